This design comes from an exercise in tuning for small area on the open sky130 flow, not from production work.
Function was checked by simulation only, so behaviour that the tests miss may differ from the original.
Runs are listed by start time; runs that overlapped did not see each other's results, and the first one shown may already differ from the original design.
Some runs may be left out. An edit can pass the tests and still lose a function that they never use.
The clock cells of runs 6 to 8 come from the design's own scripts or RTL, not from TritonCTS.
The clock input has no modelled driver; a real chip could not lean on it and would need a root buffer or a full tree.

<file path="design/flow/design.v">
module tmds_encoder (
    input clk,
    input rst,
    input [7:0] data_in,
    input c0,
    input c1,
    input de,
    output reg [9:0] data_out
  );
  reg [9:0] M_dout_d, M_dout_q;
  reg [4:0] M_count_d, M_count_q;
  reg [3:0] M_num_ones_d, M_num_ones_q;
  reg [7:0] M_din_d, M_din_q;
  reg [3:0] M_num_ones9_d, M_num_ones9_q;
  reg [1:0] M_c0_pipe_d, M_c0_pipe_q;
  reg [1:0] M_c1_pipe_d, M_c1_pipe_q;
  reg [1:0] M_de_pipe_d, M_de_pipe_q;
  reg [8:0] M_data9_pipe_d, M_data9_pipe_q;
  reg xor_flag;
  reg [8:0] data9;
  integer i;
  reg cond_flip;
  reg flip;
  always @* begin
    M_c1_pipe_d = M_c1_pipe_q;
    M_din_d = M_din_q;
    M_count_d = M_count_q;
    M_data9_pipe_d = M_data9_pipe_q;
    M_num_ones9_d = M_num_ones9_q;
    M_de_pipe_d = M_de_pipe_q;
    M_num_ones_d = M_num_ones_q;
    M_dout_d = M_dout_q;
    M_c0_pipe_d = M_c0_pipe_q;
    data_out = M_dout_q;
    M_c0_pipe_d = {M_c0_pipe_q[0+0-:1], c0};
    M_c1_pipe_d = {M_c1_pipe_q[0+0-:1], c1};
    M_de_pipe_d = {M_de_pipe_q[0+0-:1], de};
    M_num_ones_d = data_in[0+0-:1] + data_in[1+0-:1] + data_in[2+0-:1] + data_in[3+0-:1] + data_in[4+0-:1] + data_in[5+0-:1] + data_in[6+0-:1] + data_in[7+0-:1];
    M_din_d = data_in;
    xor_flag = (M_num_ones_q > 3'h4) || (M_num_ones_q == 3'h4 && M_din_q[0+0-:1] == 1'h0);
    data9[0+0-:1] = M_din_q[0+0-:1];
    for (i = 1; i < 8; i = i + 1) begin
      data9[i] = xor_flag ? data9[i - 1] ~^ M_din_q[i] : data9[i - 1] ^ M_din_q[i];
    end
    data9[8+0-:1] = ~xor_flag;
    M_num_ones9_d = data9[0+0-:1] + data9[1+0-:1] + data9[2+0-:1] + data9[3+0-:1] + data9[4+0-:1] + data9[5+0-:1] + data9[6+0-:1] + data9[7+0-:1];
    M_data9_pipe_d = data9;
    cond_flip = M_count_q == 1'h0 || M_num_ones9_q == 3'h4;
    flip = ((~M_count_q[4+0-:1]) && (M_num_ones9_q > 3'h4)) || (M_count_q[4+0-:1] && (3'h4 > M_num_ones9_q));
    if (M_de_pipe_q[1+0-:1]) begin
      if (cond_flip) begin
        M_dout_d[9+0-:1] = ~M_data9_pipe_q[8+0-:1];
        M_dout_d[8+0-:1] = M_data9_pipe_q[8+0-:1];
        M_dout_d[0+7-:8] = M_data9_pipe_q[8+0-:1] ? M_data9_pipe_q[0+7-:8] : ~M_data9_pipe_q[0+7-:8];
        M_count_d = (~M_data9_pipe_q[8+0-:1]) ? (M_count_q + (4'h8 - M_num_ones9_q) - M_num_ones9_q) : (M_count_q + M_num_ones9_q - (4'h8 - M_num_ones9_q));
      end else begin
        if (flip) begin
          M_dout_d[9+0-:1] = 1'h1;
          M_dout_d[8+0-:1] = M_data9_pipe_q[8+0-:1];
          M_dout_d[0+7-:8] = ~M_data9_pipe_q[0+7-:8];
          M_count_d = M_count_q + {M_data9_pipe_q[8+0-:1], 1'h0} + (4'h8 - M_num_ones9_q) - M_num_ones9_q;
        end else begin
          M_dout_d[9+0-:1] = 1'h0;
          M_dout_d[0+8-:9] = M_data9_pipe_q[0+8-:9];
          M_count_d = M_count_q - {~M_data9_pipe_q[8+0-:1], 1'h0} + M_num_ones9_q - (4'h8 - M_num_ones9_q);
        end
      end
    end else begin
      case ({M_c1_pipe_q[1+0-:1], M_c0_pipe_q[1+0-:1]})
        2'h0: begin
          M_dout_d = 10'h354;
        end
        2'h1: begin
          M_dout_d = 10'h0ab;
        end
        2'h2: begin
          M_dout_d = 10'h154;
        end
        default: begin
          M_dout_d = 10'h2ab;
        end
      endcase
      M_count_d = 1'h0;
    end
  end
  always @(posedge clk) begin
    M_num_ones_q <= M_num_ones_d;
    M_din_q <= M_din_d;
    M_num_ones9_q <= M_num_ones9_d;
    M_c0_pipe_q <= M_c0_pipe_d;
    M_c1_pipe_q <= M_c1_pipe_d;
    M_de_pipe_q <= M_de_pipe_d;
    M_data9_pipe_q <= M_data9_pipe_d;
    if (rst == 1'b1) begin
      M_dout_q <= 1'h0;
      M_count_q <= 1'h0;
    end else begin
      M_dout_q <= M_dout_d;
      M_count_q <= M_count_d;
    end
  end
endmodule
module hdmi_tx_core (
    input clk,
    input rst,
    input [7:0] red,
    input [7:0] green,
    input [7:0] blue,
    output reg active,
    output reg [10:0] x,
    output reg [9:0] y,
    output [9:0] tmds_red,
    output [9:0] tmds_green,
    output [9:0] tmds_blue
  );
  localparam Y_RES = 10'h2d0;
  localparam X_RES = 11'h500;
  localparam Y_FRAME = 10'h2ee;
  localparam X_FRAME = 11'h683;
  reg [10:0] M_ctrX_d, M_ctrX_q;
  reg [9:0] M_ctrY_d, M_ctrY_q;
  reg hSync;
  reg vSync;
  reg drawArea;
  tmds_encoder enc_blue (
    .clk(clk),
    .rst(rst),
    .data_in(blue),
    .c0(hSync),
    .c1(vSync),
    .de(drawArea),
    .data_out(tmds_blue)
  );
  tmds_encoder enc_green (
    .clk(clk),
    .rst(rst),
    .data_in(green),
    .c0(hSync),
    .c1(vSync),
    .de(drawArea),
    .data_out(tmds_green)
  );
  tmds_encoder enc_red (
    .clk(clk),
    .rst(rst),
    .data_in(red),
    .c0(hSync),
    .c1(vSync),
    .de(drawArea),
    .data_out(tmds_red)
  );
  always @* begin
    M_ctrX_d = M_ctrX_q;
    M_ctrY_d = M_ctrY_q;
    M_ctrX_d = (M_ctrX_q == 12'h682) ? 1'h0 : M_ctrX_q + 1'h1;
    if (M_ctrX_q == 12'h682) begin
      M_ctrY_d = (M_ctrY_q == 11'h2ed) ? 1'h0 : M_ctrY_q + 1'h1;
    end
    hSync = (M_ctrX_q >= 12'h50a) && (M_ctrX_q < 12'h514);
    vSync = (M_ctrY_q >= 11'h2da) && (M_ctrY_q < 11'h2dc);
    drawArea = (M_ctrX_q < 11'h500) && (M_ctrY_q < 10'h2d0);
    active = drawArea;
    x = M_ctrX_q;
    y = M_ctrY_q;
  end
  always @(posedge clk) begin
    if (rst == 1'b1) begin
      M_ctrX_q <= 1'h0;
      M_ctrY_q <= 1'h0;
    end else begin
      M_ctrX_q <= M_ctrX_d;
      M_ctrY_q <= M_ctrY_d;
    end
  end
endmodule
</file>
<file path="design/flow/run.sh">
#!/bin/bash
# synth_recipe.tcl (not shown) runs the flow's synth.tcl, then flattens the netlist and writes it again
# the make line also repeats each setting of config.mk as NAME=value (left out here)
make -C /OpenROAD-flow-scripts/flow DESIGN_CONFIG=/design/flow/config.mk WORK_HOME=/design/flow/orfs CLKGATE_MAP_FILE= SYNTH_SCRIPT=/design/flow/synth_recipe.tcl finish
</file>
<file path="design/flow/config.mk">
export PLATFORM = sky130hd
export DESIGN_NAME = hdmi_tx_core
export DESIGN_NICKNAME = hdmi_tx_core
export VERILOG_FILES = /design/flow/design.v
export SDC_FILE = /design/flow/constraint.sdc
export NUM_CORES = 4
export LEC_CHECK = 0
export CAP_MARGIN = 20
export CORE_MARGIN = 2
export CORE_UTILIZATION = 40
export SLEW_MARGIN = 20
</file>
<file path="design/flow/constraint.sdc">
create_clock -name core_clock -period 5.0 [get_ports {clk}]
set_input_delay 1.0000 -clock core_clock [delete_from_list [all_inputs] [get_ports {clk}]]
set_output_delay 1.0000 -clock core_clock [all_outputs]
set_load 0.01 [all_outputs]
</file>
==> summary.md, run 1 <==
| Metric | Value |
|---|---|
| Die area | `22,700 um^2` |
| Initial Utilization | `40.8%` |
| H-tree depth | `4` |
| RSZ-0062 raised after global routing | `false` |
| Async SR Flop Fraction | `0%` |
| Post-detail-place hpwl | `13,200 um` |
| CTS buffer count | `17` |
| Setup violators final | `0` |
| TritonCTS Sinks | `147` |
| Post-cts resize count | `0` |
| CP cell instances | `o21ba_1 -> a31oi_1 -> xnor2_2 -> xnor2_4 -> xor2_2 -> xnor2_1 -> fa_1 -> fa_1 -> fa_1 -> fa_1 -> inv_1` |
| DR WL/cell | `13.5 um` |
| Final period utilization | `74.1%` |
| Worst setup EP type | `flop` |
| RR Startpoint | `enc_green.M_din_q[0]` |
| Worst Path Arrival | `4030 ps` |
| Initial drt markers | `224` |
| Setup Skew | `15.8 ps` |
| Number of antenna diodes | `0` |
| Total GRT Usage | `16.2%` |
| Yosys reg bits | `147` |
| YS warnings | `2` |
| Tmin final | `3710 ps` |
| Vias in the first global route | `5,981` |
| PortBufs | `77` |
| Crit path top cell by count | `fa_1` |
| DRC Markers | `0` |
| Avg Cell Area, Syn | `9.66 um^2` |
| Fillers | `2,014` |
| Final std cells w/o fill | `1,256` |
| Cells after DPL | `1,224` |
| Register-to-register path setup slack | `1290 ps` |
| First-pass GRT wire length | `28,800 um` |
| Die width | `151 um` |
| Crit path max fanout | `6` |
| CTS tree | `yes` |
| GRT overflow | `0` |
| # hold bufs at CTS | `0` |
| Row cnt | `53` |
| Status | `complete, no violations` |
| Layout cells sized above 1 | `5.91%` |
| Core area | `21,100 um^2` |
| Cell Area, Synth | `8600 um^2` |
| CP Data Required Time | `5330 ps` |
| Die height | `151 um` |
| Max-Cap Viols | `0` |
| Post-synth net total | `1,040` |
| Ys flop type | `dfxtp_1` |
| Initial antenna violation count | `0` |
| GP Congestion | `0.826` |
| Setup Buffers After CTS | `0` |
| Critical path class | `flop to flop` |
| Clock latency on the worst-skew pair | `430 ps` |
| Slew Viols, Final | `0` |
| Number of flops mapped to enable cells by yosys | `0` |
| Measured slew at the worst slew-check pin | `950 ps` |
| Fmax | `270 MHz` |
| Worst path max stage delay | `490 ps` |
| Routed WL | `17,000 um` |
| Layout area overhead | `18.7%` |
| Sum Neg Setup Slack | `0 ps` |
| Normalized max-slew margin | `36.3%` |
| Critical path startpoint category | `flop` |
| Synth cell types | `57` |
| Vias/cell | `4.76` |
| I/O pin cnt | `78` |
| Reg clk slew, reported paths | `60 ps` |
| Routed Antenna Nets | `0` |
| NumNets Final | `1,118` |
| Crit path from | `enc_green.M_din_q[0]` |
| Via count | `5,978` |
| Seq/Total Area, Yosys | `34.2%` |
| 1st-pass router iterations | `4` |
| Mapped Cells | `890` |
| Hold Crit Class | `flop to flop` |
| CP max-delay cell | `fa_1` |
| Root Buffer | `clkbuf_16` |
| Hold_sp | `enc_red.M_c1_pipe_q[0]` |
| Pin count of the biggest net entering global routing | `40` |
| Hold Fails Final Rpt | `0` |
| Longest Clk Path Bufs | `2` |
[per-layer routing]
metal | up-vias | global-route usage, % | share of wire [%]
li1 | 3105 | - | -
met1 | 2748 | 21.9 | 49
met2 | 113 | 25.8 | 46
met3 | 12 | 3.94 | 4.4
met4 | 0 | 4.67 | 0.87
met5 | - | 0 | 0
[cells by family (layout without fill, tap and decap cells)]
kind of cell             count (synthesis)  in the layout  synth area share, %
AO/OA/AOI/OAI                          175            175                 13.4
buffers and inverters                  136            227                 6.10
flip-flops                             147            147                 34.2
AND/OR/NAND/NOR                        157            157                 8.99
multiplexers                            11             11                 1.31
adder cells (fa/ha/maj)                124            124                 21.2
XOR/XNOR                               140            140                 14.7
[synthesized netlist by cell type, types with 11 or more instances]
library cell	instances	share of area, %
clkbuf_1	15	0.65
nor2b_1	11	0.80
a21o_1	12	1.0
nand2_1	34	1.5
nand3_1	12	0.70
nor3_1	11	0.64
a21oi_1	43	2.5
o21ai_1	17	0.99
nor2_1	54	2.4
ha_1	88	13
xnor2_1	99	10
a211oi_1	15	1.3
fa_1	36	8.4
dfxtp_1	147	34
o21ai_0	43	2.5
inv_1	115	5.0
xor2_1	37	3.8
[final timing paths]
kind / cells after the start / to
worst max-delay path: 11 / enc_green.M_num_ones9_q[1]
worst min-delay path: 0 / enc_blue.M_c1_pipe_q[1]
worst max register to register: 11 / enc_green.M_num_ones9_q[1]
worst min register to register: 0 / enc_blue.M_c1_pipe_q[1]
[metrics by stage]
stage | cell area [um^2] | util, % | hold WS, ps | setup slack, ps
after CTS | 10200 | 48.4 | 326 | 1280
after global routing | 10200 | 48.4 | 334 | 1050
after detailed placement | 9640 | 45.7 | 312 | 1240
after floorplan | 8600 | - | 310 | 1510
final | 10200 | 48.4 | 324 | 1290
after global placement | 9640 | 45.7 | 310 | 1290
[worst max-delay path: cells and delay by family (launching register included)]
kind | cells | cell delay, ps
buffers and inverters | 1 | 40
DFF | 1 | 440
AOI/OAI and AO/OA | 2 | 410
xor gates and xnor gates | 4 | 890
adders and majority gates | 4 | 1820
[cell usage in the layout, fill, tap and decap left out, types with 5 or more instances in the layout]
master	Yosys	final
o211a_1	5	5
nor3_1	11	11
ha_1	88	88
inv_6	0	5
nand3_1	12	12
xnor2_1	99	99
nand2_1	34	34
o21ai_1	17	19
dfxtp_1	147	147
clkbuf_16	0	17
inv_1	115	115
nor2_1	54	54
clkdlybuf4s50_1	0	77
o31ai_1	6	6
mux2i_1	9	9
a21boi_0	6	6
a21oi_1	43	43
o21ai_0	43	41
xor2_1	37	37
fa_1	36	36
a211oi_1	15	15
or3_1	7	7
nor2b_1	11	11
a21o_1	12	12
[final cells by class]
| cell class | instances | area, um^2 | share of cell area [%] |
|---|---|---|---|
| clock inverter | 13 | 116 | 1.14 |
| multi-input combinational | 607 | 5130 | 50.3 |
| clock buffer | 19 | 443 | 4.34 |
| timing repair buffer | 80 | 793 | 7.78 |
| tap | 275 | 344 | 3.37 |
| sequential | 147 | 2940 | 28.8 |
| inverter | 115 | 432 | 4.23 |
[flip-flops by register name, indices dropped and copies added, names as in the netlist, 4 cells and up]
name                      cells
enc_blue.M_data9_pipe_q       9
enc_red.M_num_ones_q          4
enc_blue.M_dout_q            10
enc_green.M_num_ones_q        4
enc_green.M_count_q           5
enc_red.M_dout_q             10
enc_red.M_din_q               8
enc_blue.M_count_q            5
enc_red.M_count_q             5
M_ctrX_q                     11
enc_green.M_num_ones9_q       4
M_ctrY_q                     10
enc_blue.M_num_ones9_q        4
enc_blue.M_num_ones_q         4
enc_red.M_data9_pipe_q        9
enc_blue.M_din_q              8
enc_green.M_dout_q           10
enc_red.M_num_ones9_q         4
enc_green.M_data9_pipe_q      9
enc_green.M_din_q             8
Power of run 1 is not shown: default switching activity piles up to over one toggle a cycle in this logic, so the estimate is an artifact.
==> inputs of run 2 (changes only) <==
==> design/flow/design.v (replaced) <==
module tmds_encoder (
    input clk,
    input rst,
    input [7:0] data_in,
    input c0,
    input c1,
    input de,
    output reg [9:0] data_out
  );
  reg [7:0] din1, din2;
  reg [3:0] cnt;              
  reg xf;                     
  reg [7:0] q;
  reg [3:0] n;                
  reg inv;
  reg [3:0] cnt_d;
  integer i;
  always @* begin
    xf = (din2[1] + din2[2] + din2[3] + din2[4] + din2[5] + din2[6] + din2[7]) > 3'd3;
    q[0] = din2[0];
    for (i = 1; i < 8; i = i + 1)
      q[i] = q[i-1] ^ din2[i] ^ xf;
    n = q[0] + q[1] + q[2] + q[3] + q[4] + q[5] + q[6] + q[7];
    if (cnt == 4'd0 || n == 4'd4)
      inv = xf;
    else
      inv = cnt[3] == (n < 4'd4);
    if (inv)
      cnt_d = cnt + 4'd4 - n + {3'd0, ~xf};
    else
      cnt_d = cnt + n - 4'd5 + {3'd0, ~xf};
  end
  always @(posedge clk) begin
    din1 <= data_in;
    din2 <= din1;
    if (rst) begin
      data_out <= 10'd0;
      cnt <= 4'd0;
    end else if (de) begin
      data_out <= {inv, ~xf, q ^ {8{inv}}};
      cnt <= cnt_d;
    end else begin
      data_out <= {~(c1 ^ c0), ~c0, 8'h54 ^ {8{c0}}};
      cnt <= 4'd0;
    end
  end
endmodule
module hdmi_tx_core (
    input clk,
    input rst,
    input [7:0] red,
    input [7:0] green,
    input [7:0] blue,
    output reg active,
    output reg [10:0] x,
    output reg [9:0] y,
    output [9:0] tmds_red,
    output [9:0] tmds_green,
    output [9:0] tmds_blue
  );
  reg hsync, vsync;
  reg de1, de2, c01, c02, c11, c12;
  always @* begin
    active = (x < 11'd1280) && (y < 10'd720);
    hsync = (x >= 11'd1290) && (x < 11'd1300);
    vsync = (y >= 10'd730) && (y < 10'd732);
  end
  always @(posedge clk) begin
    if (rst) begin
      x <= 11'd0;
      y <= 10'd0;
    end else begin
      x <= (x == 11'd1666) ? 11'd0 : x + 11'd1;
      if (x == 11'd1666)
        y <= (y == 10'd749) ? 10'd0 : y + 10'd1;
    end
  end
  always @(posedge clk) begin
    de1 <= active;
    c01 <= hsync;
    c11 <= vsync;
    de2 <= de1;
    c02 <= c01;
    c12 <= c11;
  end
  tmds_encoder enc_blue (
    .clk(clk), .rst(rst), .data_in(blue),
    .c0(c02), .c1(c12), .de(de2), .data_out(tmds_blue));
  tmds_encoder enc_green (
    .clk(clk), .rst(rst), .data_in(green),
    .c0(c02), .c1(c12), .de(de2), .data_out(tmds_green));
  tmds_encoder enc_red (
    .clk(clk), .rst(rst), .data_in(red),
    .c0(c02), .c1(c12), .de(de2), .data_out(tmds_red));
endmodule
==> run 2 against run 1 <==
Die area decreased by 28%. Now fails the layout checks on setup timing. Worst hold slack about the same. Final cell count down 23%.
==> summary.md, run 2 <==
| Metric | Value |
|---|---|
| DR WL/cell | `13.7 um` |
| CTS tree | `yes` |
| Clock latency on the worst-skew pair | `410 ps` |
| Layout area overhead | `46.9%` |
| Final worst slack | `-1110 ps` |
| Mapped Cells | `599` |
| Cells after DPL | `930` |
| Ys flop type | `dfxtp_1` |
| Post-synth net total | `704` |
| R2r worst-path depth | `27` |
| Fmax | `164 MHz` |
| Worst hold stages | `0` |
| DRC Markers | `0` |
| Hold_sp | `enc_blue.din1[7]` |
| Setup violators final | `39` |
| Setup Skew | `10.1 ps` |
| Max FFs per register | `11` |
| Final std cells w/o fill | `972` |
| Most common cell after layout, fill and taps aside | `dfxtp_1` |
| Post-detail-place hpwl | `9750 um` |
| Routed WL | `13,300 um` |
| Core area | `15,100 um^2` |
| RR Endpoint | `enc_blue.cnt[3]` |
| Synth cell types | `49` |
| Vias/cell | `4.72` |
| CP bufs+invs | `7` |
| Tmin final | `6110 ps` |
| Cell Area, Synth | `6110 um^2` |
| Hold Fails Final Rpt | `0` |
| Seq/Total Area, Yosys | `38.3%` |
| Final period utilization | `122%` |
| Yosys reg bits | `117` |
| Reg clk slew, reported paths | `60 ps` |
| RR Startpoint | `enc_blue.din2[2]` |
| Synth area leader | `dfxtp_1` |
| Die width | `128 um` |
| NumNets Final | `876` |
| Routed Antenna Nets | `0` |
| Worst Path Arrival | `6390 ps` |
| RSZ-0062 raised after global routing | `true` |
| CP max-delay cell | `fa_1` |
| Crit path top cell by count | `inv_2` |
| Critical path class | `flop to flop` |
| Synth top area share | `38.3%` |
| Longest Clk Path Bufs | `2` |
| Failing Checks | `setup timing` |
| I/O pin cnt | `78` |
| Initial drt markers | `111` |
| Number of flops mapped to enable cells by yosys | `0` |
| Worst path max stage delay | `510 ps` |
| WHS Endpoint | `enc_blue.din2[7]` |
| Commonest non-fill, non-tap cells in the layout | `111 x dfxtp_1, 77 x clkdlybuf4s50_1, 72 x buf_4` |
| Layout cells sized above 1 | `31.8%` |
| Top cells by area, synth | `dfxtp_1 38%, ha_1 11%, fa_1 7.9%` |
| YS warnings | `2` |
| Status | `complete, but fails checks` |
| GRT overflow | `0` |
| Register-to-register path setup slack | `-1110 ps` |
| Vias in the first global route | `4,946` |
| Avg Cell Area, Syn | `10.2 um^2` |
| Die area | `16,300 um^2` |
| Place WS | `-1220 ps` |
| Top delay family on crit path | `adder cells` |
| First-pass GRT wire length | `22,800 um` |
| Total GRT Usage | `17.7%` |
| CP Data Required Time | `5280 ps` |
| TritonCTS Sinks | `117` |
| Critical path startpoint category | `flop` |
| Crit path depth | `27` |
| CTS buffer count | `17` |
| Biggest register | `x` |
| Async SR Flop Fraction | `0%` |
| 1st-pass router iterations | `4` |
| Initial Utilization | `40.5%` |
| Post-layout util | `59.5%` |
| Row cnt | `45` |
| Die height | `128 um` |
| Worst setup EP type | `flop` |
| Via count | `4,592` |
| Synth cell count leaders | `117 x dfxtp_1, 77 x inv_1, 55 x ha_1` |
| Root Buffer | `clkbuf_16` |
| H-tree depth | `4` |
| Max-Cap Viols | `0` |
| # hold bufs at CTS | `0` |
| PortBufs | `77` |
| Crit path max fanout | `2` |
| Hold Crit Class | `flop to flop` |
| Most frequent cell after synthesis | `dfxtp_1` |
| GP Congestion | `0.846` |
| Measured slew at the worst slew-check pin | `605 ps` |
| Pin count of the biggest net entering global routing | `34` |
| Slew Viols, Final | `0` |
| Number of antenna diodes | `0` |
| Initial antenna violation count | `0` |
| Normalized max-slew margin | `59.6%` |
-- run 2: how the worst max path moves through the flow --
| stage | from | end |
|---|---|---|
| 6_report | enc_blue.din2[2] | enc_blue.cnt[3] |
| 5_1_grt | enc_blue.din2[2] | enc_blue.cnt[3] |
| 4_1_cts | enc_blue.din2[2] | enc_blue.cnt[3] |
| 3_5_place_dp | enc_red.din2[2] | enc_red.cnt[3] |
| 3_3_place_gp | enc_red.din2[2] | enc_red.cnt[3] |
| 2_1_floorplan | enc_blue.din2[1] | enc_blue.cnt[3] |
-- run 2: cell type report --
type	count	area, um^2
Fill cell	1267	6110
Tap cell	188	235
Sequential cell	117	2350
Clock inverter	15	169
Inverter	79	304
Timing Repair Buffer	165	1500
Multi-Input combinational cell	391	3990
Clock buffer	17	425
-- run 2: layer usage --
layer	vias up	wire, um	track usage [%]	share of wire (%)
li1	2302	-	-	-
met1	2207	5890	21.3	44
met2	65	6840	30.8	51
met3	18	350	3.98	2.6
met4	0	249	6.72	1.9
met5	-	0	0	0
-- run 2: metrics by stage --
stage                     instance area [um^2]  hold WS (ps)  setup TNS [ps]
after floorplan                           6340           310          -25840
after global placement                    7860           310          -28820
after detailed placement                  7860           312          -33230
after CTS                                 8820           325          -32500
after global routing                      8980           331          -40540
final                                     8980           324          -31570
-- run 2: logic make-up (layout without fill, tap and decap cells) --
group,after synthesis,count (layout),synth area share [%]
AO/OA/AOI/OAI,86,86,8.82
XOR/XNOR,99,99,16.8
buffers and inverters,91,276,5.83
AND/OR/NAND/NOR,118,118,9.58
multiplexers,9,9,1.54
flip-flops,117,117,38.3
adder cells (fa/ha/maj),79,79,19.1
-- run 2: worst register-to-register path, delay by kind of cell (launching register included) --
family	cells	cell delay (ps)
XOR/XNOR	2	330
flip-flops	1	350
buffers and inverters	7	440
adder cells (fa/ha/maj)	11	3930
AO/OA/AOI/OAI	4	580
AND/OR/NAND/NOR	3	370
-- run 2: repair_timing --
item | in CTS | in global routing
gates resized for setup | 62 | 27
setup buffers | 6 | 6
pin swaps | 69 | 46
setup endpoints to repair | 39 | 39
Power of run 2 is left out for the same reason.
==> inputs of run 3 (changes only) <==
--- a/design/flow/design.v
+++ b/design/flow/design.v
@@ -5,21 +5,25 @@
     input c0,
     input c1,
     input de,
+    output bit0,
     output reg [9:0] data_out
   );
-  reg [7:0] din1, din2;
+  reg [7:0] din;
+  reg xf;                     
+  reg [7:0] q;                
   reg [3:0] cnt;              
-  reg xf;                     
-  reg [7:0] q;
+  reg xf_d;
+  reg [7:0] q_d;
   reg [3:0] n;                
   reg inv;
   reg [3:0] cnt_d;
   integer i;
+  assign bit0 = q[0];
   always @* begin
-    xf = (din2[1] + din2[2] + din2[3] + din2[4] + din2[5] + din2[6] + din2[7]) > 3'd3;
-    q[0] = din2[0];
+    xf_d = (din[1] + din[2] + din[3] + din[4] + din[5] + din[6] + din[7]) > 3'd3;
+    q_d[0] = din[0];
     for (i = 1; i < 8; i = i + 1)
-      q[i] = q[i-1] ^ din2[i] ^ xf;
+      q_d[i] = q_d[i-1] ^ din[i] ^ xf_d;
     n = q[0] + q[1] + q[2] + q[3] + q[4] + q[5] + q[6] + q[7];
     if (cnt == 4'd0 || n == 4'd4)
       inv = xf;
@@ -31,8 +35,9 @@
       cnt_d = cnt + n - 4'd5 + {3'd0, ~xf};
   end
   always @(posedge clk) begin
-    din1 <= data_in;
-    din2 <= din1;
+    din <= data_in;
+    xf <= xf_d;
+    q <= q_d;
     if (rst) begin
       data_out <= 10'd0;
       cnt <= 4'd0;
@@ -59,7 +64,8 @@
     output [9:0] tmds_blue
   );
   reg hsync, vsync;
-  reg de1, de2, c01, c02, c11, c12;
+  reg de1, de2;
+  wire c0, c1;
   always @* begin
     active = (x < 11'd1280) && (y < 10'd720);
     hsync = (x >= 11'd1290) && (x < 11'd1300);
@@ -77,19 +83,15 @@
   end
   always @(posedge clk) begin
     de1 <= active;
-    c01 <= hsync;
-    c11 <= vsync;
     de2 <= de1;
-    c02 <= c01;
-    c12 <= c11;
   end
   tmds_encoder enc_blue (
-    .clk(clk), .rst(rst), .data_in(blue),
-    .c0(c02), .c1(c12), .de(de2), .data_out(tmds_blue));
+    .clk(clk), .rst(rst), .data_in({blue[7:1], active ? blue[0] : hsync}),
+    .c0(c0), .c1(c1), .de(de2), .bit0(c0), .data_out(tmds_blue));
   tmds_encoder enc_green (
-    .clk(clk), .rst(rst), .data_in(green),
-    .c0(c02), .c1(c12), .de(de2), .data_out(tmds_green));
+    .clk(clk), .rst(rst), .data_in({green[7:1], active ? green[0] : vsync}),
+    .c0(c0), .c1(c1), .de(de2), .bit0(c1), .data_out(tmds_green));
   tmds_encoder enc_red (
     .clk(clk), .rst(rst), .data_in(red),
-    .c0(c02), .c1(c12), .de(de2), .data_out(tmds_red));
+    .c0(c0), .c1(c1), .de(de2), .bit0(), .data_out(tmds_red));
 endmodule
==> run 3 against run 2 <==
The run now finishes clean. Via count shrank 7.3%. Sequential share of layout area grew 4.1 points. Die area is the same. Critical endpoint is now enc_green.cnt[3]. Maximum frequency grew 39%. Core utilization shrank 8.6 points. Non-clock buffer count shrank 82. Flip-flop and latch count shrank 1.
==> summary.md, run 3 <==
| Metric | Value |
|---|---|
| Die area | `16,300 um^2` |
| Synth cell count leaders | `116 x dfxtp_1, 107 x inv_1, 75 x xnor2_1` |
| Crit path top cell by count | `fa_1` |
| I/O pin cnt | `78` |
| RSZ-0062 raised after global routing | `false` |
| Vias/cell | `4.69` |
| Tmin final | `4400 ps` |
| Cells after DPL | `875` |
| Via count | `4,255` |
| Seq/Total Area, Yosys | `38.0%` |
| Fmax | `227 MHz` |
| Die height | `128 um` |
| Commonest non-fill, non-tap cells in the layout | `116 x dfxtp_1, 107 x inv_1, 77 x clkdlybuf4s50_1` |
| Post-synth net total | `727` |
| Core area | `15,100 um^2` |
| Synth cell types | `47` |
| Root Buffer | `clkbuf_16` |
| DR WL/cell | `13.4 um` |
| CP max-delay cell | `fa_1` |
| Reg clk slew, reported paths | `50 ps` |
| # hold bufs at CTS | `0` |
| Routed Antenna Nets | `0` |
| Final period utilization | `88.0%` |
| Pin count of the biggest net entering global routing | `35` |
| Initial drt markers | `170` |
| 1st-pass router iterations | `4` |
| NumNets Final | `814` |
| Synth top area share | `38.0%` |
| Clock latency on the worst-skew pair | `410 ps` |
| Routed WL | `12,200 um` |
| Synth area leader | `dfxtp_1` |
| Initial Utilization | `40.5%` |
| Setup violators final | `0` |
| Number of flops mapped to enable cells by yosys | `0` |
| First-pass GRT wire length | `21,100 um` |
| CP Data Required Time | `5300 ps` |
| Avg Cell Area, Syn | `9.87 um^2` |
| DRC Markers | `0` |
| Most common cell after layout, fill and taps aside | `dfxtp_1` |
| Max FFs per register | `11` |
| Hold Crit Class | `flop to flop` |
| Initial antenna violation count | `0` |
| Layout cells sized above 1 | `7.51%` |
| Final std cells w/o fill | `907` |
| Top cells by area, synth | `dfxtp_1 38%, ha_1 12%, xnor2_1 11%` |
| Measured slew at the worst slew-check pin | `667 ps` |
| Post-detail-place hpwl | `9110 um` |
| Normalized max-slew margin | `55.5%` |
| Async SR Flop Fraction | `0%` |
| Post-layout util | `50.9%` |
| GP Congestion | `0.840` |
| Longest Clk Path Bufs | `2` |
| Hold Fails Final Rpt | `0` |
| Max-Cap Viols | `0` |
| CTS buffer count | `17` |
| PortBufs | `77` |
| Critical path class | `flop to flop` |
| Setup Skew | `4.58 ps` |
| Layout area overhead | `25.6%` |
| Ys flop type | `dfxtp_1` |
| Cell Area, Synth | `6110 um^2` |
| CP cell instances | `ha_1 -> inv_1 -> fa_1 -> fa_1 -> fa_1 -> fa_1 -> ha_1 -> inv_1 -> ha_1 -> a21o_1 -> a21oi_1 -> xor2_1 -> nor3_1 -> a211o_1` |
| GRT overflow | `0` |
| TritonCTS Sinks | `116` |
| Vias in the first global route | `4,524` |
| Mapped Cells | `619` |
| YS warnings | `2` |
| Post-cts resize count | `0` |
| Critical path startpoint category | `flop` |
| Number of antenna diodes | `0` |
| Top delay family on crit path | `adder cells` |
| Row cnt | `45` |
| Most frequent cell after synthesis | `dfxtp_1` |
| CTS tree | `yes` |
| H-tree depth | `4` |
| Setup Buffers After CTS | `0` |
| Die width | `128 um` |
| Worst path max stage delay | `500 ps` |
| Biggest register | `x` |
| Slew Viols, Final | `0` |
| Sum Neg Setup Slack | `0 ps` |
| Yosys reg bits | `116` |
| CP bufs+invs | `2` |
| Worst setup EP type | `flop` |
| Total GRT Usage | `16.5%` |
| Status | `complete, no violations` |
| Worst Path Arrival | `4700 ps` |
| Crit path max fanout | `3` |
run 3: changes by cell type in the layout (fill, tap and decap cells not counted), moves of 7 or more:
cell	change
a21oi_1	+13
xor2_1	-14
inv_1	+45
ha_1	+19
fa_1	+15
xnor2_2	-11
buf_4	-66
ha_4	-14
buf_6	-14
xnor2_1	+43
inv_2	-13
a21oi_2	-12
nor2_1	+7
fa_2	-15
run 3: per-stage QoR:
step / hold WS [ps] / cell area (um^2) / worst slack, ps
6_report: 327 / 7670 / 599
5_1_grt: 338 / 7670 / 380
4_1_cts: 333 / 7670 / 577
3_5_place_dp: 316 / 7080 / 588
3_3_place_gp: 313 / 7080 / 696
2_1_floorplan: 310 / 6110 / 874
run 3: cell type report:
| type | instances | area (um^2) |
|---|---|---|
| clock buffers | 18 | 439 |
| clock inverters | 14 | 160 |
| fillers | 1377 | 7410 |
| inverters | 107 | 402 |
| multi-input cells | 381 | 3300 |
| flip-flops and latches | 116 | 2320 |
| well taps | 188 | 235 |
| repair buffers | 83 | 816 |
run 3: per-layer routing:
metal / track usage, % / routed length [um]
met1: 20.0 / 5500
met2: 27.6 / 5970
met3: 5.15 / 540
met4: 6.08 / 189
met5: 0 / 0
run 3: worst reg2reg max path, delay by kind of cell, from the launching register on:
family                     cells  cell delay [ps]
adders and majority gates      7             2770
AOI/OAI and AO/OA              3              640
DFF                            1              420
xor gates and xnor gates       1              230
buffers and inverters          2              150
and+or+nand+nor                1               70
run 3: logic make-up after synthesis:
| logic type | Yosys count | share of synthesized area [%] |
|---|---|---|
| xor+xnor | 100 | 14.7 |
| fa+ha+maj | 82 | 19.7 |
| buf+inv | 122 | 8.00 |
| simple gates | 110 | 9.25 |
| compound gates | 77 | 8.29 |
| flops | 116 | 38.0 |
| mux | 12 | 2.03 |
run 3: final timing paths:
path | start | endpoint | slack (ps) | cells past startpoint
setup / recovery | enc_green.q[0] | enc_green.cnt[3] | 600 | 14
hold / removal | de1 | de2 | 330 | 0
setup reg to reg | enc_green.q[0] | enc_green.cnt[3] | 600 | 14
hold reg to reg | de1 | de2 | 330 | 0
Power of run 3 is left out for the same reason.
==> inputs of run 4 (changes only) <==
--- a/design/flow/config.mk
+++ b/design/flow/config.mk
@@ -8,4 +8,7 @@
 export CAP_MARGIN = 20
 export CORE_MARGIN = 2
 export CORE_UTILIZATION = 40
+export CTS_BUF_LIST = sky130_fd_sc_hd__clkbuf_4
+export CTS_CLUSTER_DIAMETER = 100
+export CTS_CLUSTER_SIZE = 30
 export SLEW_MARGIN = 20
==> run 4 against run 3 <==
Worst hold slack better by 10 ps. Register-to-register slack about the same. First-iteration DRC count is 6.5% lower. Critical path depth stayed put. Synthesized cell count did not move. Design area shrank 4.0%. Clock-buffer cell count down 1. Critical path type unchanged.
==> summary.md, run 4 <==
| Metric | Value |
|---|---|
| Measured slew at the worst slew-check pin | `649 ps` |
| Hold Fails Final Rpt | `0` |
| Yosys reg bits | `116` |
| Routed WL | `11,900 um` |
| Register-to-register path setup slack | `590 ps` |
| Post-cts resize count | `0` |
| Die height | `128 um` |
| Worst Path Arrival | `4840 ps` |
| First-pass GRT wire length | `20,700 um` |
| RSZ-0062 raised after global routing | `false` |
| Row cnt | `45` |
| Synth cell count leaders | `116 x dfxtp_1, 107 x inv_1, 75 x xnor2_1` |
| Mapped Cells | `619` |
| Post-layout util | `48.8%` |
| GRT overflow | `0` |
| Place WS | `588 ps` |
| YS warnings | `2` |
| Seq/Total Area, Yosys | `38.0%` |
| Initial drt markers | `159` |
| R2r worst-path depth | `14` |
| Most common cell after layout, fill and taps aside | `dfxtp_1` |
| # hold bufs at CTS | `0` |
| Setup Skew | `13.4 ps` |
| Vias in the first global route | `4,487` |
| Root Buffer | `clkbuf_4` |
| Longest Clk Path Bufs | `2` |
| Pin count of the biggest net entering global routing | `35` |
| Initial Utilization | `40.5%` |
| Post-synth net total | `727` |
| Async SR Flop Fraction | `0%` |
| Core area | `15,100 um^2` |
| Design Area, Final | `7370 um^2` |
| Vias/cell | `4.66` |
| Number of flops mapped to enable cells by yosys | `0` |
| Status | `complete, no violations` |
| Worst hold stages | `0` |
| Max FFs per register | `11` |
| Critical path class | `flop to flop` |
| Worst setup EP type | `flop` |
| Clock latency on the worst-skew pair | `540 ps` |
| Slew Viols, Final | `0` |
| Total GRT Usage | `16.1%` |
| Normalized max-slew margin | `56.7%` |
| Fillers | `1,425` |
| Final period utilization | `88.2%` |
| Synth area leader | `dfxtp_1` |
| 1st-pass router iterations | `4` |
| GP Congestion | `0.840` |
| Hold_sp | `de1` |
| CTS tree | `yes` |
| Critical path startpoint category | `flop` |
| Final worst slack | `589 ps` |
| Layout area overhead | `20.5%` |
| RR Startpoint | `enc_green.q[0]` |
| Layout cells sized above 1 | `7.37%` |
| Top cells by area, synth | `dfxtp_1 38%, ha_1 12%, xnor2_1 11%` |
| Initial antenna violation count | `0` |
| Sum Neg Setup Slack | `0 ps` |
| Avg Cell Area, Syn | `9.87 um^2` |
| Register area | `2320 um^2` |
| Ys flop type | `dfxtp_1` |
| Setup violators final | `0` |
| Commonest non-fill, non-tap cells in the layout | `116 x dfxtp_1, 107 x inv_1, 77 x clkdlybuf4s50_1` |
| Routed Antenna Nets | `0` |
| Crit path max fanout | `3` |
| Die width | `128 um` |
| Post-DP Area | `7080 um^2` |
| Via count | `4,224` |
| PortBufs | `77` |
| Fmax | `227 MHz` |
| RR Endpoint | `enc_green.cnt[3]` |
| Cell Area, Synth | `6110 um^2` |
| H-tree depth | `4` |
| CP Data Required Time | `5430 ps` |
| Setup Buffers After CTS | `0` |
| Multi-input gate area in the final layout | `3300 um^2` |
| CTS buffer count | `17` |
| Post-detail-place hpwl | `9110 um` |
| NumNets Final | `814` |
| DRC Markers | `0` |
| WHS Endpoint | `de2` |
| Die area | `16,300 um^2` |
| Synth cell types | `47` |
| Synth top area share | `38.0%` |
| Tmin final | `4410 ps` |
| Number of antenna diodes | `0` |
| DR WL/cell | `13.1 um` |
| Biggest register | `x` |
| TritonCTS Sinks | `116` |
| Max-Cap Viols | `0` |
| Reg clk slew, reported paths | `110 ps` |
| I/O pin cnt | `78` |
| Hold Crit Class | `flop to flop` |
| Most frequent cell after synthesis | `dfxtp_1` |
==> run 4: cell count changes in the layout (fill, tap and decap cells not counted) <==
| cell | before | now |
|---|---|---|
| clkbuf_4 | 0 | 17 |
| clkbuf_8 | 1 | 0 |
| clkbuf_16 | 17 | 0 |
| clkinv_1 | 0 | 1 |
==> run 4: worst max path at each step <==
| stage | from | depth (start not counted) | endpoint |
|---|---|---|---|
| detailed placement | enc_blue.q[0] | 14 | enc_blue.cnt[3] |
| global placement | enc_blue.q[0] | 14 | enc_blue.cnt[3] |
| finish | enc_green.q[0] | 14 | enc_green.cnt[3] |
| CTS | enc_blue.q[0] | 14 | enc_blue.cnt[3] |
| floorplan | enc_blue.q[0] | 14 | enc_blue.cnt[3] |
| global route | enc_green.q[0] | 14 | enc_green.cnt[3] |
==> run 4: cell type report <==
type	count	share of cell area, %
Clock buffer	17	1.73
Clock inverter	15	2.22
Inverter	107	5.45
Multi-Input combinational cell	381	44.8
Sequential cell	116	31.5
Tap cell	188	3.19
Timing Repair Buffer	83	11.1
==> run 4: kinds of logic after synthesis <==
group                      synth area share [%]
AOI/OAI and AO/OA                          8.29
xor gates and xnor gates                   14.7
adders and majority gates                  19.7
buffers and inverters                      8.00
DFF                                        38.0
muxes                                      2.03
and+or+nand+nor                            9.25
==> run 4: stage by stage <==
| stage | cells | hold slack, ps |
|---|---|---|
| 2_1_floorplan | 619 | 310 |
| 6_report | 907 | 338 |
| 4_1_cts | 907 | 345 |
| 3_3_place_gp | 875 | 313 |
| 5_1_grt | 907 | 351 |
| 3_5_place_dp | 875 | 316 |
==> run 4: layer usage <==
metal / up-vias / global-route usage (%) / wire length (um)
li1: 2159 / - / -
met1: 1978 / 19.7 / 5470
met2: 72 / 26.8 / 5700
met3: 15 / 5.57 / 582
met4: 0 / 5.11 / 166
met5: - / 0 / 0
==> run 4: worst max-delay path, cell delays in order, from the launching register on <==
cell	delay, ps
dfxtp_1	440
ha_1	260
inv_1	70
fa_1	430
fa_1	470
fa_1	420
fa_1	500
ha_1	390
inv_1	80
ha_1	290
a21o_1	170
a21oi_1	160
xor2_1	230
nor3_1	70
a211o_1	310
Power of run 4 is left out for the same reason.
==> inputs of run 5 (changes only) <==
==> design/flow/design.v (replaced) <==
module tmds_encoder (
    input clk,
    input rst,
    input [7:0] data_in,
    input c0,
    input c1,
    input de,
    output bit0,
    output reg [9:0] data_out
  );
  reg [7:0] din;
  reg xf;                     
  reg [7:0] q;                
  reg [3:0] cnt;              
  reg xf_d;
  reg [7:0] q_d;
  reg s1, k1, s2, k2, k3;
  reg a0, a1, b0, b1, h0, h1, e1, f1, f2, g2;
  reg [3:0] n;                
  reg lt4, eq4;
  reg inv;
  reg [3:0] delta;
  reg [3:0] cnt_d;
  reg en;
  integer i;
  assign bit0 = q[0];
  always @* begin
    {k1, s1} = {din[1] & din[2] | din[1] & din[3] | din[2] & din[3], din[1] ^ din[2] ^ din[3]};
    {k2, s2} = {din[4] & din[5] | din[4] & din[6] | din[5] & din[6], din[4] ^ din[5] ^ din[6]};
    k3 = s1 & s2 | s1 & din[7] | s2 & din[7];
    xf_d = k1 & k2 | k1 & k3 | k2 & k3;
    q_d[0] = din[0];
    for (i = 1; i < 8; i = i + 1)
      q_d[i] = q_d[i-1] ^ din[i];
    q_d[1] = q_d[1] ^ xf_d;
    q_d[3] = q_d[3] ^ xf_d;
    q_d[5] = q_d[5] ^ xf_d;
    q_d[7] = q_d[7] ^ xf_d;
    {a1, a0} = {q[0] & q[1] | q[0] & q[2] | q[1] & q[2], q[0] ^ q[1] ^ q[2]};
    {b1, b0} = {q[3] & q[4] | q[3] & q[5] | q[4] & q[5], q[3] ^ q[4] ^ q[5]};
    {h1, h0} = {q[6] & q[7], q[6] ^ q[7]};
    {e1, n[0]} = {a0 & b0 | a0 & h0 | b0 & h0, a0 ^ b0 ^ h0};
    {f2, f1} = {a1 & b1 | a1 & h1 | b1 & h1, a1 ^ b1 ^ h1};
    {g2, n[1]} = {f1 & e1, f1 ^ e1};
    n[2] = f2 ^ g2;
    n[3] = f2 & g2;
    lt4 = ~n[3] & ~n[2];
    eq4 = n[2] & ~n[1] & ~n[0];
    if (cnt == 4'd0 || eq4)
      inv = xf;
    else
      inv = cnt[3] == lt4;
    if (inv)
      delta = 4'd5 - n - {3'd0, xf};
    else
      delta = n - 4'd4 - {3'd0, xf};
    cnt_d = cnt + delta;
    en = de & ~rst;
  end
  always @(posedge clk) begin
    din <= data_in;
    xf <= xf_d;
    q <= q_d;
    cnt <= en ? cnt_d : 4'd0;
    if (rst)
      data_out <= 10'd0;
    else if (de)
      data_out <= {inv, ~xf, q ^ {8{inv}}};
    else
      data_out <= {~(c1 ^ c0), ~c0, 8'h54 ^ {8{c0}}};
  end
endmodule
module hdmi_tx_core (
    input clk,
    input rst,
    input [7:0] red,
    input [7:0] green,
    input [7:0] blue,
    output reg active,
    output reg [10:0] x,
    output reg [9:0] y,
    output [9:0] tmds_red,
    output [9:0] tmds_green,
    output [9:0] tmds_blue
  );
  reg hsync, vsync;
  reg x_end, y_end;
  reg de1, de2;
  wire c0, c1;
  always @* begin
    x_end = x[10] & x[9] & x[7] & x[1];                           
    y_end = y[9] & y[7] & y[6] & y[5] & y[3] & y[2] & y[0];       
    active = ~(x[10] & (x[9] | x[8])) &
             ~(y[9] & (y[8] | (y[7] & y[6] & (y[5] | y[4]))));
    hsync = x[10] & ~x[9] & x[8] & ~x[7] & ~x[6] & ~x[5] &
            (x[4] ? ~(x[3] | x[2]) : (x[3] & (x[2] | x[1])));
    vsync = y[9] & y[7] & y[6] & ~y[5] & y[4] & y[3] & ~y[2] & y[1];
  end
  always @(posedge clk) begin
    if (rst | x_end)
      x <= 11'd0;
    else
      x <= x + 11'd1;
    if (rst | (x_end & y_end))
      y <= 10'd0;
    else
      y <= y + {9'd0, x_end};
  end
  always @(posedge clk) begin
    de1 <= active;
    de2 <= de1;
  end
  tmds_encoder enc_blue (
    .clk(clk), .rst(rst), .data_in({blue[7:1], active ? blue[0] : hsync}),
    .c0(c0), .c1(c1), .de(de2), .bit0(c0), .data_out(tmds_blue));
  tmds_encoder enc_green (
    .clk(clk), .rst(rst), .data_in({green[7:1], active ? green[0] : vsync}),
    .c0(c0), .c1(c1), .de(de2), .bit0(c1), .data_out(tmds_green));
  tmds_encoder enc_red (
    .clk(clk), .rst(rst), .data_in(red),
    .c0(c0), .c1(c1), .de(de2), .bit0(), .data_out(tmds_red));
endmodule
==> design/flow/flow/run.sh (new file) <==
#!/bin/bash
# The standard layout, with the smallest buffer on each port and a clock tree
# of clkbuf_8 leaves without dummy balancing loads.
set -euo pipefail
bash standard.sh \
  BUFFER_PORTS_ARGS="-buffer_cell sky130_fd_sc_hd__buf_1" \
  CTS_ARGS="-sink_clustering_enable -repair_clock_nets -buf_list sky130_fd_sc_hd__clkbuf_8 -dont_use_dummy_load -sink_clustering_size 30 -sink_clustering_max_diameter 100" \
  finish > standard.log 2>&1
==> design/flow/standard.sh (new file) <==
#!/bin/bash
# synth_recipe.tcl (not shown) runs the flow's synth.tcl, then flattens the netlist and writes it again
# the make line also repeats each setting of config.mk as NAME=value (left out here)
make -C /OpenROAD-flow-scripts/flow DESIGN_CONFIG=/design/flow/config.mk WORK_HOME=/design/flow/orfs CLKGATE_MAP_FILE= SYNTH_SCRIPT=/design/flow/synth_recipe.tcl "${@:-finish}"
--- a/design/flow/config.mk
+++ b/design/flow/config.mk
@@ -8,7 +8,4 @@
 export CAP_MARGIN = 20
 export CORE_MARGIN = 2
 export CORE_UTILIZATION = 40
-export CTS_BUF_LIST = sky130_fd_sc_hd__clkbuf_4
-export CTS_CLUSTER_DIAMETER = 100
-export CTS_CLUSTER_SIZE = 30
 export SLEW_MARGIN = 20
removed: design/flow/run.sh
==> run 5 against run 4 <==
Still clean. Sequential share of layout area up 4.7 points. First-iteration DRC count increased by 3.1%. Die area is 6.4% lower. Register-to-register slack got worse by 110 ps. Maximum frequency decreased by 2.4%. Worst setup slack got worse by 110 ps. Synthesized cell count down 8.6%. Critical path depth up 4. Non-clock buffer count is 3 lower. Wire length shrank 11%. Flip-flop and latch count did not move. Clock skew is 7.1 ps higher.
==> summary.md, run 5 <==
| Metric | Value |
|---|---|
| Routed WL | `10,600 um` |
| Via count | `3,862` |
| Die height | `123 um` |
| Worst setup EP type | `flop` |
| Critical path startpoint category | `flop` |
| Cell Area, Synth | `5710 um^2` |
| Synth cell types | `42` |
| Post-synthesis compound-gate area fraction | `5.83%` |
| WHS Endpoint | `de2` |
| Setup violators final | `0` |
| Pin count of the biggest net entering global routing | `38` |
| Mapped Cells | `566` |
| 1st-pass router iterations | `4` |
| RSZ-0062 raised after global routing | `false` |
| Synth cell count leaders | `116 x dfxtp_1, 70 x inv_1, 39 x ha_1, 39 x xnor2_1` |
| Hold Crit Class | `flop to flop` |
| Die width | `123 um` |
| Fillers | `1,327` |
| Vias/cell | `4.66` |
| CP Data Required Time | `5340 ps` |
| Most frequent cell after synthesis | `dfxtp_1` |
| Yosys reg bits | `116` |
| RR Endpoint | `enc_red.cnt[3]` |
| Commonest non-fill, non-tap cells in the layout | `116 x dfxtp_1, 77 x buf_1, 70 x inv_1` |
| Status | `complete, no violations` |
| Post-detail-place hpwl | `8330 um` |
| Post-cts resize count | `0` |
| Row cnt | `43` |
| WHS | `340 ps` |
| Design Area, Final | `6420 um^2` |
| YS warnings | `2` |
| DR WL/cell | `12.8 um` |
| Synth Area in Adders | `20.1%` |
| Xor/xnor share of the synthesized area | `14.1%` |
| Seq/Total Area, Yosys | `40.7%` |
| Total GRT Usage | `15.3%` |
| R2r worst-path depth | `18` |
| Largest family of logic cells by synthesized area | `adder cells` |
| Slew Viols, Final | `0` |
| Vias in the first global route | `3,951` |
| Core area | `13,900 um^2` |
| Setup Skew | `20.5 ps` |
| Sum Neg Setup Slack | `0 ps` |
| Longest Clk Path Bufs | `2` |
| Clock latency on the worst-skew pair | `430 ps` |
| Crit path max fanout | `12` |
| Top cells by area, synth | `dfxtp_1 41%, fa_1 9.5%, ha_1 8.5%` |
| H-tree depth | `4` |
| # hold bufs at CTS | `0` |
| Layout area overhead | `12.4%` |
| Max-Cap Viols | `0` |
| Synth area leader | `dfxtp_1` |
| Critical path class | `flop to flop` |
| Avg Cell Area, Syn | `10.1 um^2` |
| Initial drt markers | `164` |
| Measured slew at the worst slew-check pin | `761 ps` |
| Multiplexer share of the synthesized area | `0.175%` |
| Root Buffer | `clkbuf_8` |
| Hold Fails Final Rpt | `0` |
| Number of antenna diodes | `0` |
| GP Congestion | `0.804` |
| Register area | `2320 um^2` |
| Layout cells sized above 1 | `5.86%` |
| TritonCTS Sinks | `116` |
| Initial Utilization | `41.0%` |
| Setup Buffers After CTS | `0` |
| Worst Path Arrival | `4860 ps` |
| Die area | `15,200 um^2` |
| CTS tree | `yes` |
| Final period utilization | `90.4%` |
| Reg clk slew, reported paths | `60 ps` |
| I/O pin cnt | `78` |
| PortBufs | `77` |
| Multi-input gate area in the final layout | `3060 um^2` |
| RR Startpoint | `enc_red.q[1]` |
| Routed Antenna Nets | `0` |
| Register-to-register path setup slack | `480 ps` |
| GRT overflow | `0` |
| Ys flop type | `dfxtp_1` |
| Biggest register | `x` |
| Number of flops mapped to enable cells by yosys | `0` |
| Normalized max-slew margin | `49.0%` |
| CTS buffer count | `17` |
| First-pass GRT wire length | `18,100 um` |
| Post-synth net total | `658` |
| NumNets Final | `743` |
| Async SR Flop Fraction | `0%` |
| Initial antenna violation count | `0` |
| Fmax | `221 MHz` |
| Most common cell after layout, fill and taps aside | `dfxtp_1` |
| Synth Area in Simple Gates | `13.4%` |
| Tmin final | `4520 ps` |
| DRC Markers | `0` |
| Worst hold stages | `0` |
| Max FFs per register | `11` |
| Post-DP Area | `6180 um^2` |
| Synth top area share | `40.7%` |
| Hold_sp | `de1` |
==> run 5: layout make-up <==
class / instances / area share, %
Multi-Input combinational cell: 366 / 47.7
Tap cell: 180 / 3.51
Timing Repair Buffer: 80 / 4.85
Clock buffer: 17 / 3.65
Inverter: 70 / 4.09
Sequential cell: 116 / 36.2
==> run 5: logic make-up after synthesis <==
group | Yosys count
flops | 116
fa+ha+maj | 78
mux | 1
buf+inv | 84
simple gates | 151
xor+xnor | 78
compound gates | 58
==> run 5: layer usage <==
layer  track usage (%)  vias up  part of all wire (%)
met4              6.53        0                   1.4
met1              18.0     1786                    45
met2              25.5       84                    48
li1                  -     1975                     -
met5                 0        -                     0
met3              5.21       17                   5.7
==> run 5: per-stage QoR <==
stage	std cells	setup slack [ps]	util [%]
final	829	480	46.1
after global routing	829	139	46.1
after CTS	829	470	46.1
after global placement	812	665	44.4
after detailed placement	812	502	44.4
after floorplan	566	953	-
==> run 5: worst max path at each step <==
stage                   from              end  slack, ps  cells past startpoint
5_1_grt         enc_red.q[1]   enc_red.cnt[3]        140                     18
2_1_floorplan  enc_blue.q[3]  enc_blue.cnt[3]        950                     19
6_report        enc_red.q[1]   enc_red.cnt[3]        480                     18
3_5_place_dp    enc_red.q[1]   enc_red.cnt[3]        500                     18
4_1_cts         enc_red.q[1]   enc_red.cnt[3]        470                     18
3_3_place_gp    enc_red.q[1]   enc_red.cnt[3]        660                     18
==> run 5: worst max-delay path, cell delays in order (launching register included) <==
cell and delay [ps]:
dfxtp_1 330, inv_1 80, fa_1 460, fa_1 540
inv_1 40, ha_1 200, ha_1 320, ha_1 200
and2_1 160, o21a_1 190, nor2_1 590, nand2_1 110
nand2_1 130, ha_1 240, a21o_1 180, a21oi_1 190
xnor2_1 180, a21oi_1 80, nor3b_1 210
Power of run 5 is left out for the same reason.
==> inputs of run 6 (changes only) <==
==> design/flow/flow/run.sh (replaced) <==
#!/bin/bash
# Layout flow: the standard flow (standard.sh) with
#  - synthesis by flow/synth.tcl (area-oriented ABC script flow/area.abc,
#    no adder cell extraction; registers as in the standard synthesis),
#  - the smallest buffer (buf_1) on each port,
#  - a hand-built clock tree (flow/mcts.tcl) in place of clock_tree_synthesis.
set -euo pipefail
F=$PWD/flow
export MY_ABC_SCRIPT=$F/area.abc
export MCTS_N=4 MCTS_BUF=sky130_fd_sc_hd__clkbuf_16 MCTS_ROOT=
export PRE_CTS_TCL=$F/mcts.tcl
bash standard.sh \
  SYNTH_SCRIPT=$F/synth.tcl \
  PRE_CTS_TCL=$F/mcts.tcl \
  BUFFER_PORTS_ARGS="-buffer_cell sky130_fd_sc_hd__buf_1" \
  finish > standard.log 2>&1
==> design/flow/flow/area.abc (new file) <==
strash
&get -n
&deepsyn -T 30
&put
dch -f
amap
topo
==> design/flow/flow/mcts.tcl (new file) <==
proc mcts_split {sinks n axis} {
  if {$n <= 1} { return [list $sinks] }
  set idx [expr {$axis == 0 ? 1 : 2}]
  set s [lsort -integer -index $idx $sinks]
  set n1 [expr {$n / 2}]
  set cut [expr {int(round([llength $s] * double($n1) / $n))}]
  set a [lrange $s 0 [expr {$cut - 1}]]
  set b [lrange $s $cut end]
  return [concat [mcts_split $a $n1 [expr {1 - $axis}]] [mcts_split $b [expr {$n - $n1}] [expr {1 - $axis}]]]
}

proc mcts_run {n buf root} {
  set block [ord::get_db_block]
  set clknet [[sta::sta_to_db_net [get_nets clk]] getName]
  set clknet [$block findNet $clknet]
  set sinks {}
  foreach it [$clknet getITerms] {
    set inst [$it getInst]
    set bb [$inst getBBox]
    lappend sinks [list $it [expr {([$bb xMin] + [$bb xMax]) / 2}] [expr {([$bb yMin] + [$bb yMax]) / 2}]]
  }
  set die [$block getDieArea]
  set axis [expr {([$die dx] >= [$die dy]) ? 0 : 1}]
  set groups [mcts_split $sinks $n $axis]
  set master [[ord::get_db] findMaster $buf]
  set drv $clknet
  if {$root ne ""} {
    set rinst [odb::dbInst_create $block [[ord::get_db] findMaster $root] "clkbuf_root"]
    set rnet [odb::dbNet_create $block "clknet_root"]
    $rnet setSigType CLOCK
    [$rinst findITerm A] connect $clknet
    [$rinst findITerm X] connect $rnet
    set sx 0; set sy 0
    foreach s $sinks { incr sx [lindex $s 1]; incr sy [lindex $s 2] }
    $rinst setLocation [expr {$sx / [llength $sinks]}] [expr {$sy / [llength $sinks]}]
    $rinst setPlacementStatus PLACED
    set drv $rnet
  }
  set k 0
  set sizes {}
  foreach g $groups {
    set inst [odb::dbInst_create $block $master "clkbuf_leaf_$k"]
    set net [odb::dbNet_create $block "clknet_leaf_$k"]
    $net setSigType CLOCK
    [$inst findITerm A] connect $drv
    [$inst findITerm X] connect $net
    set sx 0; set sy 0
    foreach s $g {
      set it [lindex $s 0]
      $it disconnect
      $it connect $net
      incr sx [lindex $s 1]; incr sy [lindex $s 2]
    }
    $inst setLocation [expr {$sx / [llength $g]}] [expr {$sy / [llength $g]}]
    $inst setPlacementStatus PLACED
    lappend sizes [llength $g]
    incr k
  }
  puts "mcts: [llength $sinks] sinks, root '$root', $n x $buf, groups $sizes"
}

# Run as PRE_CTS_TCL: build the tree here and make the flow's own
# clock_tree_synthesis call a no-op.
mcts_run $::env(MCTS_N) $::env(MCTS_BUF) $::env(MCTS_ROOT)
set_propagated_clock [all_clocks]
rename clock_tree_synthesis ""
proc clock_tree_synthesis {args} { puts "clock_tree_synthesis skipped: manual tree built by mcts.tcl" }
==> design/flow/flow/synth.tcl (new file) <==
# The standard synthesis (synth_recipe.tcl), with two changes to the
# combinational mapping only: no full/half-adder cell extraction, and the ABC
# script named by MY_ABC_SCRIPT. The registers are mapped exactly as in the
# standard synthesis.
proc synth {args} { yosys synth -nofsm -noshare {*}$args }
proc abc {args} {
  set i [lsearch -exact $args -script]
  if { $i >= 0 } {
    lset args [expr {$i + 1}] $::env(MY_ABC_SCRIPT)
  }
  yosys abc {*}$args
}
proc extract_fa {args} { }
source $::env(SCRIPTS_DIR)/synth.tcl
# left out here: clear keep_hierarchy, flatten, clean up, hide names made inside functions, write 1_2_yosys.v
==> run 6 against run 5 <==
Critical path depth grew 11. Maximum frequency up 1.4%. Core utilization barely moved. Design area is 19% lower. Register-to-register slack gained 60 ps. Global-route usage down 0.59 points. First-iteration DRC count decreased by 12%. Largest cell class is now flip-flops and latches. Clock skew shrank 7.7 ps. Worst setup slack better by 63 ps. Final cell count fell by 2.9%. Still clean. Sequential share of layout area increased by 8.3 points. Synthesized cell count increased by 2.3%.
==> summary.md, run 6 <==
| Metric | Value |
|---|---|
| Status | `complete, no violations` |
| Final period utilization | `89.1%` |
| Initial Utilization | `40.7%` |
| Layout area overhead | `13.2%` |
| GRT overflow | `0` |
| 1st-pass router iterations | `4` |
| Initial antenna violation count | `0` |
| Row cnt | `39` |
| Die width | `111 um` |
| Most frequent cell after synthesis | `dfxtp_1` |
| Top delay family on crit path | `compound AO/OA/AOI/OAI gates` |
| CP Data Required Time | `5080 ps` |
| Setup Skew | `12.9 ps` |
| Biggest register | `x` |
| Synth area leader | `dfxtp_1` |
| Cells after DPL | `801` |
| Core area | `11,300 um^2` |
| Crit path max fanout | `5` |
| Initial drt markers | `144` |
| Worst Path Arrival | `4530 ps` |
| Layout cells sized above 1 | `1.81%` |
| Number of antenna diodes | `0` |
| Die area | `12,400 um^2` |
| Design Area, Final | `5220 um^2` |
| Most common cell after layout, fill and taps aside | `dfxtp_1` |
| Post-detail-place hpwl | `7370 um` |
| Commonest non-fill, non-tap cells in the layout | `116 x dfxtp_1, 96 x nor2_1, 79 x clkinv_1` |
| GP Congestion | `0.894` |
| Hold Crit Class | `flop to flop` |
| Die height | `111 um` |
| Ys flop type | `dfxtp_1` |
| DRC Markers | `0` |
| Avg Cell Area, Syn | `7.96 um^2` |
| Place WS | `139 ps` |
| DR WL/cell | `11.8 um` |
| CP max-delay cell | `dfxtp_1` |
| Critical path class | `flop to flop` |
| Reg clk slew, reported paths | `110 ps` |
| Vias/cell | `5.09` |
| Synth cell count leaders | `116 x dfxtp_1, 96 x nor2_1, 79 x clkinv_1` |
| Seq/Total Area, Yosys | `50.4%` |
| Normalized max-slew margin | `62.3%` |
| Routed WL | `9480 um` |
| Worst path max stage delay | `360 ps` |
| Via count | `4,100` |
| Measured slew at the worst slew-check pin | `565 ps` |
| Async SR Flop Fraction | `0%` |
| # hold bufs at CTS | `0` |
| First-pass GRT wire length | `16,200 um` |
| Number of flops mapped to enable cells by yosys | `0` |
| Synth top area share | `50.4%` |
| Vias in the first global route | `3,836` |
| Post-synth net total | `605` |
| Max-Cap Viols | `0` |
| Final std cells w/o fill | `805` |
| YS warnings | `2` |
| Final worst slack | `543 ps` |
| Top cells by area, synth | `dfxtp_1 50%, nor2_1 7.8%, clkinv_1 6.4%` |
| Tmin final | `4460 ps` |
| Slew Viols, Final | `0` |
| Critical path startpoint category | `flop` |
| Sum Neg Setup Slack | `0 ps` |
| Post-DP Area | `5090 um^2` |
| Routed Antenna Nets | `0` |
| Cell Area, Synth | `4610 um^2` |
| Hold Fails Final Rpt | `0` |
| Worst setup EP type | `flop` |
| Yosys reg bits | `116` |
| Synth cell types | `32` |
| Mapped Cells | `579` |
| Max FFs per register | `11` |
| Setup violators final | `0` |
| Fmax | `224 MHz` |
| I/O pin cnt | `78` |
| CP bufs+invs | `4` |
| Pin count of the biggest net entering global routing | `30` |
| Clock latency on the worst-skew pair | `170 ps` |
| PortBufs | `77` |
| NumNets Final | `690` |
| Total GRT Usage | `14.8%` |
| Crit path top cell by count | `nor2_1` |
==> run 6: cell count changes after synthesis, moves of 31 or more <==
cell,previous run,this run
ha_1,39,0
nor2_1,34,96
inv_1,70,0
clkinv_1,0,79
nand3_1,34,3
o21ai_0,9,54
xnor2_1,39,0
==> run 6: timing repair <==
item | CTS | global route
buffers inserted | 0 | 0
gates resized for setup | 0 | 11
endpoints found under the setup margin | 0 | 4
==> run 6: cell type report <==
class                   instances  area, um^2
multi-input cells             384        2020
fillers                      1176        6100
flip-flops and latches        116        2320
plain buffers                   4         100
inverters                      79         297
repair buffers                 79         304
well taps                     143         179
==> run 6: worst register-to-register path: cells and delay by family, from the launching register on <==
family	cells	cell delay [ps]
buffers and inverters	4	430
AND/OR/NAND/NOR	10	1120
AO/OA/AOI/OAI	15	2460
flip-flops	1	360
==> run 6: final timing paths <==
| check | from | end | slack (ps) | cells after the start |
|---|---|---|---|---|
| worst max-delay path | enc_red.q[7] | enc_red.cnt[3] | 540 | 29 |
| worst min-delay path | de1 | de2 | 340 | 0 |
| worst max register to register | enc_red.q[7] | enc_red.cnt[3] | 540 | 29 |
| worst min register to register | de1 | de2 | 340 | 0 |
==> run 6: per-layer routing <==
layer | wire length [um] | share of wire (%) | vias to the layer above | GRT usage, %
li1 | - | - | 2196 | -
met1 | 4470 | 47 | 1819 | 18.7
met2 | 4420 | 47 | 72 | 27.3
met3 | 440 | 4.6 | 13 | 1.91
met4 | 139 | 1.5 | 0 | 2.39
met5 | 0 | 0 | - | 0
==> run 6: metrics by stage <==
step	hold WS, ps	util (%)
floorplan	310	-
global placement	313	45.0
detailed placement	313	45.0
CTS	340	45.9
global route	350	46.1
finish	340	46.1
==> run 6: cell families after synthesis <==
logic type / count (synthesis) / share of synthesized area [%]
DFF: 116 / 50.4
and+or+nand+nor: 189 / 17.3
buffers and inverters: 79 / 6.43
AOI/OAI and AO/OA: 195 / 25.9
Power of run 6 is not shown: the default activity estimate is doubtful for this run.
==> inputs of run 7 (changes only) <==
--- a/design/flow/flow/run.sh
+++ b/design/flow/flow/run.sh
@@ -7,7 +7,7 @@
 set -euo pipefail
 F=$PWD/flow
 export MY_ABC_SCRIPT=$F/area.abc
-export MCTS_N=4 MCTS_BUF=sky130_fd_sc_hd__clkbuf_16 MCTS_ROOT=
+export MCTS_N=6 MCTS_BUF=sky130_fd_sc_hd__clkbuf_8 MCTS_ROOT=sky130_fd_sc_hd__clkbuf_4
 export PRE_CTS_TCL=$F/mcts.tcl
 bash standard.sh \
   SYNTH_SCRIPT=$F/synth.tcl \
==> run 7 against run 6 <==
Core utilization shrank 0.088 points. Die area stayed put. Synthesized cell count did not move. Design area shrank 0.19%. Register-to-register slack better by 50 ps. Global-route usage increased by 0.17 points. Via count grew 0.12%. Clock skew fell by 1.0 ps.
==> summary.md, run 7 <==
| Metric | Value |
|---|---|
| Crit path top cell by count | `nor2_1` |
| Routed Antenna Nets | `0` |
| Hold Fails Final Rpt | `0` |
| Initial Utilization | `40.7%` |
| Post-DP Area | `5090 um^2` |
| Critical path class | `flop to flop` |
| PortBufs | `77` |
| Xor/xnor share of the synthesized area | `0%` |
| Register-to-register path setup slack | `600 ps` |
| Normalized max-slew margin | `60.9%` |
| Sum Neg Setup Slack | `0 ps` |
| Design Area, Final | `5210 um^2` |
| Top cells by area, synth | `dfxtp_1 50%, nor2_1 7.8%, clkinv_1 6.4%` |
| Largest family of logic cells by synthesized area | `compound AO/OA/AOI/OAI gates` |
| Place WS | `139 ps` |
| Worst Path Arrival | `4760 ps` |
| Post-synth net total | `605` |
| Post-detail-place hpwl | `7370 um` |
| Slew Viols, Final | `0` |
| Fillers | `1,188` |
| Measured slew at the worst slew-check pin | `586 ps` |
| Clock latency on the worst-skew pair | `450 ps` |
| Ys flop type | `dfxtp_1` |
| Die area | `12,400 um^2` |
| Worst path max stage delay | `360 ps` |
| DRC Markers | `0` |
| Post-synthesis compound-gate area fraction | `25.9%` |
| Top delay family on crit path | `compound AO/OA/AOI/OAI gates` |
| CP bufs+invs | `4` |
| Layout area overhead | `12.9%` |
| Critical path startpoint category | `flop` |
| # hold bufs at CTS | `0` |
| Fmax | `227 MHz` |
| Most common cell after layout, fill and taps aside | `dfxtp_1` |
| 1st-pass router iterations | `4` |
| Die height | `111 um` |
| CP max-delay cell | `dfxtp_1` |
| RSZ-0062 raised after global routing | `false` |
| Row cnt | `39` |
| Multiplexer share of the synthesized area | `0%` |
| Seq/Total Area, Yosys | `50.4%` |
| DR WL/cell | `11.8 um` |
| Register area | `2320 um^2` |
| WHS Endpoint | `de2` |
| Most frequent cell after synthesis | `dfxtp_1` |
| Biggest register | `x` |
| Die width | `111 um` |
| Number of flops mapped to enable cells by yosys | `0` |
| Initial drt markers | `171` |
| Hold_sp | `de1` |
| Setup Skew | `11.8 ps` |
| Synth top area share | `50.4%` |
| Max FFs per register | `11` |
| R2r worst-path depth | `29` |
| Status | `complete, no violations` |
| Commonest non-fill, non-tap cells in the layout | `116 x dfxtp_1, 96 x nor2_1, 79 x clkinv_1` |
| Synth cell types | `32` |
| GP Congestion | `0.894` |
| Synth Area in Simple Gates | `17.3%` |
| Multi-input gate area in the final layout | `2020 um^2` |
| Final period utilization | `88.1%` |
| Synth cell count leaders | `116 x dfxtp_1, 96 x nor2_1, 79 x clkinv_1` |
| Via count | `4,105` |
| Final worst slack | `596 ps` |
| Worst setup EP type | `flop` |
| Hold Crit Class | `flop to flop` |
| Pin count of the biggest net entering global routing | `21` |
| CP Data Required Time | `5360 ps` |
| RR Endpoint | `enc_red.cnt[3]` |
| First-pass GRT wire length | `16,300 um` |
| Crit path max fanout | `5` |
| Async SR Flop Fraction | `0%` |
| GRT overflow | `0` |
| Mapped Cells | `579` |
| I/O pin cnt | `78` |
| Tmin final | `4400 ps` |
| Reg clk slew, reported paths | `120 ps` |
| Setup violators final | `0` |
| Number of antenna diodes | `0` |
| Total GRT Usage | `14.9%` |
| Layout cells sized above 1 | `2.26%` |
| RR Startpoint | `enc_red.q[7]` |
| Synth area leader | `dfxtp_1` |
| NumNets Final | `693` |
| Avg Cell Area, Syn | `7.96 um^2` |
| Vias in the first global route | `3,853` |
| Max-Cap Viols | `0` |
| Initial antenna violation count | `0` |
| Routed WL | `9570 um` |
| Vias/cell | `5.08` |
| Core area | `11,300 um^2` |
| Worst hold stages | `0` |
| Yosys reg bits | `116` |
| YS warnings | `2` |
| Synth Area in Adders | `0%` |
| Cell Area, Synth | `4610 um^2` |
| WHS | `341 ps` |
## run 7: final cells by class
cell class | instances | share of cell area (%)
Sequential cell | 116 | 44.6
Inverter | 79 | 5.69
Multi-Input combinational cell | 384 | 38.7
Timing Repair Buffer | 79 | 5.84
Buffer | 7 | 1.73
Tap cell | 143 | 3.44
## run 7: per-layer routing
layer  GRT usage, %  up-vias  wire [um]
li1               -     2202          -
met1           18.5     1822       4400
met2           27.7       69       4510
met3           2.61       12        527
met4           2.39        0        133
met5              0        -          0
## run 7: through the flow
step / util [%] / instances
3_3_place_gp: 45.0 / 801
2_1_floorplan: - / 579
5_1_grt: 46.0 / 808
6_report: 46.0 / 808
4_1_cts: 45.8 / 808
3_5_place_dp: 45.0 / 801
## run 7: worst reg2reg max path: cells and delay by family, from the launching register on
kind | cells | cell delay, ps
buf+inv | 4 | 420
flops | 1 | 360
simple gates | 10 | 1110
compound gates | 15 | 2440
## run 7: cells by family (layout without fill, tap and decap cells)
kind of cell    after synthesis  after routing
flops                       116            116
simple gates                189            189
compound gates              195            195
buf+inv                      79            165
## run 7: repair_timing
item                                    in CTS  in global routing
endpoints found under the setup margin       0                  4
hold endpoints to repair                     0                  0
resized for setup                            0                 11
buffers inserted                             0                  0
## run 7: how the worst max path moves through the flow
stage,start,to,slack [ps],depth (start not counted)
floorplan,enc_red.q[7],enc_red.cnt[3],810,28
global placement,enc_red.q[4],enc_red.cnt[3],470,28
detailed placement,enc_red.q[7],enc_red.cnt[3],140,28
CTS,enc_red.q[7],enc_red.cnt[3],90,28
global route,enc_red.q[7],enc_red.cnt[3],10,29
finish,enc_red.q[7],enc_red.cnt[3],600,29
Power of run 7 is not shown: the default activity estimate is doubtful for this run.
==> inputs of run 8 (changes only) <==
==> design/flow/flow/run.sh (replaced) <==
#!/bin/bash
# Layout flow: the standard flow (standard.sh) with
#  - synthesis by flow/synth.tcl: area-oriented ABC scripts (flow/*.abc),
#    best of several runs, no adder cell extraction; registers exactly as in
#    the standard synthesis,
#  - the smallest buffer (buf_1) on each port,
#  - a hand-built, balanced clock tree (flow/mcts.tcl) in place of
#    clock_tree_synthesis: one clkbuf_4 root, six clkbuf_8 leaves.
# All tool output goes to standard.log and ORFS's own logs under orfs/logs.
set -euo pipefail
F=$PWD/flow
export MY_FLOW_DIR=$F
export MY_ABC_RUNS="deep_nf.abc:0 deep_nf.abc:1 deep_nf.abc:2 deep_nf.abc:3 deep_amap.abc:0"
export MCTS_N=6 MCTS_BUF=sky130_fd_sc_hd__clkbuf_8 MCTS_ROOT=sky130_fd_sc_hd__clkbuf_4
export PRE_CTS_TCL=$F/mcts.tcl
bash standard.sh \
  SYNTH_SCRIPT=$F/synth.tcl \
  PRE_CTS_TCL=$F/mcts.tcl \
  BUFFER_PORTS_ARGS="-buffer_cell sky130_fd_sc_hd__buf_1" \
  finish > standard.log 2>&1
==> design/flow/flow/deep_amap.abc (new file) <==
strash
&get -n
&deepsyn -T 30 -S @SEED@
&put
dch -f
amap
topo
==> design/flow/flow/deep_nf.abc (new file) <==
strash
&get -n
&deepsyn -T 30 -S @SEED@
&dch -f
&nf -R 1000
&put
topo
==> design/flow/flow/synth.tcl (replaced) <==
# The standard synthesis (synth_recipe.tcl), with two changes to the
# combinational mapping only: no full/half-adder cell extraction, and ABC
# run with area-oriented scripts instead of ORFS's speed script. Each entry
# "SCRIPT:SEED" of MY_ABC_RUNS is tried (SCRIPT's @SEED@ replaced by SEED) and
# the mapping with the smallest cell area is kept. The registers are mapped
# exactly as in the standard synthesis.
proc synth {args} { yosys synth -nofsm -noshare {*}$args }
proc abc_area_now {} {
  set s [tee -q -s result.string stat -liberty [lindex $::env(LIB_FILES) 0]]
  if { [regexp {Chip area for module [^:]*:\s*([0-9.]+)} $s -> a] } { return $a }
  return 1e30
}
proc abc {args} {
  set i [lsearch -exact $args -script]
  design -save my_pre_abc
  set best 1e30
  set bestrun ""
  set k 0
  foreach run $::env(MY_ABC_RUNS) {
    lassign [split $run :] script seed
    set f [open $::env(MY_FLOW_DIR)/$script r]
    set tmpl [read $f]
    close $f
    design -load my_pre_abc
    set sf $::env(OBJECTS_DIR)/abc_run$k.abc
    set f [open $sf w]
    puts $f [string map [list @SEED@ $seed] $tmpl]
    close $f
    set a2 $args
    lset a2 [expr {$i + 1}] $sf
    yosys abc {*}$a2
    set a [abc_area_now]
    puts "abc run $run: area $a"
    if { $a < $best } {
      set best $a
      set bestrun $run
      design -save my_best_abc
    }
    incr k
  }
  puts "abc: keeping run $bestrun, area $best"
  design -load my_best_abc
}
proc extract_fa {args} { }
source $::env(SCRIPTS_DIR)/synth.tcl
# left out here: clear keep_hierarchy, flatten, clean up, hide names made inside functions, write 1_2_yosys.v
removed: design/flow/flow/area.abc
==> run 8 against run 7 <==
Synthesized cell count decreased by 15%. Critical path depth shrank 10. Via count is 12% lower. Core utilization is 0.46 points lower. Flip-flop and latch count did not move. Global-route usage is 1.1 points lower. Design area shrank 1.0%. Worst hold slack lost 1.4 ps. First-iteration DRC count fell by 29%. Maximum frequency up 5.6%. Critical endpoint is now enc_red.cnt[2].
==> summary.md, run 8 <==
| Metric | Value |
|---|---|
| Synth cell count leaders | `116 x dfxtp_1, 57 x xnor2_1, 56 x nand2_1` |
| Yosys reg bits | `116` |
| RR Endpoint | `enc_red.cnt[2]` |
| Row cnt | `39` |
| Die area | `12,400 um^2` |
| Routed Antenna Nets | `0` |
| Vias in the first global route | `3,368` |
| 1st-pass router iterations | `5` |
| Layout area overhead | `12.1%` |
| Worst path max stage delay | `420 ps` |
| Critical path startpoint category | `flop` |
| Routed WL | `8890 um` |
| Max FFs per register | `11` |
| Die height | `111 um` |
| PortBufs | `77` |
| Register-to-register path setup slack | `830 ps` |
| WHS Endpoint | `de2` |
| DR WL/cell | `12.4 um` |
| Vias/cell | `5.02` |
| NumNets Final | `602` |
| Sum Neg Setup Slack | `0 ps` |
| Final std cells w/o fill | `717` |
| Max-Cap Viols | `0` |
| Fmax | `240 MHz` |
| Via count | `3,599` |
| I/O pin cnt | `78` |
| Synth cell types | `39` |
| Crit path max fanout | `5` |
| Die width | `111 um` |
| Crit path depth | `19` |
| Post-synth net total | `516` |
| R2r worst-path depth | `19` |
| Layout cells sized above 1 | `1.22%` |
| Hold Fails Final Rpt | `0` |
| Final period utilization | `83.4%` |
| Biggest register | `x` |
| Total GRT Usage | `13.8%` |
| Async SR Flop Fraction | `0%` |
| # hold bufs at CTS | `0` |
| Tmin final | `4170 ps` |
| Core area | `11,300 um^2` |
| Initial antenna violation count | `0` |
| Worst Path Arrival | `4500 ps` |
| Post-cts resize count | `0` |
| Number of antenna diodes | `0` |
| Hold_sp | `de1` |
| Setup violators final | `0` |
| Measured slew at the worst slew-check pin | `841 ps` |
| Number of flops mapped to enable cells by yosys | `0` |
| CP max-delay cell | `dfxtp_1` |
| Commonest non-fill, non-tap cells in the layout | `116 x dfxtp_1, 77 x buf_1, 57 x xnor2_1` |
| Worst hold stages | `0` |
| Reg clk slew, reported paths | `110 ps` |
| Clock latency on the worst-skew pair | `430 ps` |
| Cells after DPL | `710` |
| Normalized max-slew margin | `43.8%` |
| Most frequent cell after synthesis | `dfxtp_1` |
| Avg Cell Area, Syn | `9.38 um^2` |
| CP cell instances | `xor2_1 -> nor2_1 -> nand2b_1 -> xnor2_1 -> or3_1 -> nand2_1 -> xor2_1 -> xnor2_1 -> nand2_1 -> o21ai_0 -> o21ai_0 -> xor2_1 -> xnor2_1 -> nand2_1 -> nand2_1 -> nand2_1 -> xnor2_1 -> o21ai_0 -> o311a_1` |
| Top delay family on crit path | `XOR/XNOR gates` |
| Cell Area, Synth | `4600 um^2` |
| Critical path class | `flop to flop` |
| YS warnings | `2` |
| Pin count of the biggest net entering global routing | `21` |
| RR Startpoint | `enc_red.q[6]` |
| Worst setup EP type | `flop` |
| GP Congestion | `0.875` |
| Initial Utilization | `40.6%` |
| Synth area leader | `dfxtp_1` |
| Slew Viols, Final | `0` |
| CP Data Required Time | `5330 ps` |
| Initial drt markers | `122` |
| CP bufs+invs | `0` |
| First-pass GRT wire length | `15,100 um` |
| GRT overflow | `0` |
| RSZ-0062 raised after global routing | `false` |
| Crit path top cell by count | `nand2_1` |
| Setup Skew | `9.56 ps` |
| DRC Markers | `0` |
| Ys flop type | `dfxtp_1` |
| Mapped Cells | `490` |
| Status | `complete, no violations` |
| Most common cell after layout, fill and taps aside | `dfxtp_1` |
| Seq/Total Area, Yosys | `50.5%` |
| Top cells by area, synth | `dfxtp_1 51%, xnor2_1 11%, o21ai_0 5.0%` |
| Post-detail-place hpwl | `6710 um` |
| Hold Crit Class | `flop to flop` |
| Synth top area share | `50.5%` |
| Setup Buffers After CTS | `0` |
## run 8: how the worst max path moves through the flow
stage | to | startpoint
after floorplan | enc_red.cnt[2] | enc_red.q[6]
after global placement | enc_red.cnt[2] | enc_red.q[6]
after detailed placement | enc_red.cnt[2] | enc_red.q[6]
after CTS | enc_red.cnt[2] | enc_red.q[7]
after global routing | enc_red.cnt[2] | enc_red.q[7]
final | enc_red.cnt[2] | enc_red.q[6]
## run 8: final cells by class
type	count	area (um^2)
timing repair buffer	77	289
fill	1126	6170
buffer	7	90.1
multi-input combinational	369	2260
sequential	116	2320
tap	143	179
inverter	5	18.8
## run 8: per-layer routing
layer  part of all wire [%]  vias to the layer above  track usage (%)
met2                     50                       68             25.6
met1                     44                     1644             17.1
met5                      0                        -                0
met3                    4.5                        9             1.91
met4                    1.6                        0             2.55
li1                       -                     1878                -
## run 8: cell families (layout without fill, tap and decap cells)
group | count (synthesis) | count (layout) | synth area share [%]
AOI/OAI and AO/OA | 124 | 124 | 16.0
xor gates and xnor gates | 79 | 79 | 15.1
adders and majority gates | 11 | 11 | 2.40
buffers and inverters | 5 | 89 | 0.408
DFF | 116 | 116 | 50.5
muxes | 2 | 2 | 0.463
and+or+nand+nor | 153 | 153 | 15.2
## run 8: stage by stage
| step | utilization [%] | setup WS [ps] | instance area [um^2] | hold slack, ps |
|---|---|---|---|---|
| 5_1_grt | 45.5 | 468 | 5150 | 357 |
| 6_report | 45.5 | 828 | 5150 | 340 |
| 3_5_place_dp | 44.7 | 860 | 5060 | 313 |
| 2_1_floorplan | - | 1330 | 4600 | 310 |
| 3_3_place_gp | 44.7 | 1120 | 5060 | 315 |
| 4_1_cts | 45.5 | 843 | 5150 | 341 |
Power of run 8 is not shown: the default activity estimate is doubtful for this run.

-- separate check: timing with driven ports --
The results above use ideal ports. As a check the final layouts listed here were re-extracted and re-timed, cells and wires unchanged. Step 1 sets driving cells, clkbuf_16 on the clock port and buf_2 on the other inputs (assumed; they add their load-dependent delay and slew). Step 2, shift: input delay + t, output delay - t, t = (earliest + latest rising clock arrival at the registers) / 2. This alone moves slack from input paths to output paths. a / b / c = ideal ports / drivers / drivers and shift; a / b = the first two.
| run | t, ns | setup WS [ns] | worst register clock-pin slew, ns |
|---|---|---|---|
| run 1 | 0.467 | 1.295 / 1.295 / 1.247 | 0.07 / 0.07 |
| run 2 | 0.453 | -1.109 / -1.109 / -1.109 | 0.06 / 0.06 |
| run 3 | 0.454 | 0.599 / 0.599 / 0.599 | 0.05 / 0.05 |
| run 4 | 0.570 | 0.589 / 0.589 / 0.589 | 0.11 / 0.11 |
| run 5 | 0.457 | 0.480 / 0.480 / 0.480 | 0.07 / 0.07 |
| run 6 | 0.247 | 0.543 / 0.543 / 0.543 | 0.11 / 0.11 |
| run 7 | 0.475 | 0.596 / 0.596 / 0.596 | 0.12 / 0.12 |
| run 8 | 0.456 | 0.828 / 0.828 / 0.828 | 0.11 / 0.11 |
The setup slack of run 1, which loses most, moves by 0.000 ns with the drivers and by -0.048 ns with both steps.
